What follows belongs to an exercise in optimizing a design on an open flow for small area, a short achievable clock period and few clock cycles; a production flow would make more cautious choices.
The RTL was checked by simulation tests, not by an equivalence proof against the original design.
The runs stand in the order in which they began. Some may have run side by side, so a run need not build on the results above it, and the first need not be the original design.
Not every run is shown, and edits may drop behaviour that the tests do not exercise.
Power and IR drop assume default switching activity.

[design/flow/config.mk]
export PLATFORM = sky130hd
export DESIGN_NAME = riscv
export DESIGN_NICKNAME = riscv
export VERILOG_FILES = /design/flow/design.v
export SDC_FILE = /design/flow/constraint.sdc
export NUM_CORES = 4
export LEC_CHECK = 0
export CAP_MARGIN = 20
export CORE_MARGIN = 2
export CORE_UTILIZATION = 40
export PLACE_DENSITY = 0.6
export SLEW_MARGIN = 20
[design/flow/constraint.sdc]
create_clock -name core_clock -period 9.0 [get_ports {clk}]
set_input_delay 1.8000 -clock core_clock [delete_from_list [all_inputs] [get_ports {clk}]]
set_output_delay 1.8000 -clock core_clock [all_outputs]
set_load 0.01 [all_outputs]
[design/flow/design.v]
module risc_v_32_if(clk,clrn,inst_i,MUX_1,PCSrc,pc_write,pc,inst_o);
	input         clk, clrn;                                  
    input  [31:0] inst_i;                                     
	input  [31:0] MUX_1;									  
	input 		  PCSrc;									  
	input		  pc_write;									  
    output [31:0] pc;                                         
	output [31:0] inst_o;                                     
	reg   [31:0]  next_pc;                                    
    wire  [31:0]  pc_plus_4 = pc + 4;                         
	always @ (*) begin
		if (PCSrc)	next_pc = MUX_1;
		else 		next_pc = pc_plus_4;
	end
    reg  [31:0]    pc;
    always @ (posedge clk) begin
        if (!clrn) 				pc <= 0;
        else if (pc_write)      pc <= next_pc;
    end
	assign inst_o = inst_i;
endmodule
module ifidreg(clk,clrn,ifid_write,PCsrc,pc_i,inst_i,pc_o,inst_o);
    input             clk, clrn;                              
    input             ifid_write;                             
    input             PCsrc;                                  
    input      [31:0] pc_i;                                   
    input      [31:0] inst_i;                                 
    output reg [31:0] pc_o;                                   
    output reg [31:0] inst_o;                                 
    always @ (posedge clk) begin
        if (clrn && ifid_write && (!PCsrc)) begin
            pc_o   <= pc_i;
            inst_o <= inst_i;
        end
        else if (!ifid_write) ;
        else begin
            pc_o   <= 0;
            inst_o <= 0;
        end
    end
endmodule
module risc_v_32_id(inst,pc_i,pc_o,inst_decode,imm_out,rd1,rd2,wr);
    input  [31:0] inst;                                   
	input  [31:0] pc_i;									  
    output [31:0] pc_o;                                   
	output [36:0] inst_decode;							  
	output reg [31:0] imm_out;							  
	output [4:0]  rd1;									  
	output [4:0]  rd2;									  
	output [4:0]  wr;									  
    wire [6:0]    opcode = inst[6:0];   
    wire [2:0]    func3  = inst[14:12]; 
    wire [6:0]    func7  = inst[31:25]; 
    wire [4:0]    rd     = inst[11:7];  
    wire [4:0]    rs     = inst[19:15];  
    wire [4:0]    rt     = inst[24:20];  
    wire [4:0]    shamt  = inst[24:20];  
    wire          sign   = inst[31];
	assign rd1  = rs;
	assign rd2  = rt;
	assign wr   = rd;
	assign pc_o = pc_i;
    wire          i_auipc = (opcode == 7'b0010111);  
    wire          i_lui   = (opcode == 7'b0110111);  
    wire          i_jal   = (opcode == 7'b1101111);  
    wire          i_jalr  = (opcode == 7'b1100111) & (func3 == 3'b000);  
    wire          i_beq   = (opcode == 7'b1100011) & (func3 == 3'b000);  
    wire          i_bne   = (opcode == 7'b1100011) & (func3 == 3'b001);  
    wire          i_blt   = (opcode == 7'b1100011) & (func3 == 3'b100);  
    wire          i_bge   = (opcode == 7'b1100011) & (func3 == 3'b101);  
    wire          i_bltu  = (opcode == 7'b1100011) & (func3 == 3'b110);  
    wire          i_bgeu  = (opcode == 7'b1100011) & (func3 == 3'b111);  
    wire          i_lb    = (opcode == 7'b0000011) & (func3 == 3'b000);  
    wire          i_lh    = (opcode == 7'b0000011) & (func3 == 3'b001);  
    wire          i_lw    = (opcode == 7'b0000011) & (func3 == 3'b010);  
    wire          i_lbu   = (opcode == 7'b0000011) & (func3 == 3'b100);  
    wire          i_lhu   = (opcode == 7'b0000011) & (func3 == 3'b101);  
    wire          i_sb    = (opcode == 7'b0100011) & (func3 == 3'b000);  
    wire          i_sh    = (opcode == 7'b0100011) & (func3 == 3'b001);  
    wire          i_sw    = (opcode == 7'b0100011) & (func3 == 3'b010);  
    wire          i_addi  = (opcode == 7'b0010011) & (func3 == 3'b000);  
    wire          i_slti  = (opcode == 7'b0010011) & (func3 == 3'b010);  
    wire          i_sltiu = (opcode == 7'b0010011) & (func3 == 3'b011);  
    wire          i_xori  = (opcode == 7'b0010011) & (func3 == 3'b100);  
    wire          i_ori   = (opcode == 7'b0010011) & (func3 == 3'b110);  
    wire          i_andi  = (opcode == 7'b0010011) & (func3 == 3'b111);  
    wire          i_slli  = (opcode == 7'b0010011) & (func3 == 3'b001) & (func7 == 7'b0000000);  
    wire          i_srli  = (opcode == 7'b0010011) & (func3 == 3'b101) & (func7 == 7'b0000000);  
    wire          i_srai  = (opcode == 7'b0010011) & (func3 == 3'b101) & (func7 == 7'b0100000);  
    wire          i_add   = (opcode == 7'b0110011) & (func3 == 3'b000) & (func7 == 7'b0000000);  
    wire          i_sub   = (opcode == 7'b0110011) & (func3 == 3'b000) & (func7 == 7'b0100000);  
    wire          i_sll   = (opcode == 7'b0110011) & (func3 == 3'b001) & (func7 == 7'b0000000);  
    wire          i_slt   = (opcode == 7'b0110011) & (func3 == 3'b010) & (func7 == 7'b0000000);  
    wire          i_sltu  = (opcode == 7'b0110011) & (func3 == 3'b011) & (func7 == 7'b0000000);  
    wire          i_xor   = (opcode == 7'b0110011) & (func3 == 3'b100) & (func7 == 7'b0000000);  
    wire          i_srl   = (opcode == 7'b0110011) & (func3 == 3'b101) & (func7 == 7'b0000000);  
    wire          i_sra   = (opcode == 7'b0110011) & (func3 == 3'b101) & (func7 == 7'b0100000);  
    wire          i_or    = (opcode == 7'b0110011) & (func3 == 3'b110) & (func7 == 7'b0000000);  
    wire          i_and   = (opcode == 7'b0110011) & (func3 == 3'b111) & (func7 == 7'b0000000);  
	assign inst_decode = {i_and,i_or,i_sra,i_srl,i_xor,i_sltu,i_slt,i_sll,i_sub,i_add,i_srai,i_srli,i_slli,i_andi,i_ori,i_xori,i_sltiu,i_slti,i_addi,i_sw,i_sh,i_sb,i_lhu,i_lbu,i_lw,i_lh,i_lb,i_bgeu,i_bltu,i_bge,i_blt,i_bne,i_beq,i_jalr,i_jal,i_lui,i_auipc};
    wire   [31:0] broffset  = {{19{sign}},inst[31],inst[7],inst[30:25],inst[11:8],1'b0};    
    wire   [31:0] simm      = {{20{sign}},inst[31:20]};                                     
    wire   [31:0] jroffset  = {{20{sign}},inst[31:21],1'b0};                                
    wire   [31:0] stimm     = {{20{sign}},inst[31:25],inst[11:7]};                          
    wire   [31:0] uimm      = {inst[31:12],12'h0};                                          
    wire   [31:0] jaloffset = {{11{sign}},inst[31],inst[19:12],inst[20],inst[30:21],1'b0};  
    wire	[5:0] outselect = {i_beq|i_bne|i_blt|i_bge|i_bltu|i_bgeu, i_lw|i_lb|i_lh|i_lbu|i_lhu|i_addi|i_slti|i_sltiu|i_xori|i_ori|i_andi, i_jalr, i_sw|i_sh|i_sb, i_lui|i_auipc, i_jal}; 
	always @(*)
	case (outselect)
		6'b100000: imm_out = broffset;
		6'b010000: imm_out = simm;
		6'b001000: imm_out = simm;
		6'b000100: imm_out = stimm;
		6'b000010: imm_out = uimm;
		6'b000001: imm_out = jaloffset;
		default: imm_out = 32'h0;
	endcase
endmodule
module risc_v_32_regfile(clk,clrn,rd1,rd2,wr,wd,wreg,read_data1,read_data2);
    input         clk, clrn;                              
    input  [4:0]  rd1;                                    
    input  [4:0]  rd2;                                    
    input  [4:0]  wr;                                     
    input  [31:0] wd;                                     
    input         wreg;                                   
    output [31:0] read_data1;
    output [31:0] read_data2;
    reg  [31:0] regfile [1:31];
    wire [31:0]   read_data1 = (rd1==0) ? 0 : regfile[rd1];            
    wire [31:0]   read_data2 = (rd2==0) ? 0 : regfile[rd2];            
    always @ (negedge clk) begin
        if (wreg && (wr != 0)) begin
            regfile[wr] <= wd;                       
        end
    end
endmodule
module risc_v_32_hazard(memread,inst_decode,ifid_rs1,ifid_rs2,idex_rd,pc_write,ifid_write,MUX_out);
    input         memread;                           
    input  [36:0] inst_decode;                       
    input   [4:0] ifid_rs1;                          
    input   [4:0] ifid_rs2;                          
    input   [4:0] idex_rd;                           
    output        pc_write;                          
    output        ifid_write;                        
    output [36:0] MUX_out;                           
    wire          stall;
    reg    [36:0] MUX_out;
    assign stall = (memread && ((idex_rd == ifid_rs1) || (idex_rd == ifid_rs2)));
    assign   pc_write = ~stall;
    assign ifid_write = ~stall;
    always @ (stall, inst_decode) begin
        MUX_out = 0;
        case (~stall)
            1'b0:   MUX_out = 0;
            1'b1:   MUX_out = inst_decode;
        endcase
    end
endmodule
module idexreg(clk,clrn,PCsrc,inst_i,pc_i,inst_decode_i,imm_in,read_data1_i,read_data2_i,wr_i,rs1_i,rs2_i,inst_o,pc_o,inst_decode_o,imm_out,read_data1_o,read_data2_o,wr_o,rs1_o,rs2_o);
    input             clk, clrn;                              
    input             PCsrc;                                  
    input      [31:0] pc_i;                                   
    input      [31:0] inst_i;                                 
    input      [36:0] inst_decode_i;                          
    input      [31:0] imm_in;                                 
    input      [31:0] read_data1_i;                           
    input      [31:0] read_data2_i;                           
    input       [4:0] wr_i;                                   
    input       [4:0] rs1_i;                                  
    input       [4:0] rs2_i;                                  
    output reg [31:0] pc_o;                                   
    output reg [31:0] inst_o;                                 
    output reg [36:0] inst_decode_o;                          
    output reg [31:0] imm_out;                                
    output reg [31:0] read_data1_o;                           
    output reg [31:0] read_data2_o;                           
    output reg  [4:0] wr_o;                                   
    output reg  [4:0] rs1_o;                                  
    output reg  [4:0] rs2_o;                                  
    always @ (posedge clk) begin
        if (clrn && (!PCsrc)) begin
            pc_o          <= pc_i;
            inst_o        <= inst_i;
            inst_decode_o <= inst_decode_i;
            imm_out       <= imm_in;
            read_data1_o  <= read_data1_i;
            read_data2_o  <= read_data2_i;
            wr_o          <= wr_i;
            rs1_o         <= rs1_i;
            rs2_o         <= rs2_i;
        end
        else begin
            pc_o          <= 0;
            inst_o        <= 0;
            inst_decode_o <= 0;
            imm_out       <= 0;
            read_data1_o  <= 0;
            read_data2_o  <= 0;
            wr_o          <= 0;
            rs1_o         <= 0;
            rs2_o         <= 0;
        end
    end
endmodule
module risc_v_32_forward(a1,a2,a3,b1,b2,b3,idex_rs1,idex_rs2,exmem_wreg,exmem_rd,memwb_wreg,memwb_rd,a,b);
    input      [31:0] a1,a2,a3;                          
    input      [31:0] b1,b2,b3;                          
    input       [4:0] idex_rs1,idex_rs2;                 
    input             exmem_wreg,memwb_wreg;             
    input       [4:0] exmem_rd,memwb_rd;                 
    output reg [31:0] a,b;                               
    reg [1:0] forward_a;
    reg [1:0] forward_b;
    always @ (*) begin
        forward_a = 0;
        forward_b = 0;
        if (exmem_wreg && (exmem_rd != 0) && (exmem_rd == idex_rs1))                                                                forward_a = 2'b10;
        if (exmem_wreg && (exmem_rd != 0) && (exmem_rd == idex_rs2))                                                                forward_b = 2'b10;
        if (memwb_wreg && (memwb_rd != 0) && !(exmem_wreg && (exmem_rd != 0) && (exmem_rd == idex_rs1)) && (memwb_rd == idex_rs1))  forward_a = 2'b01;
        if (memwb_wreg && (memwb_rd != 0) && !(exmem_wreg && (exmem_rd != 0) && (exmem_rd == idex_rs2)) && (memwb_rd == idex_rs2))  forward_b = 2'b01;
    end
    always @ (*) begin
        a = a1;
        case (forward_a)
            2'b00:  a = a1;
            2'b01:  a = a2;
            2'b10:  a = a3;
        endcase
    end
    always @ (*) begin
        b = b1;
        case (forward_b)
            2'b00:  b = b1;
            2'b01:  b = b2;
            2'b10:  b = b3;
        endcase
    end
endmodule
module risc_v_32_ex(pc,a,b,inst,inst_decode,imm_in,m_addr,d_t_mem,wreg,wmem,rmem,i_load,alu_out,next_pc,PCSrc);
    input  [31:0] inst;                                       
    input  [31:0] pc;                                         
    input  [31:0] a;                                          
    input  [31:0] b;                                          
    input  [36:0] inst_decode;                                
    input  [31:0] imm_in;                                     
    output [31:0] m_addr;                                     
    output [31:0] d_t_mem;                                    
    output        wreg;                                       
    output        wmem;                                       
    output        rmem;                                       
    output        i_load;                                     
    output [31:0] alu_out;                                    
    output [31:0] next_pc;                                    
    output        PCSrc;                                      
    wire [6:0]    opcode = inst[6:0];   
    wire [2:0]    func3  = inst[14:12]; 
    wire [6:0]    func7  = inst[31:25]; 
    wire [4:0]    rd     = inst[11:7];  
    wire [4:0]    rs     = inst[19:15];  
    wire [4:0]    rt     = inst[24:20];  
    wire [4:0]    shamt  = inst[24:20];  
    wire          sign   = inst[31];
    wire          i_auipc = inst_decode[0] ;  
    wire          i_lui   = inst_decode[1] ;  
    wire          i_jal   = inst_decode[2] ;  
    wire          i_jalr  = inst_decode[3] ;  
    wire          i_beq   = inst_decode[4] ;  
    wire          i_bne   = inst_decode[5] ;  
    wire          i_blt   = inst_decode[6] ;  
    wire          i_bge   = inst_decode[7] ;  
    wire          i_bltu  = inst_decode[8] ;  
    wire          i_bgeu  = inst_decode[9] ;  
    wire          i_lb    = inst_decode[10];  
    wire          i_lh    = inst_decode[11];  
    wire          i_lw    = inst_decode[12];  
    wire          i_lbu   = inst_decode[13];  
    wire          i_lhu   = inst_decode[14];  
    wire          i_sb    = inst_decode[15];  
    wire          i_sh    = inst_decode[16];  
    wire          i_sw    = inst_decode[17];  
    wire          i_addi  = inst_decode[18];  
    wire          i_slti  = inst_decode[19];  
    wire          i_sltiu = inst_decode[20];  
    wire          i_xori  = inst_decode[21];  
    wire          i_ori   = inst_decode[22];  
    wire          i_andi  = inst_decode[23];  
    wire          i_slli  = inst_decode[24];  
    wire          i_srli  = inst_decode[25];  
    wire          i_srai  = inst_decode[26];  
    wire          i_add   = inst_decode[27];  
    wire          i_sub   = inst_decode[28];  
    wire          i_sll   = inst_decode[29];  
    wire          i_slt   = inst_decode[30];  
    wire          i_sltu  = inst_decode[31];  
    wire          i_xor   = inst_decode[32];  
    wire          i_srl   = inst_decode[33];  
    wire          i_sra   = inst_decode[34];  
    wire          i_or    = inst_decode[35];  
    wire          i_and   = inst_decode[36];  
    assign d_t_mem =  b;                                      
    assign i_load = i_lw | i_lb | i_lbu | i_lh | i_lhu;
    reg           wreg;                                       
    reg           wmem;                                       
    reg           rmem;                                       
    reg   [31:0]  alu_out;                                    
    reg   [31:0]  m_addr;                                     
    reg   [31:0]  next_pc;                                    
    reg           PCSrc;                                      
    wire  [31:0]  pc_plus_4 = pc + 4;                         
    always @(*) begin                                       
        alu_out = 0;                                        
        m_addr  = 0;                                        
        wreg    = 0;                                        
        wmem    = 0;                                        
        rmem    = 0;                                        
        PCSrc   = 0;                                        
        next_pc = 0;                                        
        case (1'b1)
            i_add: begin                                    
                alu_out = a + b;
                wreg    = 1; end
            i_sub: begin                                    
                alu_out = a - b;
                wreg    = 1; end
            i_and: begin                                    
                alu_out = a & b;
                wreg    = 1; end
            i_or: begin                                     
                alu_out = a | b;
                wreg    = 1; end
            i_xor: begin                                    
                alu_out = a ^ b;
                wreg    = 1; end
            i_sll: begin                                    
                alu_out = a << b[4:0];
                wreg    = 1; end
            i_srl: begin                                    
                alu_out = a >> b[4:0];
                wreg    = 1; end
            i_sra: begin                                    
                alu_out = $signed(a) >>> b[4:0];
                wreg    = 1; end
            i_slli: begin                                   
                alu_out = a << shamt;
                wreg    = 1; end
            i_srli: begin                                   
                alu_out = a >> shamt;
                wreg    = 1; end
            i_srai: begin                                   
                alu_out = $signed(a) >>> shamt;
                wreg    = 1; end
            i_slt: begin                                    
                if ($signed(a) < $signed(b)) 
                  alu_out = 1;
                wreg    = 1; end
            i_sltu: begin                                   
                if ({1'b0,a} < {1'b0,b}) 
                  alu_out = 1;
                wreg    = 1; end
            i_addi: begin                                   
                alu_out = a + imm_in;
                wreg    = 1; end
            i_andi: begin                                   
                alu_out = a & imm_in;
                wreg    = 1; end
            i_ori: begin                                    
                alu_out = a | imm_in;
                wreg    = 1; end
            i_xori: begin                                   
                alu_out = a ^ imm_in;
                wreg    = 1; end
            i_slti: begin                                   
                if ($signed(a) < $signed(imm_in)) 
                  alu_out = 1;
                wreg    = 1; end
            i_sltiu: begin                                  
                if ({1'b0,a} < {1'b0,imm_in}) 
                  alu_out = 1;
                wreg    = 1; end
            i_lw: begin                                     
                alu_out = a + imm_in;
                m_addr  = {alu_out[31:2],2'b00};            
                rmem    = 1;
                wreg    = 1; end
            i_lbu: begin                                    
                alu_out = a + imm_in;
                m_addr  = alu_out;
                rmem    = 1;
                wreg    = 1; end
            i_lb: begin                                     
                alu_out = a + imm_in;
                m_addr  = alu_out;
                rmem    = 1;
                wreg    = 1; end
            i_lhu: begin                                    
                alu_out = a + imm_in;
                m_addr  = {alu_out[31:1],1'b0};             
                rmem    = 1;
                wreg    = 1; end
            i_lh: begin                                     
                alu_out = a + imm_in;
                m_addr  = {alu_out[31:1],1'b0};             
                rmem    = 1;
                wreg    = 1; end
            i_sb: begin                                     
                alu_out = a + imm_in;
                m_addr  = alu_out;
                wmem    = 1; end
            i_sh: begin                                     
                alu_out = a + imm_in;
                m_addr  = {alu_out[31:1],1'b0};             
                wmem    = 1; end
            i_sw: begin                                     
                alu_out = a + imm_in;
                m_addr  = {alu_out[31:2],2'b00};            
                wmem    = 1; end
            i_beq: begin                                    
                if (a == b) begin
                  next_pc = pc + imm_in;
                  PCSrc   = 1; end end
            i_bne: begin                                    
                if (a != b) begin
                  next_pc = pc + imm_in;
                  PCSrc   = 1; end end
            i_blt: begin                                    
                if ($signed(a) < $signed(b)) begin
                  next_pc = pc + imm_in;
                  PCSrc   = 1; end end
            i_bge: begin                                    
                if ($signed(a) >= $signed(b)) begin
                  next_pc = pc + imm_in;
                  PCSrc   = 1; end end
            i_bltu: begin                                   
                if ({1'b0,a} < {1'b0,b}) begin
                  next_pc = pc + imm_in;
                  PCSrc   = 1; end end
            i_bgeu: begin                                   
                if ({1'b0,a} >= {1'b0,b}) begin
                  next_pc = pc + imm_in;
                  PCSrc   = 1; end end
            i_auipc: begin                                  
                alu_out = pc + imm_in;
                wreg    = 1; end
            i_lui: begin                                    
                alu_out = imm_in;
                wreg    = 1; end
            i_jal: begin                                    
                alu_out = pc_plus_4;
                wreg    = 1;
                next_pc = pc + imm_in;
                PCSrc   = 1; end
            i_jalr: begin                                   
                alu_out = pc_plus_4;
                wreg    = 1;
                next_pc = (a + imm_in) & 32'hffff_fffe;
                PCSrc   = 1; end
            default: ;
        endcase
    end
endmodule
module exmemreg(clk,clrn,inst_i,pc_i,next_pc_i,m_addr_i,d_t_mem_i,wreg_i,wr_i,wmem_i,rmem_i,i_load_i,alu_out_i,PCSrc_i,inst_decode_i,inst_o,pc_o,next_pc_o,m_addr_o,d_t_mem_o,wreg_o,wr_o,wmem_o,rmem_o,i_load_o,alu_out_o,PCSrc_o,inst_decode_o);
    input             clk, clrn;                              
    input      [31:0] pc_i;                                   
    input      [31:0] next_pc_i;                              
    input      [31:0] inst_i;                                 
    input      [31:0] m_addr_i;                               
    input      [31:0] d_t_mem_i;                              
    input             wreg_i;                                 
    input       [4:0] wr_i;                                   
    input             wmem_i;                                 
    input             rmem_i;                                 
    input             i_load_i;                               
    input      [31:0] alu_out_i;                              
    input             PCSrc_i;                                
    input      [36:0] inst_decode_i;                          
    output reg [31:0] next_pc_o;                              
    output reg [31:0] inst_o;                                 
    output reg [31:0] pc_o;                                   
    output reg [31:0] m_addr_o;                               
    output reg [31:0] d_t_mem_o;                              
    output reg        wreg_o;                                 
    output reg  [4:0] wr_o;                                   
    output reg        wmem_o;                                 
    output reg        rmem_o;                                 
    output reg        i_load_o;                               
    output reg [31:0] alu_out_o;                              
    output reg        PCSrc_o;                                
    output reg [36:0] inst_decode_o;                          
    always @ (posedge clk) begin
        if (clrn) begin
            next_pc_o     <= next_pc_i;
            inst_o        <= inst_i;
            pc_o          <= pc_i;
            m_addr_o      <= m_addr_i;
            d_t_mem_o     <= d_t_mem_i;
            wreg_o        <= wreg_i;
            wr_o          <= wr_i;
            wmem_o        <= wmem_i;
            rmem_o        <= rmem_i;
            i_load_o      <= i_load_i;
            alu_out_o     <= alu_out_i;
            PCSrc_o       <= PCSrc_i;
            inst_decode_o <= inst_decode_i;
        end
        else begin
            next_pc_o     <= 0;
            inst_o        <= 0;
            pc_o          <= 0;
            m_addr_o      <= 0;
            d_t_mem_o     <= 0;
            wreg_o        <= 0;
            wr_o          <= 0;
            wmem_o        <= 0;
            rmem_o        <= 0;
            i_load_o      <= 0;
            alu_out_o     <= 0;
            PCSrc_o       <= 0;
            inst_decode_o <= 0;
        end
    end
endmodule
module risc_v_32_mem(m_addr,d_f_mem,inst_decode,mem_out);
	input  [31:0] m_addr;                                     
    input  [31:0] d_f_mem;                                    
    input  [36:0] inst_decode;								  
	output reg [31:0] mem_out;                                
    wire          i_lb    = inst_decode[10];  
    wire          i_lh    = inst_decode[11];  
    wire          i_lw    = inst_decode[12];  
    wire          i_lbu   = inst_decode[13];  
    wire          i_lhu   = inst_decode[14];  
	always @(*) begin                                       
        mem_out = 0;                                        
        case (1'b1)
            i_lw: begin                                     
                mem_out = d_f_mem;end
            i_lbu: begin                                    
                case(m_addr[1:0])
                  2'b00: mem_out = {24'h0,d_f_mem[ 7: 0]};
                  2'b01: mem_out = {24'h0,d_f_mem[15: 8]};
                  2'b10: mem_out = {24'h0,d_f_mem[23:16]};
                  2'b11: mem_out = {24'h0,d_f_mem[31:24]};
                endcase end
            i_lb: begin                                     
                case(m_addr[1:0])
                  2'b00: mem_out = {{24{d_f_mem[ 7]}},d_f_mem[ 7: 0]};
                  2'b01: mem_out = {{24{d_f_mem[15]}},d_f_mem[15: 8]};
                  2'b10: mem_out = {{24{d_f_mem[23]}},d_f_mem[23:16]};
                  2'b11: mem_out = {{24{d_f_mem[31]}},d_f_mem[31:24]};
                endcase end
            i_lhu: begin                                    
                case(m_addr[1])
                  1'b0: mem_out = {16'h0,d_f_mem[15: 0]};
                  1'b1: mem_out = {16'h0,d_f_mem[31:16]};
                endcase end
            i_lh: begin                                     
                case(m_addr[1])
                  1'b0: mem_out = {{16{d_f_mem[15]}},d_f_mem[15: 0]};
                  1'b1: mem_out = {{16{d_f_mem[31]}},d_f_mem[31:16]};
                endcase end
            default: ;
        endcase
    end
endmodule
module memwbreg(clk,clrn,pc_i,inst_i,mem_out_i,alu_out_i,wreg_i,wr_i,memtoreg_i,pc_o,inst_o,mem_out_o,alu_out_o,wreg_o,wr_o,memtoreg_o);
    input             clk, clrn;                              
    input      [31:0] pc_i;                                   
    input      [31:0] inst_i;                                 
    input      [31:0] mem_out_i;                              
    input      [31:0] alu_out_i;                              
    input             wreg_i;                                 
    input       [4:0] wr_i;                                   
    input             memtoreg_i;                             
    output reg [31:0] pc_o;                                   
    output reg [31:0] inst_o;                                 
    output reg [31:0] mem_out_o;                              
    output reg [31:0] alu_out_o;                              
    output reg        wreg_o;                                 
    output reg  [4:0] wr_o;                                   
    output reg        memtoreg_o;                             
    always @ (posedge clk) begin
        if (clrn) begin
            pc_o       <= pc_i;
            inst_o     <= inst_i;
            mem_out_o  <= mem_out_i;
            alu_out_o  <= alu_out_i;
            wreg_o     <= wreg_i;
            wr_o       <= wr_i;
            memtoreg_o <= memtoreg_i;
        end
        else begin
            pc_o       <= 0;
            inst_o     <= 0;
            mem_out_o  <= 0;
            alu_out_o  <= 0;
            wreg_o     <= 0;
            wr_o       <= 0;
            memtoreg_o <= 0;
        end
    end
endmodule
module risc_v_32_wb(mem_out,alu_out,MemtoReg,data_2_rf);
    input      [31:0] mem_out;                                    
	input      [31:0] alu_out;									  
	input 	          MemtoReg;									  
    output 	   [31:0] data_2_rf;								  
    wire   [31:0] data_2_rf = MemtoReg ? mem_out : alu_out;
endmodule
module riscv(
    input wire               clk,
    input wire               rst,         
    input wire[31:0]         inst_i,
    output wire[31:0]        inst_addr_o,
    output wire              inst_ce_o,  
    input wire[31:0]         data_i,       
    output wire              data_we_o,
    output wire              data_ce_o,
    output wire[31:0]        data_addr_o,
    output wire[31:0]        data_o,       
    output wire[3:0]         data_be_o     
);
wire clrn = !rst;
wire        PCSrc1,PCSrc2;                            
wire [31:0] pc1;                                      
wire [31:0] pc2;                                      
wire [31:0] pc3;                                      
wire [31:0] pc4;                                      
wire [31:0] pc5;                                      
wire [31:0] inst1;                                    
wire [31:0] inst2;                                    
wire [31:0] inst3;                                    
wire [31:0] inst4;                                    
wire [31:0] inst5;                                    
wire [31:0] pc_o;                                     
wire [36:0] inst_decode1;                             
wire [36:0] inst_decode2;                             
wire [36:0] inst_decode3;                             
wire [31:0] imm1;                                     
wire [31:0] imm2;                                     
wire [4:0]  rd11,rd12;                                
wire [4:0]  rd21,rd22;                                
wire [4:0]  wr1;                                      
wire [4:0]  wr2,wr3,wr4;                              
wire        i_load1,i_load2,i_load3;                  
wire        wreg1,wreg2,wreg3;                        
wire [31:0] read_data11,read_data12;
wire [31:0] read_data21,read_data22;
wire [31:0] m_addr1,m_addr2;                          
wire [31:0] d_t_mem_i,d_t_mem_o;                      
wire        wmem1,wmem2;                              
wire        rmem1,rmem2;                              
wire [31:0] data_2_rf;                                
wire [31:0] alu_out1,alu_out2,alu_out3;               
wire [31:0] mem_out1,mem_out2;                        
wire [31:0] next_pc1,next_pc2;                        
wire        pc_write;                                 
wire        ifid_write;                               
wire [36:0] MUX_out;                                  
wire [31:0] a,b;                                      
assign data_ce_o = rmem2 | wmem2;
assign data_we_o = wmem2;
assign data_addr_o = m_addr2;
wire        st_b = inst_decode3[15];
wire        st_h = inst_decode3[16];
assign data_be_o = st_b ? (4'b0001 << m_addr2[1:0]) :
                   st_h ? (m_addr2[1] ? 4'b1100 : 4'b0011) : 4'b1111;
assign data_o = st_b ? {4{d_t_mem_o[7:0]}} :
                st_h ? {2{d_t_mem_o[15:0]}} : d_t_mem_o;
assign inst_addr_o = pc1;
assign inst_ce_o = 1;
risc_v_32_if IF(clk,clrn,inst_i,next_pc1,PCSrc1,pc_write,pc1,inst1);
ifidreg ifid(clk,clrn,ifid_write,PCSrc1,pc1,inst1,pc2,inst2);
risc_v_32_id ID(inst2,pc2,pc_o,inst_decode1,imm1,rd11,rd21,wr1);
risc_v_32_regfile regfile(clk,clrn,rd11,rd21,wr4,data_2_rf,wreg3,read_data11,read_data21);
risc_v_32_hazard hazard(rmem1,inst_decode1,rd11,rd21,wr2,pc_write,ifid_write,MUX_out);
idexreg idex(clk,clrn,PCSrc1,inst2,pc2,MUX_out,imm1,read_data11,read_data21,wr1,rd11,rd21,inst3,pc3,inst_decode2,imm2,read_data12,read_data22,wr2,rd12,rd22);
risc_v_32_forward forward(read_data12,data_2_rf,alu_out2,read_data22,data_2_rf,alu_out2,rd12,rd22,wreg2,wr3,wreg3,wr4,a,b);
risc_v_32_ex EX(pc3,a,b,inst3,inst_decode2,imm2,m_addr1,d_t_mem_i,wreg1,wmem1,rmem1,i_load1,alu_out1,next_pc1,PCSrc1);
exmemreg exmem(clk,clrn,inst3,pc3,next_pc1,m_addr1,d_t_mem_i,wreg1,wr2,wmem1,rmem1,i_load1,alu_out1,PCSrc1,inst_decode2,inst4,pc4,next_pc2,m_addr2,d_t_mem_o,wreg2,wr3,wmem2,rmem2,i_load2,alu_out2,PCSrc2,inst_decode3);
risc_v_32_mem MEM(m_addr2,data_i,inst_decode3,mem_out1);
memwbreg memwb(clk,clrn,pc4,inst4,mem_out1,alu_out2,wreg2,wr3,i_load2,pc5,inst5,mem_out2,alu_out3,wreg3,wr4,i_load3);
risc_v_32_wb WB(mem_out2,alu_out3,i_load3,data_2_rf);
endmodule
[design/flow/run.sh]
#!/bin/bash
# synth_recipe.tcl (not shown) runs the flow's synth.tcl, then flattens the netlist and writes it again
# the make line also repeats each setting of config.mk as NAME=value (left out here)
make -C /OpenROAD-flow-scripts/flow DESIGN_CONFIG=/design/flow/config.mk WORK_HOME=/design/flow/orfs CLKGATE_MAP_FILE= SYNTH_SCRIPT=/design/flow/synth_recipe.tcl finish
==> results of run 1 <==
cells in the mapped netlist, drive strengths merged, types with 36 or more instances:
cell type  instances
xnor2            110
dfxtp            395
a21o              37
o31ai             72
nand4             62
o211ai            62
a31oi             53
a221oi            57
mux2              70
clkbuf           434
and2             133
nand3             96
nand2b            54
nor2             733
nor3             183
ha               226
nor2b             86
inv              217
xor2              48
nand2            362
edfxtp          1056
mux4             538
o21ai            389
and3              36
o221ai            47
o22ai             73
mux2i            359
buf              135
a21oi            613
a211oi           108
final cells by class:
| class | instances | area share, % |
|---|---|---|
| Antenna cell | 17 | 0.04279 |
| Timing Repair Buffer | 416 | 3.852 |
| Tap cell | 2805 | 3.530 |
| Clock inverter | 1101 | 5.026 |
| Multi-Input combinational cell | 5120 | 42.64 |
| Inverter | 221 | 0.8357 |
| Clock buffer | 177 | 4.206 |
| Sequential cell | 1451 | 39.86 |
kinds of logic after synthesis:
group                    count (synthesis)  share of synthesized area [%]
AO/OA/AOI/OAI                         1868                          14.54
XOR/XNOR                               158                          1.634
adder cells (fa/ha/maj)                230                          3.434
buffers and inverters                  791                          3.628
flip-flops                            1451                          46.79
multiplexers                           967                          19.49
other                                    1                       0.004429
AND/OR/NAND/NOR                       1896                          10.48
critical path, cell delays in order (launching register included):
cell and delay (ns):
dfxtp_1 0.50, or3_1 0.45, o21ai_1 0.14, or4_1 0.73, and2_1 0.24, buf_4 0.26, a222oi_1 1.01, ha_1 0.54
nand2_1 0.22, nor4_1 0.21, inv_1 0.15, nor4_1 0.74, nand3_1 0.72, a2111oi_0 0.70, a221oi_1 0.14, buf_4 0.23
o211ai_1 0.85, a221oi_1 0.22, nor2_1 0.20, o21ai_0 0.11, a21oi_1 0.14
per-layer routing:
metal	global-route usage [%]	wire length (um)	vias to the layer above	share of wire, %
li1	-	-	30470	-
met3	8.864	37010	1111	10
met4	23.57	26910	10	7.3
met2	50.62	166700	4779	45
met5	0	79	-	0.022
met1	40.81	136700	36050	37
worst max-delay path by stage:
| stage | cells past startpoint | endpoint |
|---|---|---|
| final | 20 | IF.pc[22]$_SDFFE_PP0N_ |
| after global routing | 20 | IF.pc[22]$_SDFFE_PP0N_ |
| after CTS | 20 | IF.pc[22]$_SDFFE_PP0N_ |
| after detailed placement | 20 | IF.pc[22]$_SDFFE_PP0N_ |
| after global placement | 20 | IF.pc[22]$_SDFFE_PP0N_ |
| after floorplan | 3 | regfile.regfile[10][0]$_DFFE_NP_ |
power breakdown:
group          total [mW]  internal (mW)  switching (mW)  leakage [nW]
Combinational        1.74          0.593            1.15          16.3
Sequential           7.22           7.18          0.0460          11.4
Clock                8.62           4.54            4.08          7.99
Total                17.6           12.3            5.28          35.7
==> results_dict.tcl, run 1 <==
set metrics [dict create \
    status "timing/DRC/antenna clean" \
    worst_slew_pin_slew_ns 1.367 \
    hold_depth 1 \
    hold_ws_ns 0.4314 \
    largest_reg_flops 992 \
    clock_sinks 1451 \
    place_inst 10010 \
    min_from "ifid.pc_o[17]$_SDFFCE_PN0P_" \
    power_density_nw_per_um2 176.9 \
    core_area_sq_um 210000 \
    wl_per_cell_um 32.49 \
    io-pin-count 169 \
    grt_pass1_vias 72100 \
    post-dp-hpwl_um 252000 \
    arrival_ns 9.37 \
    worstPathRequired_ns 9.76 \
    fin_cells 11310 \
    crit_fanout 31 \
    p_total_mw 17.59 \
    track_usage_pct 33.20 \
    multi_input_area_sq_um 42390 \
    dpl-instance-area_sq_um 90190 \
    synth_area_leaders "edfxtp_1, mux4_2, dfxtp_1, mux2i_1, a21oi_1" \
    drt-pass1-iter-count 14 \
    cp-start-kind "flop" \
    antenna_found_initial 22 \
    period_needed_ns 8.607 \
    irDropWorstVdd_v 0.0002046 \
    clk_path_buf_depth 3 \
    ys_types 96 \
    routed_wl_um 367400 \
    cts_tree "built" \
    drv_cap 0 \
    fillers 19060 \
    yosysTopAreaCell "edfxtp_1" \
    die_y_um 464.1 \
    worstReg2RegStart "memwb.wr_o[3]$_SDFF_PP0_" \
    fin_tns_setup_ns 0 \
    finalClockSkew_ns 0.09091 \
    grt_max_degree 130 \
    io_buffers 167 \
    drive_above_1_share_pct 15.33 \
    hold_class "flop to flop" \
    die_w_um 464.1 \
    fp-row-count 168 \
    htreeDepth 4 \
    overflow 0 \
    reg2reg_slack_ns 0.39 \
    largest_register "regfile.regfile" \
    ant_nets 0 \
    cts.repair.resized 0 \
    synth_top_flop_cell "edfxtp_1" \
    rr_worst_depth 20 \
    fin_crit_sh_pct 95.63 \
    final_cell_mix "inv_1, edfxtp_1, nor2_1, a21oi_1, mux4_2" \
    drt-initial-drc-count 10120 \
    layout_commonest_cell "inv_1" \
    cts_buffers 160 \
    yosys_warnings 11 \
    rsz0062_at_grt "no" \
    path_class "flop to flop" \
    reg_top3 "regfile.regfile: 992 flops, idex.inst_decode_o: 37 flops" \
    yosysSeqAreaShare_pct 46.79 \
    hold_buffers 0 \
    max_slew_margin_pct 6.483 \
    dp_slack_ns 0.6489 \
    fin_ws_ns 0.3932 \
    clock_latency_ns 0.88 \
    min_delay_worst_endpoint "idex.pc_o[17]$_SDFF_PP0_" \
    max_freq_mhz 116.2 \
    synth-edff-count 1056 \
    final-max-slew-violation-count 0 \
    cp-startpoint "memwb.wr_o[3]$_SDFF_PP0_" \
    dieArea_sq_um 215400 \
    cts_setup_buffers 0 \
    final_util_pct 47.34 \
    syn2layout_area_growth_pct 17.42 \
    syn_area_sq_um 84670 \
    vias 72420 \
    start_util_pct 40.32 \
    cts-root-buf "clkbuf_16" \
    async_flop_share_pct 0 \
    setup_viol 0 \
    synth_seq_cells 1451 \
    vias_per_cell 6.404 \
    synth_cells 7362 \
    nets 8658 \
    syn_avg_cell_area_sq_um 11.50 \
    gp_congestion 1.062 \
    regArea_sq_um 39630 \
    synth_top_area_share_pct 37.45 \
    drcViolationCount 0 \
    r2r-end "IF.pc[22]$_SDFFE_PP0N_" \
    hold_violations 0 \
    p_leak_nw 35.68 \
    clk_pin_slew_ns 0.06 \
    synth_nets 7658 \
    grt_pass1_wl_um 515900 \
    final_cell_area_sq_um 99420 \
    critPathCaptureType "flop" \
]
Testbench counts, summed over its fixed seeds: cycles 152,565.
==> inputs of run 2 (changes only) <==
==> design/flow/design.v (replaced) <==
module riscv(
    input wire               clk,
    input wire               rst,         
    input wire[31:0]         inst_i,
    output wire[31:0]        inst_addr_o,
    output wire              inst_ce_o,
    input wire[31:0]         data_i,
    output wire              data_we_o,
    output wire              data_ce_o,
    output wire[31:0]        data_addr_o,
    output wire[31:0]        data_o,
    output wire[3:0]         data_be_o
);
reg  [31:0] x_pc;                        
reg  [31:0] x_a;                         
reg  [31:0] x_b;                         
reg  [31:0] x_c;                         
reg  [4:0]  x_rd;
reg         x_we;                        
reg         x_ld, x_st, x_br, x_jal, x_jalr;
reg  [2:0]  x_f3;
reg         x_s_add, x_s_sub, x_s_slt, x_s_sltu, x_s_xor, x_s_or, x_s_and;
reg         x_s_sll, x_s_srl, x_s_sra, x_s_lui, x_s_auipc, x_s_link;
reg  [31:0] rf [1:31];
wire [31:0] sum  = x_a + x_b;
wire [32:0] dif  = {1'b0, x_a} - {1'b0, x_b};
wire        eq   = (x_a == x_b);
wire        lt_u = dif[32];
wire        lt_s = (x_a[31] ^ x_b[31]) ? x_a[31] : dif[31];
wire [31:0] tgt  = x_pc + x_c;
wire [31:0] pc4  = x_pc + 32'd4;
wire        bc   = x_f3[2] ? (x_f3[1] ? lt_u : lt_s) : eq;
wire        take = x_jal | (x_br & (bc ^ x_f3[0]));
assign inst_addr_o = x_jalr ? {sum[31:1], 1'b0} : take ? tgt : pc4;
assign inst_ce_o   = 1'b1;
wire [31:0] a_rev;
genvar gi;
generate for (gi = 0; gi < 32; gi = gi + 1) begin : g_rev
    assign a_rev[gi] = x_a[31-gi];
end endgenerate
wire [31:0] sh_in  = x_s_sll ? a_rev : x_a;
wire [32:0] sh_ext = {x_s_sra & x_a[31], sh_in};
wire [32:0] sh_r   = $signed(sh_ext) >>> x_b[4:0];
wire [31:0] sh_rev;
generate for (gi = 0; gi < 32; gi = gi + 1) begin : g_rev2
    assign sh_rev[gi] = sh_r[31-gi];
end endgenerate
wire [31:0] alu =
      ({32{x_s_add}}   & sum)
    | ({32{x_s_sub}}   & dif[31:0])
    | ({32{x_s_slt}}   & {31'b0, lt_s})
    | ({32{x_s_sltu}}  & {31'b0, lt_u})
    | ({32{x_s_xor}}   & (x_a ^ x_b))
    | ({32{x_s_or}}    & (x_a | x_b))
    | ({32{x_s_and}}   & (x_a & x_b))
    | ({32{x_s_sll}}   & sh_rev)
    | ({32{x_s_srl}}   & sh_r[31:0])
    | ({32{x_s_lui}}   & x_b)
    | ({32{x_s_auipc}} & tgt)
    | ({32{x_s_link}}  & pc4);
wire [1:0]  ba = sum[1:0];
assign data_addr_o = sum;
assign data_ce_o   = x_ld | x_st;
assign data_we_o   = x_st;
assign data_be_o   = (x_f3[1:0] == 2'b00) ? (4'b0001 << ba) :
                     (x_f3[1:0] == 2'b01) ? (ba[1] ? 4'b1100 : 4'b0011) : 4'b1111;
assign data_o      = (x_f3[1:0] == 2'b00) ? {4{x_c[7:0]}} :
                     (x_f3[1:0] == 2'b01) ? {2{x_c[15:0]}} : x_c;
wire [7:0]  ld_b = ba[1] ? (ba[0] ? data_i[31:24] : data_i[23:16])
                         : (ba[0] ? data_i[15:8]  : data_i[7:0]);
wire [15:0] ld_h = ba[1] ? data_i[31:16] : data_i[15:0];
wire [31:0] ld   = (x_f3[1:0] == 2'b00) ? {{24{ld_b[7] & ~x_f3[2]}}, ld_b} :
                   (x_f3[1:0] == 2'b01) ? {{16{ld_h[15] & ~x_f3[2]}}, ld_h} : data_i;
wire [31:0] wb = x_ld ? ld : alu;
always @ (posedge clk) begin
    if (x_we) rf[x_rd] <= wb;
end
wire [6:0]  op  = inst_i[6:0];
wire [2:0]  f3  = inst_i[14:12];
wire [6:0]  f7  = inst_i[31:25];
wire [4:0]  rd  = inst_i[11:7];
wire [4:0]  rs1 = inst_i[19:15];
wire [4:0]  rs2 = inst_i[24:20];
wire op_lui   = (op == 7'b0110111);
wire op_auipc = (op == 7'b0010111);
wire op_jal   = (op == 7'b1101111);
wire op_jalr  = (op == 7'b1100111) & (f3 == 3'b000);
wire op_br    = (op == 7'b1100011) & (f3[2:1] != 2'b01);
wire op_ld    = (op == 7'b0000011) & (f3 != 3'b011) & (f3[2:1] != 2'b11);
wire op_st    = (op == 7'b0100011) & ~f3[2] & (f3[1:0] != 2'b11);
wire f7z      = (f7 == 7'b0000000);
wire f7s      = (f7 == 7'b0100000);
wire op_imm   = (op == 7'b0010011) & ((f3 == 3'b001) ? f7z : (f3 == 3'b101) ? (f7z | f7s) : 1'b1);
wire op_reg   = (op == 7'b0110011) & (f7z | (f7s & ((f3 == 3'b000) | (f3 == 3'b101))));
wire wr_rd    = (op_lui | op_auipc | op_jal | op_jalr | op_ld | op_imm | op_reg) & (rd != 5'd0);
wire [31:0] imm_i = {{20{inst_i[31]}}, inst_i[31:20]};
wire [31:0] imm_s = {{20{inst_i[31]}}, inst_i[31:25], inst_i[11:7]};
wire [31:0] imm_b = {{19{inst_i[31]}}, inst_i[31], inst_i[7], inst_i[30:25], inst_i[11:8], 1'b0};
wire [31:0] imm_u = {inst_i[31:12], 12'h0};
wire [31:0] imm_j = {{11{inst_i[31]}}, inst_i[31], inst_i[19:12], inst_i[20], inst_i[30:21], 1'b0};
wire [31:0] r1 = (rs1 == 5'd0) ? 32'd0 : rf[rs1];
wire [31:0] r2 = (rs2 == 5'd0) ? 32'd0 : rf[rs2];
wire [31:0] v1 = (x_we && (x_rd == rs1)) ? wb : r1;
wire [31:0] v2 = (x_we && (x_rd == rs2)) ? wb : r2;
wire [31:0] b_imm = op_st ? imm_s : op_lui ? imm_u : imm_i;
wire [31:0] c_imm = op_br ? imm_b : op_jal ? imm_j : imm_u;
wire rsub = op_reg & f7s;                
always @ (posedge clk) begin
    x_a  <= v1;
    x_b  <= (op_reg | op_br) ? v2 : b_imm;
    x_c  <= op_st ? v2 : c_imm;
    x_rd <= rd;
    x_f3 <= f3;
    if (rst) begin
        x_pc      <= 32'hffff_fffc;      
        x_we      <= 1'b0;
        x_ld      <= 1'b0;
        x_st      <= 1'b0;
        x_br      <= 1'b0;
        x_jal     <= 1'b0;
        x_jalr    <= 1'b0;
        x_s_add   <= 1'b0;
        x_s_sub   <= 1'b0;
        x_s_slt   <= 1'b0;
        x_s_sltu  <= 1'b0;
        x_s_xor   <= 1'b0;
        x_s_or    <= 1'b0;
        x_s_and   <= 1'b0;
        x_s_sll   <= 1'b0;
        x_s_srl   <= 1'b0;
        x_s_sra   <= 1'b0;
        x_s_lui   <= 1'b0;
        x_s_auipc <= 1'b0;
        x_s_link  <= 1'b0;
    end else begin
        x_pc      <= inst_addr_o;
        x_we      <= wr_rd;
        x_ld      <= op_ld;
        x_st      <= op_st;
        x_br      <= op_br;
        x_jal     <= op_jal;
        x_jalr    <= op_jalr;
        x_s_add   <= (op_imm & (f3 == 3'b000)) | (op_reg & (f3 == 3'b000) & ~rsub);
        x_s_sub   <= (op_reg & (f3 == 3'b000) & rsub);
        x_s_slt   <= (op_imm | op_reg) & (f3 == 3'b010);
        x_s_sltu  <= (op_imm | op_reg) & (f3 == 3'b011);
        x_s_xor   <= (op_imm | op_reg) & (f3 == 3'b100);
        x_s_or    <= (op_imm | op_reg) & (f3 == 3'b110);
        x_s_and   <= (op_imm | op_reg) & (f3 == 3'b111);
        x_s_sll   <= (op_imm | op_reg) & (f3 == 3'b001);
        x_s_srl   <= (op_imm | op_reg) & (f3 == 3'b101);
        x_s_sra   <= (op_imm | op_reg) & (f3 == 3'b101) & f7s;
        x_s_lui   <= op_lui;
        x_s_auipc <= op_auipc;
        x_s_link  <= op_jal | op_jalr;
    end
end
endmodule
==> results_dict.tcl, run 2 <==
set metrics [dict create \
    highest_layer "met5" \
    track_usage_pct 31.48 \
    cts_setup_buffers 0 \
    cts-root-buf "clkbuf_16" \
    yosysSeqAreaShare_pct 50.11 \
    synth_cells 4775 \
    irDropWorstVdd_v 0.0002160 \
    worstPathRequired_ns 7.20 \
    post-dp-hpwl_um 187300 \
    setup_viol 0 \
    synthMuxAreaShare_pct 25.20 \
    synthSimpleGateAreaFrac_pct 6.822 \
    antenna_found_initial 23 \
    drv_cap 0 \
    drcViolationCount 0 \
    final_util_pct 45.57 \
    synth_nets 4973 \
    grt_pass1_wl_um 370200 \
    final-max-slew-violation-count 0 \
    fin_tns_setup_ns 0 \
    synth_seq_cells 1147 \
    place_inst 6890 \
    yosys_warnings 1 \
    grt_max_degree 129 \
    arrival_ns 6.93 \
    synth_compound_area_share_pct 10.55 \
    crit_fanout 35 \
    cp-start-kind "flop" \
    htreeDepth 3 \
    largest_register "rf" \
    yosysTopAreaCell "edfxtp_1" \
    final_cell_mix "edfxtp_1, mux4_2, nor2_1, nand2_1, a21oi_1" \
    largest_reg_flops 992 \
    die_y_um 409.1 \
    clk_pin_slew_ns 0.07 \
    hold_buffers 0 \
    nets 5033 \
    critPathCaptureType "primary output" \
    cts_tree "built" \
    die_w_um 409.1 \
    synth_top_family_by_area "multiplexers" \
    syn2layout_area_growth_pct 13.01 \
    hold_class "flop to flop" \
    overflow 0 \
    fin_cells 7117 \
    hold_violations 0 \
    syn_avg_cell_area_sq_um 13.75 \
    cts_buffers 118 \
    max_freq_mhz 114.6 \
    reg2reg_slack_ns 2.39 \
    drt-initial-drc-count 7092 \
    synth_top_flop_cell "edfxtp_1" \
    core_area_sq_um 162800 \
    p_leak_nw 25.08 \
    period_needed_ns 8.725 \
    synth-edff-count 992 \
    status "timing/DRC/antenna clean" \
    wl_per_cell_um 37.67 \
    synth_top_area_share_pct 45.38 \
    start_util_pct 40.33 \
    wl_met1_um 99400 \
    grt_pass1_vias 46220 \
    clock_sinks 1147 \
    max_slew_margin_pct 12.97 \
    fp-row-count 148 \
    met3RoutedLength_um 24320 \
    clock_latency_ns 0.76 \
    io_buffers 167 \
    syn_area_sq_um 65640 \
    synthTopCellsByCount "edfxtp_1, mux4_2, nor2_1, nand2_1, a21oi_1" \
    io-pin-count 169 \
    path_class "flop to primary output" \
    vias_per_cell 6.687 \
    dieArea_sq_um 167400 \
    drt-pass1-iter-count 8 \
    synthXorXnorAreaFrac_pct 1.441 \
    synthAdderAreaFrac_pct 2.562 \
    worst_slew_pin_slew_ns 1.305 \
    async_flop_share_pct 0 \
    drive_above_1_share_pct 22.77 \
    routed_wl_um 268100 \
    fin_crit_sh_pct 96.95 \
    power_density_nw_per_um2 198.7 \
    synth_most_common_cell "edfxtp_1" \
    vias 47590 \
    ant_nets 0 \
    synth_area_leaders "edfxtp_1, mux4_2, dfxtp_1, mux2i_1, ha_1" \
    gp_congestion 1.057 \
    dr_wl_met2_um 124700 \
    finalClockSkew_ns 0.04139 \
    p_total_mw 14.74 \
    rsz0062_at_grt "no" \
    ys_types 101 \
    clk_path_buf_depth 3 \
    layout_commonest_cell "edfxtp_1" \
]
[run 2: worst max-delay path: stages (launching register included)]
cell and delay [ns]:
dfxtp_1 0.65, inv_1 0.20, ha_1 0.52, inv_1 0.21
a211oi_1 0.38, a311oi_1 0.32, nor2_1 0.37, o21ai_0 0.15
buf_4 0.19, a31o_2 0.24, a21oi_1 0.16, o21bai_1 0.10
fa_1 0.43, xor2_1 0.17, nor3_1 0.06, o21ai_0 0.29
o2111ai_4 0.30, buf_6 0.31, mux2i_1 0.15, o21ai_0 0.34
clkdlybuf4s50_1 0.62
[run 2: layer usage]
layer,vias to the layer above,global-route usage [%]
met4,18,19.13
li1,19400,-
met5,-,0
met2,2973,50.25
met3,687,5.927
met1,24510,39.82
[run 2: worst paths after layout]
kind / startpoint / end / cells past startpoint
worst max-delay path: x_a[5]$_DFF_P_ / inst_addr_o[5] / 20
worst min register to register: x_pc[0]$_SDFF_PP0_ / x_pc[0]$_SDFF_PP0_ / 2
worst min-delay path: x_pc[0]$_SDFF_PP0_ / x_pc[0]$_SDFF_PP0_ / 2
worst max register to register: x_a[5]$_DFF_P_ / rf[20][31]$_DFFE_PP_ / 21
[run 2: layout make-up]
| class | count | area, sq um |
|---|---|---|
| multi-input combinational | 3100 | 30920 |
| timing repair buffer | 320 | 2958 |
| clock inverter | 86 | 1011 |
| clock buffer | 135 | 3090 |
| inverter | 148 | 555.5 |
| sequential | 1147 | 32900 |
| tap | 2175 | 2721 |
| antenna | 6 | 15.01 |
| fill | 14240 | 88590 |
[run 2: cells by family (layout without fill, tap and decap cells)]
logic type | Yosys count | in the layout
AO/OA/AOI/OAI | 1013 | 1013
XOR/XNOR | 108 | 108
adder cells (fa/ha/maj) | 132 | 132
buffers and inverters | 528 | 689
flip-flops | 1147 | 1147
multiplexers | 890 | 890
other | 1 | 7
AND/OR/NAND/NOR | 956 | 956
[run 2: stage by stage]
stage	instance area [sq um]	worst slack, ns	hold WS, ns
floorplan	65640	2.249	0.5539
global placement	70020	1.249	0.6422
detailed placement	70040	1.167	0.6702
CTS	74140	0.3457	0.6933
global route	74160	0.07990	0.7202
finish	74180	0.2747	0.7096
[run 2: repair_timing]
item | 4_1_cts | 5_1_grt
setup endpoints to repair | 0 | 8
resized for setup | 0 | 1
endpoints found under the hold margin | 0 | 0
[run 2: where the power goes]
part,internal [mW],total [mW],switching [mW]
sequential,5.82,5.99,0.169
clock,2.99,5.22,2.23
combinational,1.29,3.53,2.24
Testbench counts for the RTL of run 2, summed over its fixed seeds: cycles 115,031.
==> inputs of run 3 (changes only) <==
==> design/flow/design.v (replaced) <==
module add8_cs(a, b, s0, s1, c0, c1);
    input  [7:0] a, b;
    output [7:0] s0, s1;
    output       c0, c1;
    wire [7:0] p, g, g1, p1, g2, p2, g3, p3;
    add_pg   #(8)    u_pg(a, b, p, g);
    add_lvl  #(8, 1) u_l1(g,  p,  g1, p1);
    add_lvl  #(8, 2) u_l2(g1, p1, g2, p2);
    add_lvl  #(8, 4) u_l3(g2, p2, g3, p3);
    add_sum  #(8)    u_s(p, g3, p3, s0, s1, c0, c1);
endmodule
module add_pg(a, b, p, g);
    parameter W = 8;
    input  [W-1:0] a, b;
    output [W-1:0] p, g;
    assign p = a ^ b;
    assign g = a & b;
endmodule
module add_lvl(gi, pi, go, po);
    parameter W = 8;
    parameter D = 1;
    input  [W-1:0] gi, pi;
    output [W-1:0] go, po;
    genvar i;
    generate for (i = 0; i < W; i = i + 1) begin : g_b
        if (i >= D) begin : g_c
            assign go[i] = gi[i] | (pi[i] & gi[i-D]);
            assign po[i] = pi[i] & pi[i-D];
        end else begin : g_p
            assign go[i] = gi[i];
            assign po[i] = pi[i];
        end
    end endgenerate
endmodule
module add_sum(p, G, P, s0, s1, c0, c1);
    parameter W = 8;
    input  [W-1:0] p, G, P;
    output [W-1:0] s0, s1;
    output         c0, c1;
    assign s0 = p ^ {G[W-2:0], 1'b0};
    assign s1 = p ^ ({G[W-2:0], 1'b0} | {P[W-2:0], 1'b1});
    assign c0 = G[W-1];
    assign c1 = G[W-1] | P[W-1];
endmodule
module cmp16(a, b, lt, eq);
    input  [15:0] a, b;
    output        lt, eq;
    wire [15:0] g0, p0;
    wire [7:0]  g1, p1;
    wire [3:0]  g2, p2;
    wire [1:0]  g3, p3;
    cmp_pg  #(16) u_pg(a, b, g0, p0);
    cmp_lvl #(8)  u_l1(g0, p0, g1, p1);
    cmp_lvl #(4)  u_l2(g1, p1, g2, p2);
    cmp_lvl #(2)  u_l3(g2, p2, g3, p3);
    cmp_lvl #(1)  u_l4(g3, p3, lt, eq);
endmodule
module cmp_pg(a, b, g, p);
    parameter W = 16;
    input  [W-1:0] a, b;
    output [W-1:0] g, p;
    assign g = ~a & b;
    assign p = ~(a ^ b);
endmodule
module cmp_lvl(gi, pi, go, po);
    parameter N = 8;
    input  [2*N-1:0] gi, pi;
    output [N-1:0]   go, po;
    genvar i;
    generate for (i = 0; i < N; i = i + 1) begin : g_n
        assign go[i] = gi[2*i+1] | (pi[2*i+1] & gi[2*i]);
        assign po[i] = pi[2*i+1] & pi[2*i];
    end endgenerate
endmodule
module riscv(
    input wire               clk,
    input wire               rst,         
    input wire[31:0]         inst_i,
    output wire[31:0]        inst_addr_o,
    output wire              inst_ce_o,
    input wire[31:0]         data_i,
    output wire              data_we_o,
    output wire              data_ce_o,
    output wire[31:0]        data_addr_o,
    output wire[31:0]        data_o,
    output wire[3:0]         data_be_o
);
genvar gi;
reg  [31:2] x_pc4;                       
reg  [31:2] x_tgt;                       
reg  [31:0] x_s0;                        
reg  [31:0] x_s1;                        
reg  [2:0]  x_c0, x_c1;                  
reg         x_ci;                        
reg         x_lth, x_eqh, x_ltl, x_eql;  
reg         x_jal, x_beq, x_bne, x_blt, x_bge;
reg  [31:0] x_a;                         
reg  [31:0] x_b;                         
reg  [4:0]  x_sh;                        
reg  [4:0]  x_rd;
reg         x_we;                        
reg         x_ld, x_st, x_jalr;
reg  [2:0]  x_f3;
reg         x_s_add, x_s_slt, x_s_xor, x_s_or, x_s_and;
reg         x_s_sll, x_s_srl, x_s_sra, x_s_auipc, x_s_link;
wire [32*32-1:0] rf_q;
assign rf_q[31:0] = 32'd0;
wire        cy1 = x_c0[0] | (x_c1[0] & x_ci);
wire        cy2 = x_c0[1] | (x_c1[1] & cy1);
wire        cy3 = x_c0[2] | (x_c1[2] & cy2);
wire [31:0] sum = {cy3 ? x_s1[31:24] : x_s0[31:24],
                   cy2 ? x_s1[23:16] : x_s0[23:16],
                   cy1 ? x_s1[15:8]  : x_s0[15:8],
                   x_ci ? x_s1[7:0] : x_s0[7:0]};
wire        lt   = x_lth | (x_eqh & x_ltl);
wire        eq   = x_eqh & x_eql;
wire        take = x_jal | (x_beq & eq) | (x_bne & ~eq) | (x_blt & lt) | (x_bge & ~lt);
assign inst_addr_o = x_jalr ? {sum[31:1], 1'b0} : {(take ? x_tgt : x_pc4), 2'b00};
assign inst_ce_o   = 1'b1;
wire [31:0] a_rev;
generate for (gi = 0; gi < 32; gi = gi + 1) begin : g_rev
    assign a_rev[gi] = x_a[31-gi];
end endgenerate
wire [31:0] sh_in  = x_s_sll ? a_rev : x_a;
wire [32:0] sh_ext = {x_s_sra & x_a[31], sh_in};
wire [32:0] sh_r   = $signed(sh_ext) >>> x_sh;
wire [31:0] sh_rev;
generate for (gi = 0; gi < 32; gi = gi + 1) begin : g_rev2
    assign sh_rev[gi] = sh_r[31-gi];
end endgenerate
wire [31:0] alu =
      ({32{x_s_add}}   & sum)
    | ({32{x_s_slt}}   & {31'b0, lt})
    | ({32{x_s_xor}}   & (x_a ^ x_b))
    | ({32{x_s_or}}    & (x_a | x_b))
    | ({32{x_s_and}}   & (x_a & x_b))
    | ({32{x_s_sll}}   & sh_rev)
    | ({32{x_s_srl}}   & sh_r[31:0])
    | ({32{x_s_auipc}} & {x_tgt, 2'b00})
    | ({32{x_s_link}}  & {x_pc4, 2'b00});
wire [1:0]  ba = sum[1:0];
assign data_addr_o = sum;
assign data_ce_o   = x_ld | x_st;
assign data_we_o   = x_st;
assign data_be_o   = (x_f3[1:0] == 2'b00) ? (4'b0001 << ba) :
                     (x_f3[1:0] == 2'b01) ? (ba[1] ? 4'b1100 : 4'b0011) : 4'b1111;
assign data_o      = (x_f3[1:0] == 2'b00) ? {4{x_b[7:0]}} :
                     (x_f3[1:0] == 2'b01) ? {2{x_b[15:0]}} : x_b;
wire [7:0]  ld_b = ba[1] ? (ba[0] ? data_i[31:24] : data_i[23:16])
                         : (ba[0] ? data_i[15:8]  : data_i[7:0]);
wire [15:0] ld_h = ba[1] ? data_i[31:16] : data_i[15:0];
wire [31:0] ld   = (x_f3[1:0] == 2'b00) ? {{24{ld_b[7] & ~x_f3[2]}}, ld_b} :
                   (x_f3[1:0] == 2'b01) ? {{16{ld_h[15] & ~x_f3[2]}}, ld_h} : data_i;
wire [31:0] wb = x_ld ? ld : alu;
generate for (gi = 1; gi < 32; gi = gi + 1) begin : g_rf
    reg [31:0] q;
    always @ (posedge clk) begin
        if (x_we && (x_rd == gi)) q <= wb;
    end
    assign rf_q[gi*32 +: 32] = q;
end endgenerate
wire [6:0]  op  = inst_i[6:0];
wire [2:0]  f3  = inst_i[14:12];
wire [6:0]  f7  = inst_i[31:25];
wire [4:0]  rd  = inst_i[11:7];
wire [4:0]  rs1 = inst_i[19:15];
wire [4:0]  rs2 = inst_i[24:20];
wire op_lui   = (op == 7'b0110111);
wire op_auipc = (op == 7'b0010111);
wire op_jal   = (op == 7'b1101111);
wire op_jalr  = (op == 7'b1100111) & (f3 == 3'b000);
wire op_br    = (op == 7'b1100011) & (f3[2:1] != 2'b01);
wire op_ld    = (op == 7'b0000011) & (f3 != 3'b011) & (f3[2:1] != 2'b11);
wire op_st    = (op == 7'b0100011) & ~f3[2] & (f3[1:0] != 2'b11);
wire f7z      = (f7 == 7'b0000000);
wire f7s      = (f7 == 7'b0100000);
wire op_imm   = (op == 7'b0010011) & ((f3 == 3'b001) ? f7z : (f3 == 3'b101) ? (f7z | f7s) : 1'b1);
wire op_reg   = (op == 7'b0110011) & (f7z | (f7s & ((f3 == 3'b000) | (f3 == 3'b101))));
wire op_alu   = op_imm | op_reg;
wire wr_rd    = (op_lui | op_auipc | op_jal | op_jalr | op_ld | op_alu) & (rd != 5'd0);
wire [31:0] imm_i = {{20{inst_i[31]}}, inst_i[31:20]};
wire [31:0] imm_s = {{20{inst_i[31]}}, inst_i[31:25], inst_i[11:7]};
wire [31:0] imm_b = {{19{inst_i[31]}}, inst_i[31], inst_i[7], inst_i[30:25], inst_i[11:8], 1'b0};
wire [31:0] imm_u = {inst_i[31:12], 12'h0};
wire [31:0] imm_j = {{11{inst_i[31]}}, inst_i[31], inst_i[19:12], inst_i[20], inst_i[30:21], 1'b0};
reg  [31:0] r1, r2;
integer k;
always @ (*) begin
    r1 = 32'd0;
    r2 = 32'd0;
    for (k = 1; k < 32; k = k + 1) begin
        r1 = r1 | ({32{rs1 == k}} & rf_q[k*32 +: 32]);
        r2 = r2 | ({32{rs2 == k}} & rf_q[k*32 +: 32]);
    end
end
wire [31:0] v1 = (x_we && (x_rd == rs1)) ? wb : r1;
wire [31:0] v2 = (x_we && (x_rd == rs2)) ? wb : r2;
wire is_sub   = op_reg & f7s & (f3 == 3'b000);
wire [31:0] sa = op_lui ? 32'd0 : v1;
wire [31:0] sb = is_sub ? ~v2 : op_reg ? v2 : op_st ? imm_s : op_lui ? imm_u : imm_i;
wire [31:0] bs0, bs1;
wire [3:0]  bc0, bc1;
generate for (gi = 0; gi < 4; gi = gi + 1) begin : g_add
    add8_cs u_add(sa[gi*8 +: 8], sb[gi*8 +: 8], bs0[gi*8 +: 8], bs1[gi*8 +: 8], bc0[gi], bc1[gi]);
end endgenerate
wire is_slt   = op_alu & (f3[2:1] == 2'b01);           
wire cmp_s    = is_slt ? ~f3[0] : ~f3[1];
wire [31:0] cb = (op_reg | op_br) ? v2 : imm_i;
wire [15:0] ah = {v1[31] ^ cmp_s, v1[30:16]};
wire [15:0] bh = {cb[31] ^ cmp_s, cb[30:16]};
wire eqh, lth, eql, ltl;
cmp16 u_cmph(ah, bh, lth, eqh);
cmp16 u_cmpl(v1[15:0], cb[15:0], ltl, eql);
wire [31:2] pc_f = inst_addr_o[31:2];
wire [31:0] c_imm = op_br ? imm_b : op_jal ? imm_j : imm_u;
wire [31:0] b_imm = imm_i;
always @ (posedge clk) begin
    x_s0   <= bs0;
    x_s1   <= bs1;
    x_c0   <= bc0[2:0];
    x_c1   <= bc1[2:0];
    x_ci   <= is_sub;
    x_tgt  <= pc_f + c_imm[31:2];
    x_eqh  <= eqh;
    x_lth  <= lth;
    x_ltl  <= ltl;
    x_eql  <= eql;
    x_a    <= v1;
    x_b    <= (op_reg | op_st) ? v2 : b_imm;
    x_sh   <= (op_reg ? v2[4:0] : b_imm[4:0]) & {5{op_alu & (f3[1:0] == 2'b01)}};
    x_rd   <= rd;
    x_f3   <= f3;
    if (rst) begin
        x_pc4     <= 30'd0;              
        x_jal     <= 1'b0;
        x_beq     <= 1'b0;
        x_bne     <= 1'b0;
        x_blt     <= 1'b0;
        x_bge     <= 1'b0;
        x_we      <= 1'b0;
        x_ld      <= 1'b0;
        x_st      <= 1'b0;
        x_jalr    <= 1'b0;
        x_s_add   <= 1'b0;
        x_s_slt   <= 1'b0;
        x_s_xor   <= 1'b0;
        x_s_or    <= 1'b0;
        x_s_and   <= 1'b0;
        x_s_sll   <= 1'b0;
        x_s_srl   <= 1'b0;
        x_s_sra   <= 1'b0;
        x_s_auipc <= 1'b0;
        x_s_link  <= 1'b0;
    end else begin
        x_pc4     <= pc_f + 30'd1;
        x_jal     <= op_jal;
        x_beq     <= op_br & (f3 == 3'b000);
        x_bne     <= op_br & (f3 == 3'b001);
        x_blt     <= op_br & f3[2] & ~f3[0];
        x_bge     <= op_br & f3[2] &  f3[0];
        x_we      <= wr_rd;
        x_ld      <= op_ld;
        x_st      <= op_st;
        x_jalr    <= op_jalr;
        x_s_add   <= (op_alu & (f3 == 3'b000)) | op_lui;
        x_s_slt   <= is_slt;
        x_s_xor   <= op_alu & (f3 == 3'b100);
        x_s_or    <= op_alu & (f3 == 3'b110);
        x_s_and   <= op_alu & (f3 == 3'b111);
        x_s_sll   <= op_alu & (f3 == 3'b001);
        x_s_srl   <= op_alu & (f3 == 3'b101);
        x_s_sra   <= op_alu & (f3 == 3'b101) & f7s;
        x_s_auipc <= op_auipc;
        x_s_link  <= op_jal | op_jalr;
    end
end
endmodule
--- a/design/flow/config.mk
+++ b/design/flow/config.mk
@@ -8,5 +8,8 @@
 export CAP_MARGIN = 20
 export CORE_MARGIN = 2
-export CORE_UTILIZATION = 40
-export PLACE_DENSITY = 0.6
+export CORE_UTILIZATION = 35
+export PLACE_DENSITY = 0.55
+export SETUP_SLACK_MARGIN = 5
 export SLEW_MARGIN = 20
+export SYNTH_HIERARCHICAL = 1
+export TNS_END_PERCENT = 0
==> results_dict.tcl, run 3 <==
set metrics [dict create \
    status "timing/DRC/antenna clean" \
    grt_pass1_vias 56940 \
    grt_max_degree 57 \
    grt_pass1_wl_um 496000 \
    drv_cap 0 \
    highest_layer "met5" \
    post-dp-hpwl_um 216800 \
    yosys_warnings 7 \
    largest_reg_flops 992 \
    layout_commonest_cell "edfxtp_1" \
    synth_cells 5520 \
    fin_cells 8526 \
    place_inst 7819 \
    fillers 16330 \
    max_slew_margin_pct 16.52 \
    worst_slew_pin_slew_ns 1.252 \
    p_total_mw 14.65 \
    regArea_sq_um 34440 \
    fin_crit_sh_pct 54.91 \
    final_util_pct 45.00 \
    cts-root-buf "clkbuf_16" \
    fin_tns_setup_ns 0 \
    cts_buffers 134 \
    final_cell_mix "edfxtp_1, a22oi_1, buf_4, nand2_1, dfxtp_1" \
    multi_input_area_sq_um 29430 \
    clk_pin_slew_ns 0.06 \
    hold_buffers 0 \
    internal_power_mw 10.44 \
    drive_above_1_share_pct 25.71 \
    final-max-slew-violation-count 0 \
    syn2layout_area_growth_pct 27.85 \
    finalClockSkew_ns 0.05523 \
    wl_met1_um 121600 \
    htreeDepth 4 \
    rsz0062_at_grt "yes" \
    path_class "input pin to flop" \
    largest_register "g_rf.q" \
    die_y_um 427.6 \
    p_leak_nw 29.84 \
    dieArea_sq_um 182800 \
    overflow 0 \
    slowest_delay_ns 0.45 \
    start_util_pct 35.20 \
    dr_wl_met2_um 148300 \
    cts_tree "built" \
    track_usage_pct 40.02 \
    wl_per_cell_um 44.11 \
    arrival_ns 5.67 \
    dp_slack_ns 1.012 \
    die_w_um 427.6 \
    period_needed_ns 4.942 \
    vias_per_cell 7.134 \
    pwr-share-clk_pct 39.4 \
    antenna_found_initial 35 \
    irDropWorstVdd_v 0.0001494 \
    clk_path_buf_depth 3 \
    syn_area_sq_um 62800 \
    met3RoutedLength_um 64760 \
    crit_chain "buf_4 -> or3_4 -> nor2_4 -> buf_6 -> a22oi_1 -> nand4_1 -> nor2_1 -> nand2_1 -> nor2_1 -> nor2_2 -> and2_1 -> ha_1 -> a21o_1 -> a21o_1 -> a21o_1 -> nor2_2 -> xnor2_1" \
    io_buffers 166 \
    vias 60830 \
    synth_nets 5745 \
    clock_latency_ns 0.82 \
    fp-row-count 155 \
    worstPathRequired_ns 9.72 \
    power_density_nw_per_um2 182.5 \
    cp_slowest_cell "or3_4" \
    critPathBufInv 2 \
    seqPwrFrac_pct 43.6 \
    ant_nets 0 \
    cp-start-kind "input pin" \
    core_area_sq_um 178400 \
    drcViolationCount 0 \
    setup_viol 0 \
    max_freq_mhz 202.3 \
    p_switching_mw 4.214 \
    power_frac_comb_pct 17.0 \
    hold_violations 0 \
    critPathCaptureType "flop" \
    fin_ws_ns 4.058 \
    drt-initial-drc-count 13440 \
    cp_top_family "simple AND/OR/NAND/NOR gates" \
    syn_avg_cell_area_sq_um 11.38 \
    gp_congestion 1.011 \
    clock_sinks 1223 \
    cp_common_cell "a21o_1" \
    crit_fanout 15 \
    routed_wl_um 376100 \
    hold_class "flop to flop" \
    nets 6272 \
    io-pin-count 169 \
    sw_frac_of_total_pct 28.76 \
    drt-pass1-iter-count 11 \
]
run 3: tightest hold or removal path: stages (launching register included):
cell	delay, ns
dfxtp_1	0.32
nand3_1	0.06
a31o_2	0.21
xnor2_1	0.08
nor2_1	0.07
run 3: power by group through the flow:
| stage | clock network (mW) | registers [mW] | logic, mW |
|---|---|---|---|
| detailed placement | 0 | 6.49 | 1.96 |
| CTS | 5.76 | 6.38 | 2.34 |
| global placement | 0 | 6.49 | 1.96 |
| floorplan | 0 | 6.38 | 1.10 |
| global route | 5.97 | 6.39 | 2.53 |
| finish | 5.78 | 6.39 | 2.48 |
run 3: final cells by class:
cell class,count,share of cell area (%)
Tap cell,2355,3.670
Clock buffer,159,4.398
Clock inverter,83,1.191
Multi-Input combinational cell,3725,36.66
Antenna cell,18,0.05611
Timing Repair Buffer,818,10.42
Sequential cell,1223,42.90
Inverter,145,0.7076
run 3: metal layers:
metal	vias to the layer above	GRT usage (%)
li1	22650	-
met1	29380	45.14
met2	6486	55.48
met3	2274	21.14
met4	40	33.44
met5	-	0.1302
run 3: worst paths after layout:
path	startpoint	endpoint	slack [ns]	depth (start not counted)
worst max-delay path	inst_i[16]	x_s1[7]$_DFF_P_	4.06	17
worst min-delay path	x_pc4[11]$_SDFF_PP0_	x_pc4[11]$_SDFF_PP0_	0.78	4
worst max register to register	x_a[19]$_DFF_P_	x_eqh$_DFF_P_	4.10	13
worst min register to register	x_pc4[11]$_SDFF_PP0_	x_pc4[11]$_SDFF_PP0_	0.78	4
run 3: repair_timing:
item	4_1_cts	5_1_grt
endpoints found under the hold margin	0	0
gates cloned	43	0
pin swaps	209	25
gates resized for setup	840	42
buffers inserted	391	13
setup endpoints to repair	973	200
run 3: through the flow:
stage,cell area [sq um],hold slack (ns)
global route,80240,0.8282
floorplan,62970,0.6602
CTS,79930,0.7773
detailed placement,68020,0.7639
finish,80280,0.7818
global placement,67970,0.7487
Testbench counts for the RTL of run 3, summed over its fixed seeds: cycles 115,031.
==> inputs of run 4 (changes only) <==
--- a/design/flow/config.mk
+++ b/design/flow/config.mk
@@ -6,4 +6,5 @@
 export NUM_CORES = 4
 export LEC_CHECK = 0
+export ABC_AREA = 1
 export CAP_MARGIN = 20
 export CORE_MARGIN = 2
==> results_dict.tcl, run 4 <==
set metrics [dict create \
    gp_congestion 1.022 \
    arrival_ns 5.23 \
    dr_wl_met2_um 158000 \
    cts_tree "built" \
    clock_sinks 1223 \
    max_slew_margin_pct 21.74 \
    nets 8314 \
    grt_pass1_vias 60320 \
    dp_slack_ns 1.556 \
    routed_wl_um 390000 \
    drt-pass1-iter-count 10 \
    ant_nets 0 \
    vias_per_cell 6.251 \
    cp-startpoint "inst_i[18]" \
    met3RoutedLength_um 60300 \
    irDropWorstVdd_v 0.0001494 \
    final_cell_mix "nand2_1, edfxtp_1, inv_1, nand3_1, buf_4" \
    final_cell_area_sq_um 82500 \
    cts_buffers 142 \
    seqPwrFrac_pct 41.0 \
    synth_nets 7803 \
    fin_crit_sh_pct 50.48 \
    fp-row-count 158 \
    final_util_pct 44.44 \
    max_freq_mhz 220.1 \
    fin_cells 10720 \
    min_delay_worst_endpoint "x_pc4[8]$_SDFF_PP0_" \
    synth_cells 7578 \
    dpl-instance-area_sq_um 70480 \
    die_w_um 436.7 \
    hold_violations 0 \
    r2r-end "x_s1[30]$_DFF_P_" \
    grt_max_degree 65 \
    drv_cap 0 \
    io_buffers 166 \
    io-pin-count 169 \
    setup_viol 0 \
    drcViolationCount 0 \
    drive_above_1_share_pct 18.13 \
    power_frac_comb_pct 23.0 \
    reg2reg_slack_ns 4.70 \
    path_class "input pin to flop" \
    overflow 0 \
    p_switching_mw 5.263 \
    status "timing/DRC/antenna clean" \
    post-dp-hpwl_um 250400 \
    core_area_sq_um 185600 \
    clk_path_buf_depth 3 \
    crit_fanout 9 \
    fin_tns_setup_ns 0 \
    worst_slew_pin_slew_ns 1.171 \
    layout_commonest_cell "nand2_1" \
    place_inst 10070 \
    yosys_warnings 7 \
    syn_avg_cell_area_sq_um 8.646 \
    rsz0062_at_grt "yes" \
    syn_area_sq_um 65520 \
    die_y_um 436.7 \
    vias 67020 \
    finalClockSkew_ns 0.05362 \
    syn2layout_area_growth_pct 25.91 \
    worstPathRequired_ns 9.69 \
    period_needed_ns 4.544 \
    critPathCaptureType "flop" \
    track_usage_pct 39.02 \
    worstReg2RegStart "x_ci$_DFF_P_" \
    cp-start-kind "input pin" \
    largest_register "g_rf.q" \
    hold_depth 4 \
    final-max-slew-violation-count 0 \
    wl_met1_um 132600 \
    p_leak_nw 33.98 \
    largest_reg_flops 992 \
    start_util_pct 35.30 \
    internal_power_mw 10.93 \
    cts-root-buf "clkbuf_16" \
    rr_worst_depth 28 \
    clock_latency_ns 0.85 \
    clk_pin_slew_ns 0.07 \
    sw_frac_of_total_pct 32.51 \
    fin_ws_ns 4.456 \
    antenna_found_initial 36 \
    drt-initial-drc-count 11930 \
    wl_per_cell_um 36.38 \
    grt_pass1_wl_um 509400 \
    min_from "x_tgt[8]$_DFF_P_" \
    p_total_mw 16.19 \
    power_density_nw_per_um2 196.3 \
    hold_class "flop to flop" \
    hold_buffers 0 \
    highest_layer "met5" \
    hold_ws_ns 0.6874 \
    pwr-share-clk_pct 36.0 \
    dieArea_sq_um 190700 \
    htreeDepth 4 \
]
[run 4: power groups by stage]
| stage | Sequential (mW) | Combinational (mW) | Clock (mW) |
|---|---|---|---|
| after floorplan | 6.53 | 1.59 | 0 |
| after global placement | 6.71 | 2.85 | 0 |
| after detailed placement | 6.71 | 2.86 | 0 |
| after CTS | 6.61 | 3.40 | 5.80 |
| after global routing | 6.63 | 3.89 | 6.02 |
| final | 6.63 | 3.72 | 5.83 |
[run 4: area by class of cell]
class,instances,area (sq um)
fillers,18040,103100
clock inverters,65,685.7
multi-input cells,4879,28200
well taps,2480,3103
repair buffers,717,7281
repair inverters,13,81.33
diodes,50,125.1
clock buffers,182,3872
flip-flops and latches,1223,34430
inverters,1113,4718
[run 4: worst max path at each step]
stage	endpoint	cells past startpoint	slack, ns
finish	x_s1[31]$_DFF_P_	25	4.46
global route	x_s1[23]$_DFF_P_	26	4.44
CTS	inst_addr_o[21]	12	4.50
detailed placement	x_c1[0]$_DFF_P_	25	1.56
global placement	x_s1[7]$_DFF_P_	27	1.56
floorplan	x_tgt[22]$_DFF_P_	19	4.65
[run 4: timing repair]
item | 4_1_cts | 5_1_grt
endpoints found under the setup margin | 573 | 530
cloned | 15 | 12
pin swaps | 102 | 106
setup buffers | 201 | 124
gates resized for setup | 868 | 449
[run 4: layer usage]
| layer | up-vias | track usage, % |
|---|---|---|
| li1 | 26890 | - |
| met1 | 31970 | 45.77 |
| met2 | 6281 | 55.61 |
| met3 | 1848 | 16.90 |
| met4 | 26 | 30.28 |
| met5 | - | 1.739 |
[run 4: worst max-delay path: stages]
cell     delay, ns
buf_6         0.15
inv_2         0.08
nand2_4       0.10
nor2_1        0.11
nand2_2       0.19
inv_6         0.14
buf_6         0.20
a22oi_2       0.17
nand4_1       0.15
nor2_2        0.21
nand4_1       0.41
nand2_2       0.22
o21ai_4       0.09
buf_12        0.17
and2_4        0.14
ha_4          0.28
nand2_1       0.06
inv_2         0.06
nand2_1       0.05
inv_1         0.07
nand2_1       0.06
nand2_2       0.09
nor2_1        0.05
nand2_1       0.05
nand2_1       0.06
==> inputs of run 5 (changes only) <==
--- a/design/flow/config.mk
+++ b/design/flow/config.mk
@@ -10,4 +10,6 @@
 export CORE_MARGIN = 2
 export CORE_UTILIZATION = 35
+export CTS_CLUSTER_DIAMETER = 60
+export CTS_CLUSTER_SIZE = 20
 export PLACE_DENSITY = 0.55
 export SETUP_SLACK_MARGIN = 5
==> results_dict.tcl, run 5 <==
set metrics [dict create \
    status "timing/DRC/antenna clean" \
    fin_crit_sh_pct 49.62 \
    synth_cells 7578 \
    io_buffers 166 \
    cts-root-buf "clkbuf_16" \
    critPathBufInv 6 \
    wl_per_cell_um 36.47 \
    hold_class "flop to flop" \
    die_y_um 436.7 \
    fp-row-count 158 \
    irDropWorstVdd_v 0.0001730 \
    largest_register "g_rf.q" \
    nets 8323 \
    critPathCaptureType "flop" \
    p_leak_nw 33.98 \
    drcViolationCount 0 \
    power_density_nw_per_um2 189.4 \
    fin_tns_setup_ns 0 \
    drive_above_1_share_pct 19.16 \
    dieArea_sq_um 190700 \
    hold_depth 4 \
    hold_violations 0 \
    clk_path_buf_depth 3 \
    grt_pass1_wl_um 510900 \
    routed_wl_um 390500 \
    io-pin-count 169 \
    track_usage_pct 39.10 \
    grt_max_degree 65 \
    dpl-instance-area_sq_um 70480 \
    cp_slowest_cell "nand4_1" \
    finalClockSkew_ns 0.1344 \
    cp_common_cell "nand2_1" \
    rsz0062_at_grt "yes" \
    clock_latency_ns 0.87 \
    setup_viol 0 \
    period_needed_ns 4.466 \
    gp_congestion 1.022 \
    crit_chain "buf_12 -> inv_6 -> nand3_2 -> buf_8 -> o22ai_1 -> a21oi_1 -> nand4_1 -> nor2_1 -> nand4_1 -> nand2_2 -> o21ai_4 -> buf_12 -> and2_4 -> ha_4 -> nand2_1 -> inv_2 -> nand2_1 -> inv_1 -> nand2_1 -> nand2_2 -> nor2_1 -> nand2_1 -> nand2_1" \
    clock_sinks 1223 \
    start_util_pct 35.30 \
    slowest_delay_ns 0.38 \
    cts_buffers 111 \
    synth_nets 7803 \
    max_slew_margin_pct 18.38 \
    arrival_ns 5.16 \
    multi_input_area_sq_um 28360 \
    path_class "input pin to flop" \
    hold_ws_ns 0.6798 \
    ant_nets 0 \
    overflow 0 \
    max_freq_mhz 223.9 \
    final_cell_area_sq_um 82490 \
    grt_pass1_vias 60170 \
    vias_per_cell 6.255 \
    cp_top_family "simple AND/OR/NAND/NOR gates" \
    worstPathRequired_ns 9.69 \
    layout_commonest_cell "nand2_1" \
    yosys_warnings 7 \
    final_cell_mix "nand2_1, edfxtp_1, inv_1, nand3_1, buf_4" \
    cp-start-kind "input pin" \
    cts_tree "built" \
    drt-initial-drc-count 11920 \
    core_area_sq_um 185600 \
    largest_reg_flops 992 \
    syn2layout_area_growth_pct 25.90 \
    post-dp-hpwl_um 250400 \
    die_w_um 436.7 \
    drv_cap 0 \
    final-max-slew-violation-count 0 \
    syn_avg_cell_area_sq_um 8.646 \
    regArea_sq_um 34430 \
    antenna_found_initial 36 \
    vias 66980 \
    clk_pin_slew_ns 0.06 \
    fillers 17970 \
    syn_area_sq_um 65520 \
    worst_slew_pin_slew_ns 1.221 \
    htreeDepth 3 \
    rr_worst_depth 19 \
    drt-pass1-iter-count 9 \
    crit_fanout 16 \
    cp.depth 23 \
]
run 5: final timing paths:
check	from	to	slack [ns]
max	inst_i[19]	x_s1[31]$_DFF_P_	4.53
min	x_tgt[8]$_DFF_P_	x_pc4[8]$_SDFF_PP0_	0.68
max reg2reg	x_a[14]$_DFF_P_	x_eql$_DFF_P_	4.66
min reg2reg	x_tgt[8]$_DFF_P_	x_pc4[8]$_SDFF_PP0_	0.68
run 5: tightest hold or removal path: stages (launching register included):
cell,delay (ns)
dfxtp_1,0.31
nand2_1,0.07
nand2_1,0.04
nand2_1,0.11
a31oi_1,0.09
run 5: metal layers:
metal / GRT usage (%) / routed length [um] / part of all wire, %
met1: 46.29 / 132800 / 34
met2: 55.60 / 157000 / 40
met3: 16.23 / 59620 / 15
met4: 30.82 / 40580 / 10
met5: 1.008 / 583 / 0.15
run 5: metrics by stage:
step	std cells	worst slack (ns)	utilization [%]	power, mW
2_1_floorplan	7578	4.646	-	8.121
3_3_place_gp	10070	1.558	37.96	9.558
3_5_place_dp	10070	1.556	37.97	9.564
4_1_cts	10540	4.615	42.96	15.29
5_1_grt	10680	4.504	44.40	15.96
6_report	10710	4.534	44.44	15.63
run 5: power by group:
group          switching [mW]  leakage [nW]  total (mW)  internal, mW
registers               0.307          12.3        6.62          6.31
clock network            2.62          1.92        5.28          2.65
logic                    2.36          19.8        3.73          1.37
run 5: layout make-up:
cell class / count / share of cell area [%]
diodes: 33 / 0.1001
clock buffers: 122 / 3.531
clock inverters: 88 / 1.245
inverters: 1113 / 5.774
multi-input cells: 4878 / 34.38
flip-flops and latches: 1223 / 41.73
well taps: 2480 / 3.762
repair buffers: 760 / 9.398
repair inverters: 11 / 0.07735
run 5: what timing repair did:
action                                  CTS  global route
gates resized for setup                 996           366
hold buffers                              0             0
cloned                                   17             8
buffers inserted                        243           124
endpoints found under the setup margin  536           301
pin swaps                               131           127

## what the ideal ports hide
The results above use ideal ports. As a check the final layouts listed here were re-extracted and re-timed, cells and wires unchanged. Step 1 assumes that a clkbuf_16 drives the clock port and a buf_2 every other input. Step 2 also shifts input and output timing later by t, the mid clock arrival at the registers, as if the neighbouring blocks saw the same clock. Three values: no drivers, after step 1, after step 2; two values: the first two.
| run | t, ns | slack for setup (ns) | worst data-port slew with drivers (ns) |
|---|---|---|---|
| run 2 | 0.839 | 0.275 / 0.183 / 1.022 | 0.10 |
| run 3 | 0.882 | 4.058 / 4.102 / 3.220 | 0.08 |
| run 4 | 0.909 | 4.456 / 4.385 / 3.597 | 0.21 |
| run 5 | 0.889 | 4.534 / 4.536 / 3.671 | 0.17 |
After both steps setup and hold are still met in every run listed. The setup slack of run 5, which loses most, moves by +0.002 ns with the drivers and by -0.863 ns with both steps.
